This is an optimization exercise on Yosys and OpenROAD, whose aim is small area, not a production implementation.
RTL that was checked went through simulation tests only; none was proved equivalent to the original.
Runs are listed by start time; runs that overlapped did not see each other's results, and the first one shown may already differ from the original design.
Not every run is shown, and edits may drop behaviour that the tests do not exercise.
Function not checked in run 1: the RTL went through the layout flow alone.
The clock cells of runs 5 to 9 come from the design's own scripts or RTL, not from TritonCTS.
The clock port is modelled as an ideal driver, which makes a skipped or thinned clock tree look cheaper than it is; a real chip needs a root buffer or a tree.
No activity file was given, so power comes from the tool's default toggle rates.

### flow/design.v
module counter 
#(	parameter heso = 4,
	parameter size = 3
	)
(
	input clk,
	input rst_n,
	output reg clk_out,
	output rise,
	output fall
	);
	reg [size - 1'b1 : 0] Q;
	wire wrap = (Q == heso - 1'b1);
	assign rise = wrap & ~clk_out;
	assign fall = wrap & clk_out;
	always @(posedge clk or negedge rst_n) begin
		if (!rst_n) begin
			clk_out <= 0;
			Q <= 0;
		end
		else if (wrap) begin
			Q <= 0;
			clk_out <= !clk_out;
		end
		else begin
			Q <= Q + 1'b1;
		end
	end
endmodule
module adc108s102_interface (
	input clk,
	input rst_n,
	input dout,
	output reg din,
	output reg cs_n,
	output sclk,
	output reg [9:0] data,
	output check
	);
localparam [2:0] add = 3'b000;	
reg [4:0] stt;
reg [15:0] temp;
wire clk_16m, sclk_rise, sclk_fall;
counter
#(
	.heso(4),
	.size(3)
	)
clock_16m(
	.clk(clk),
	.rst_n(rst_n),
	.clk_out(clk_16m),
	.rise(sclk_rise),
	.fall(sclk_fall)
	);
assign sclk = clk_16m;
always @(posedge clk or negedge rst_n) begin
	if (!rst_n) begin
		cs_n <= 1;
		stt <= 0;
		din <= 0;
	end
	else if (sclk_fall) begin
		case (stt)
			0: begin
				cs_n <= 1;
				stt <= 1;
			end
			1: begin
				cs_n <= 0;
				din <= 1'b1;
				stt <= 2;
			end
			2: begin
				din <= 1'b1;
				stt <= 3;
			end
			3: begin
				din <= add[2];
				stt <= 4;
			end
			4: begin
				din <= add[1];
				stt <= 5;
			end	
			5: begin
				din <= add[0];
				stt <= 6;
			end
			6: begin
				din <= 1'b1;
				stt <= 7;
			end
			7: begin
				din <= 1'b1;
				stt <= 8;
			end
			8: begin
				din <= 1'b1;
				stt <= 9;
			end
			9: begin
				din <= 1'b1;
				stt <= 10;
			end
			10: begin
				din <= 1'b1;
				stt <= 11;
			end
			11: begin
				din <= 1'b1;
				stt <= 12;
			end
			12: begin
				din <= 1'b1;
				stt <= 13;
			end
			13: begin
				din <= 1'b1;
				stt <= 14;
			end
			14: begin
				din <= 1'b1;
				stt <= 15;
			end
			15: begin
				din <= 1'b1;
				stt <= 16;
			end
			16: begin
				din <= 1'b1;
				stt <= 0;
			end
			default: ;
		endcase	
	end
end
always @(posedge clk) begin
	if (sclk_fall && stt == 5'd0) begin
		data <= temp[11:2];
	end
end
reg [3:0] index;
always @(posedge clk or negedge rst_n) begin
	if (!rst_n) begin
		index <= 4'd15;
	end
	else if (sclk_fall) begin
		if (cs_n || stt == 5'd0) begin
			index <= 4'd15;
		end
		else if (index == 4'd0) begin
			index <= 4'd15;
		end
		else begin
			index <= index - 1'b1;
		end
	end
end
always @(posedge clk) begin
	if (sclk_rise && ~cs_n) begin
		temp [index] <= dout;
	end
end
assign check = temp[15] | temp[14] | temp[13] | temp[12] | temp[1] | temp[0];
endmodule
`timescale 1ns / 1ps
module seg_7_4(
    input clk,
    input rst_n,
    input [9:0] value,
    output [3:0] an_n,
    output reg [6:0] seg
    );
	 reg [3:0] an;
	 reg [3:0] m;
	 wire [3:0] nghin;
	 wire [3:0] tram;
	 wire [3:0] chuc;
	 wire [3:0] donvi;
	 reg [9:0] data;
	 reg [18:0] dem;
	 wire clk_sample, sample_rise, sample_fall;
   counter
#(
	.heso(1000),
	.size(27)
	)
clock_sample(
	.clk(clk),
	.rst_n(rst_n),
	.clk_out(clk_sample),
	.rise(sample_rise),
	.fall(sample_fall)
	);
always @(posedge clk) begin
	if (sample_rise)
		data <= value;
end
	assign nghin = data/1000;
	assign tram = (data/100)%10;
	assign chuc = (data/10)%10;
	assign donvi = data%10;
always @ (posedge clk or negedge rst_n)
begin
if (~rst_n) begin
	an <= 4'b0001;
	dem <= 0;
end
else if(dem>=100)
	begin
		if(an==4'b1000) an<= 4'b0001;
		else an <= an<<1;
		dem <=0;
	end
else dem <= dem + 1'b1;	
end
always @*
begin
   case(an)
	8 : m = nghin;
	4 : m = tram;
	2 : m = chuc;
	1 : m = donvi;
	default: m = donvi;
	endcase
	case (m)
	0: seg = 7'b0000001;
	1: seg = 7'b1001111;
	2: seg = 7'b0010010;
	3: seg = 7'b0000110;
	4: seg = 7'b1001100;
	5: seg = 7'b0100100;
	6: seg = 7'b0100000;
	7: seg = 7'b0001111;
	8: seg = 7'b0000000;
	9: seg = 7'b0000100;
	default: seg = 7'b1111111;
	endcase	
end
assign an_n = {~an[3], ~an[2], ~an[1], ~an[0]};
endmodule
module read_analog (
	input clk,
	input rst_n,
	input dout,
	output cs_n,
	output sclk,
	output din,
	output check,
	output [3:0] an,
	output [6:0] seg
	);
	wire [9:0] data;
adc108s102_interface adc108s102_interface (
	.clk(clk),
	.rst_n(rst_n),
	.dout(dout),
	.din(din),
	.cs_n(cs_n),
	.sclk(sclk),
	.data(data),
	.check(check)
	);
seg_7_4 seg_7_4 (
	.clk(clk),
	.rst_n(rst_n),
	.value(data),
	.an_n(an),
	.seg(seg)
	);
endmodule
### flow/constraint.sdc
create_clock -name core_clock -period 30.0 [get_ports {clk}]
set_input_delay 6.0000 -clock core_clock [delete_from_list [all_inputs] [get_ports {clk}]]
set_output_delay 6.0000 -clock core_clock [all_outputs]
set_load 0.01 [all_outputs]
### flow/config.mk
export PLATFORM = sky130hd
export DESIGN_NAME = read_analog
export DESIGN_NICKNAME = read_analog
export VERILOG_FILES = /design/flow/design.v
export SDC_FILE = /design/flow/constraint.sdc
export NUM_CORES = 4
export LEC_CHECK = 0
export CAP_MARGIN = 20
export CORE_MARGIN = 2
export CORE_UTILIZATION = 40
export SLEW_MARGIN = 20
### flow/run.sh
#!/bin/bash
# synth_recipe.tcl (not shown) runs the flow's synth.tcl, then flattens the netlist and writes it again
# the make line also repeats each setting of config.mk as NAME=value (left out here)
make -C /OpenROAD-flow-scripts/flow DESIGN_CONFIG=/design/flow/config.mk WORK_HOME=/design/flow/orfs CLKGATE_MAP_FILE= SYNTH_SCRIPT=/design/flow/synth_recipe.tcl finish
==> summary.txt, run 1 <==
status=complete, no violations; CTS tree=done; clk root buf=clkbuf_16; Cell Area, Synth=roughly 8500 sq um; height of the die=150 um; crit-path max FO=21; RSZ-0062 raised after global routing=false; EDFF count, synth=36; asr flop ratio synth=around 65%; max-cap viol count=0; Die X-Extent=150 um; final setup fails=0; kind of end point of the critical path=primary output; site row count=53; clk latency of the worst-skew pair=340 ps; CP peak stage delay=660 ps; Worst Hold Class=register to register; leading post-synthesis cells by cell area=dfrtp_1 18%, edfxtp_1 13%, ha_1 8.4%, nor2_1 4.5%, xnor2_1 4.4%; post-CTS sizing=0; sequential area share after synthesis=32.3%; CP Data Required Time=24000 ps; Clock Skew=about 9.0 ps; WL per Instance=15.1 um; final hold slack=421 ps; Clock transition at path regs=70 ps; DR pass1 iterations=7; final wirelength=19.1 mm; vias in the first global route=approximately 6600; most used cell, CP=ha_1; final non-filler cell total=1264; Post-synth top cells=101 x nor2_1, 96 x nand2_1, 60 x dfrtp_1, 57 x ha_1, 57 x o21ai_0; max-slew violation count=0; # DRC=0; Final ANT Viol Nets=0; Final Critical Period=24100 ps; startpoint class of the critical path=register; final cycle utilization of the critical path=80.3%; first-pass GRT wire length=32.4 mm; CTS Buffer Depth=2; Starting Density=40.6%; cts bufs inserted=9; Area after DPL=8960 sq um; initial antenna violation count=0; final hold violation count=0; library cells used by synthesis=99; setup TNS=0 ps; die area=approximately 22000 sq um; cell accounting for the most synthesized area=dfrtp_1; Yosys reg bits=102; Vias=between 7000 and 8000; gr ovfl total=0; Layout Nets=1044; Synthesis Warnings=4; most frequent cell after synthesis=nor2_1; GRT Overall Usage=17.4%; CP arrival=18100 ps; Relative slew margins=32.1%; dpl cells=1248; Slew @ Worst Pin=1010 ps; ratio of cells with drive above 1 in the final layout=8.19%; GPL Wtd Cong=0.869; leading register cell type out of synthesis=dfrtp_1; I/O Buffers=17; Setup CP Type=register to primary output; final instance area=a little over 9000 sq um; # diodes=0; CP max-delay cell=a2111oi_2; top cell type's share of synthesized area=17.7%; Post-CTS Hold Buffers=0; CTS Sinks=102; # Post-CTS Setup Buffers=0; Peak Freq=41.5 MHz; # IOs=18; H-tree lvl count=3; number of vias per cell=5.65; DRT iter0 DRCs=362; post-synthesis instance total=between 900 and 1000; Avg Cell Area, Syn=between 8 and 9 sq um; largest net degree at the start of global routing=67; core box area=between 20000 and 25000 sq um; P&R area growth vs syn=9.36%; dpl hpwl=14.6 mm
[through the flow]
stage	setup WS (ps)	utilization, %
floorplan	8910	-
global placement	6780	42.9
detailed placement	6420	42.9
CTS	6020	44.4
global route	4450	44.4
finish	5900	44.4
[kinds of logic (layout without fill, tap and decap cells)]
logic type	after synthesis	after routing	share of synthesized area, %
adder cells (fa/ha/maj)	58	58	8.53
other	1	13	0.0442
AO/OA/AOI/OAI	256	256	21.7
multiplexers	34	34	4.37
XOR/XNOR	63	63	6.51
flip-flops	102	102	32.3
AND/OR/NAND/NOR	387	387	23.2
buffers and inverters	65	76	3.31
[critical path, delay by kind of cell (launching register included)]
family                   cells  cell delay, ps
AO/OA/AOI/OAI               32            6900
adder cells (fa/ha/maj)      9            2680
flip-flops                   1             420
AND/OR/NAND/NOR             26            6330
multiplexers                 2             530
buffers and inverters        3             880
[layout by cell type, fill, tap and decap left out, drive strengths merged, types with 13 or more instances in the layout]
master / count
o21ai: 63
conb: 13
nor3: 26
edfxtp: 36
mux2: 18
xor2: 20
a211oi: 15
nor2: 102
nand2b: 13
and3: 19
nand3: 27
ha: 57
nand4: 13
or3: 17
mux2i: 16
nor4: 19
clkdlybuf4s50: 16
nor2b: 13
inv: 39
a21oi: 44
nand2: 97
xnor2: 43
dfrtp: 60
[routing by layer]
| metal | track usage (%) | wire length [um] | up-vias |
|---|---|---|---|
| li1 | - | - | 3620 |
| met1 | 24.9 | 9330 | 3358 |
| met2 | 28.0 | 8780 | 142 |
| met3 | 1.28 | 547 | 24 |
| met4 | 5.90 | 427 | 0 |
| met5 | 0 | 0 | - |
[registers in the layout, indices dropped and copies added (netlist names)]
| signal | flops |
|---|---|
| adc108s102_interface.clock_16m.clk_out | 1 |
| seg_7_4.an | 4 |
| seg_7_4.dem | 19 |
| adc108s102_interface.clock_16m.Q | 3 |
| adc108s102_interface.temp | 16 |
| seg_7_4.clock_sample.clk_out | 1 |
| adc108s102_interface.data | 10 |
| adc108s102_interface.din | 1 |
| seg_7_4.clock_sample.Q | 27 |
| adc108s102_interface.index | 4 |
| adc108s102_interface.stt | 5 |
| adc108s102_interface.cs_n | 1 |
| seg_7_4.data | 10 |
[final timing paths]
| path | cells past startpoint | start | slack, ps | endpoint |
|---|---|---|---|---|
| worst max-delay path | 72 | seg_7_4.an[2] | 5900 | seg[2] |
| max in group asynchronous | 2 | rst_n | 23640 | adc108s102_interface.stt[2] |
| min in group asynchronous | 2 | rst_n | 5820 | seg_7_4.clock_sample.Q[16] |
| worst min register to register | 0 | adc108s102_interface.data[9] | 420 | seg_7_4.data[9] |
| worst min-delay path | 0 | adc108s102_interface.data[9] | 420 | seg_7_4.data[9] |
| worst max register to register | 6 | adc108s102_interface.index[0] | 27620 | adc108s102_interface.temp[8] |
[cell type report]
class                           instances  area [sq um]
Clock inverter                          6          57.6
Inverter                               36           148
Multi-Input combinational cell        811          5510
Sequential cell                       102          2740
Fill cell                            2093         11600
Tap cell                              275           344
Timing Repair Buffer                   24           218
Clock buffer                           10           250
Power of run 1 is not shown: the default activity estimate is doubtful for this run.
==> run 2: changes to the inputs <==
==> flow/design.v (replaced) <==
module counter (
	input clk,
	input rst_n,
	output reg [2:0] p,
	output step,
	output rise
	);
	assign step = &p;
	assign rise = ~p[2] & p[1] & p[0];
	always @(posedge clk or negedge rst_n) begin
		if (!rst_n)
			p <= 3'd0;
		else
			p <= p + 1'b1;
	end
endmodule
module adc108s102_interface (
	input clk,
	input rst_n,
	input dout,
	output din,
	output cs_n,
	output sclk,
	output reg [12:0] data,
	output sample,
	output check
	);
wire [2:0] p;
wire step, rise;
counter timebase (
	.clk(clk),
	.rst_n(rst_n),
	.p(p),
	.step(step),
	.rise(rise)
	);
assign sclk = p[2];
reg [4:0] v;
reg [7:0] u;
reg hold;
wire v_wrap = v[4] & ~v[3];                  
wire v_last = ~v[4] & (&v[3:0]);             
wire u_wrap = (&u[7:3]) & u[0];              
wire u_near = (&u[7:5]) & (u[4] | u[3]);     
assign sample = step & u_wrap;
always @(posedge clk or negedge rst_n) begin
	if (!rst_n) begin
		v <= 5'd30;
		u <= 8'd125;
		hold <= 1'b0;
	end
	else if (step) begin
		v <= v_wrap ? 5'd0 : v + 1'b1;
		u <= u_wrap ? 8'd0 : u + 1'b1;
		if (u_wrap)
			hold <= 1'b0;
		else if (v_last & u_near)
			hold <= 1'b1;
	end
end
assign cs_n = v[4];
assign din = ~((v[4] & v[3]) | (v == 5'd2) | (v == 5'd3) | (v == 5'd4));
wire data_bit = ~v[4] & ((v[3:0] >= 4'd4) & (v[3:0] <= 4'd13));
wire data_first = (v == 5'd4);
wire frame_bit = ~v[4] & ((v[3:0] <= 4'd3) | (v[3:0] >= 4'd14));
function [3:0] adj;
	input [3:0] d;
	begin
		adj[3] = d[3] | (d[2] & (d[1] | d[0]));
		adj[2] = (d[3] & d[0]) | (d[2] & ~d[1] & ~d[0]);
		adj[1] = (d[1] & (~d[2] | d[0])) | (d[3] & ~d[0]);
		adj[0] = (~d[3] & ~d[2] & d[0]) | (d[2] & d[1] & ~d[0]) | (d[3] & ~d[0]);
	end
endfunction
wire [3:0] a_u = adj(data[3:0]);
wire [3:0] a_t = adj(data[7:4]);
wire [3:0] a_h = adj(data[11:8]);
always @(posedge clk) begin
	if (rise & data_bit & ~hold) begin
		if (data_first)
			data <= {12'd0, dout};
		else
			data <= {a_h[3], a_h[2:0], a_t[3], a_t[2:0], a_u[3], a_u[2:0], dout};
	end
end
reg [2:0] a;
always @(posedge clk or negedge rst_n) begin
	if (!rst_n)
		a <= 3'b000;
	else if (rise & frame_bit)
		a <= dout ? 3'b011 : {a[1:0], a[1] & (a[2] ^ a[0])};
end
assign check = |a;
endmodule
module seg_7_4(
    input clk,
    input rst_n,
    input sample,
    input [12:0] value,
    output [3:0] an_n,
    output reg [6:0] seg
    );
reg [12:0] data;
reg [6:0] dem;
reg [1:0] k;
always @(posedge clk) begin
	if (sample)
		data <= value;
end
wire dem_wrap = dem[6] & dem[5] & dem[2];    
always @(posedge clk or negedge rst_n) begin
	if (!rst_n) begin
		dem <= 7'd0;
		k <= 2'd0;
	end
	else if (dem_wrap) begin
		dem <= 7'd0;
		k <= k + 1'b1;
	end
	else
		dem <= dem + 1'b1;
end
assign an_n = ~(4'b0001 << k);
reg [3:0] m;
always @* begin
	case (k)
	2'd3: m = {3'b000, data[12]};
	2'd2: m = data[11:8];
	2'd1: m = data[7:4];
	default: m = data[3:0];
	endcase
	case (m)
	0: seg = 7'b0000001;
	1: seg = 7'b1001111;
	2: seg = 7'b0010010;
	3: seg = 7'b0000110;
	4: seg = 7'b1001100;
	5: seg = 7'b0100100;
	6: seg = 7'b0100000;
	7: seg = 7'b0001111;
	8: seg = 7'b0000000;
	9: seg = 7'b0000100;
	default: seg = 7'b1111111;
	endcase
end
endmodule
module read_analog (
	input clk,
	input rst_n,
	input dout,
	output cs_n,
	output sclk,
	output din,
	output check,
	output [3:0] an,
	output [6:0] seg
	);
wire [12:0] data;
wire sample;
adc108s102_interface adc108s102_interface (
	.clk(clk),
	.rst_n(rst_n),
	.dout(dout),
	.din(din),
	.cs_n(cs_n),
	.sclk(sclk),
	.data(data),
	.sample(sample),
	.check(check)
	);
seg_7_4 seg_7_4 (
	.clk(clk),
	.rst_n(rst_n),
	.sample(sample),
	.value(data),
	.an_n(an),
	.seg(seg)
	);
endmodule
==> summary.txt, run 2 <==
status=complete, no violations (unchanged); Yosys reg bits=55 (was 102); Setup CP Type=register to primary output (unchanged); # diodes=0 (unchanged); Synthesis Warnings=3 (was 4); Starting Density=41.7% (was 40.6%); # DRC=0 (unchanged); dpl hpwl=3.46 mm (was 14.6 mm); largest registers=adc108s102_interface.data (13), seg_7_4.data (13), adc108s102_interface.u (8) (was seg_7_4.clock_sample.Q (27), seg_7_4.dem (19), adc108s102_interface.temp (16)); CTS Sinks=55 (was 102); Synth Area in Simple Gates=14.4% (was 23.2%); CP arrival=2870 ps (was 18100 ps); final hold violation count=0 (unchanged); first-pass GRT wire length=8.43 mm (was 32.4 mm); asr flop ratio synth=52.7% (was 64.7%); clk latency of the worst-skew pair=300 ps (was 340 ps); largest family of logic cells by synthesized area=compound AO/OA/AOI/OAI gates (was simple AND/OR/NAND/NOR gates); CP max-delay cell=clkdlybuf4s50_1 (was a2111oi_2); post-synthesis instance total=265 (was 966); Worst Hold Class=register to register (unchanged); most frequent cell after synthesis=nor2_1 (unchanged); CP peak stage delay=550 ps (was 660 ps); H-tree lvl count=2 (was 3); DRT iter0 DRCs=91 (was 362); post-CTS sizing=0 (unchanged); RSZ-0062 raised after global routing=false (unchanged); height of the die=88.4 um (was 150 um); ratio of cells with drive above 1 in the final layout=10.5% (was 8.19%); CTS Buffer Depth=2 (unchanged); fill count=657 (was 2093); Cell Area, Synth=2850 sq um (was 8480 sq um); cell accounting for the most synthesized area=edfxtp_1 (was dfrtp_1); Vias=1915 (was 7144); adder-cell share of the synthesized area=8.78% (was 8.53%); leading post-synthesis cells by cell area=edfxtp_1 27%, dfrtp_1 17%, dfstp_2 9.2%, ha_1 8.8%, nor2_1 3.7% (was dfrtp_1 18%, edfxtp_1 13%, ha_1 8.4%, nor2_1 4.5%, xnor2_1 4.4%); Final Critical Period=8870 ps (was 24100 ps); Clock Skew=7.11 ps (was 8.95 ps); Slew @ Worst Pin=700 ps (was 1010 ps); Relative slew margins=53.3% (was 32.1%); post-place setup slack=21460 ps (was 6420 ps); I/O Buffers=17 (unchanged); library cells used by synthesis=49 (was 99); kind of end point of the critical path=primary output (unchanged); Final WS setup=21130 ps (was 5900 ps); final setup fails=0 (unchanged); # IOs=18 (unchanged); gr ovfl total=0 (unchanged); core box area=6830 sq um (was 20900 sq um); post-synthesis compound-gate area fraction=16.4% (was 21.7%); max-slew violation count=0 (unchanged); number of vias per cell=5.00 (was 5.65); Avg Cell Area, Syn=10.8 sq um (was 8.78 sq um); DR pass1 iterations=4 (was 7); final cycle utilization of the critical path=29.6% (was 80.3%); CTS tree=done (unchanged); cell breakdown of the critical path=inv_1 -> ha_1 -> a222oi_1 -> a21oi_1 -> inv_1 -> ha_1 -> mux2_4 -> a2bb2oi_1 -> clkdlybuf4s50_1; sequential area share after synthesis=53.3% (was 32.3%); commonest non-fill, non-tap cell in the layout=nor2_1 (unchanged); Post-synth top cells=28 x nor2_1, 26 x edfxtp_1, 23 x inv_1, 20 x ha_1, 19 x dfrtp_1 (was 101 x nor2_1, 96 x nand2_1, 60 x dfrtp_1, 57 x ha_1, 57 x o21ai_0); final hold slack=430 ps (was 421 ps); FF/Latch Area=1520 sq um (was 2740 sq um); # Post-CTS Setup Buffers=0 (unchanged); site row count=30 (was 53); initial antenna violation count=0 (unchanged); largest net degree at the start of global routing=30 (was 67); setup TNS=0 ps (unchanged); GRT Overall Usage=13.7% (was 17.4%); vias in the first global route=1799 (was 6617); Die X-Extent=88.4 um (was 150 um); top cell type's share of synthesized area=27.4% (was 17.7%); EDFF count, synth=26 (was 36); leading register cell type out of synthesis=edfxtp_1 (was dfrtp_1); die area=7810 sq um (was 22400 sq um); multi-input logic area=1220 sq um (was 5510 sq um); startpoint class of the critical path=register (unchanged); Layout Nets=309 (was 1044); Final ANT Viol Nets=0 (unchanged); Post-CTS Hold Buffers=0 (unchanged); crit-path max FO=5 (was 21); GPL Wtd Cong=0.775 (was 0.869); Post-Synth XOR/XNOR Area=2.15% (was 6.51%); clk root buf=clkbuf_8 (was clkbuf_16); Clock transition at path regs=90 ps (was 70 ps); most frequent cells in the layout=28 x nor2_1, 26 x edfxtp_1, 23 x inv_1 (was 101 x nor2_1, 96 x nand2_1, 60 x dfrtp_1); max-cap viol count=0 (unchanged); P&R area growth vs syn=13.9% (was 9.36%); final wirelength=4.85 mm (was 19.1 mm); CP Data Required Time=24000 ps (about the same); WL per Instance=12.7 um (was 15.1 um); cts bufs inserted=5 (was 9); proportion of synthesized area in mux cells=0.922% (was 4.37%); Peak Freq=113 MHz (was 41.5 MHz)
## run 2: path summary, 6_finish.rpt
kind | from | end | slack, ps | cells after the start
min in group asynchronous | rst_n | adc108s102_interface.v[0] | 6070 | 2
worst min-delay path | adc108s102_interface.data[12] | seg_7_4.data[12] | 430 | 0
max in group asynchronous | rst_n | adc108s102_interface.u[5] | 23610 | 2
worst max register to register | adc108s102_interface.timebase.p[0] | seg_7_4.data[6] | 27800 | 3
worst max-delay path | seg_7_4.k[0] | seg[1] | 21130 | 9
worst min register to register | adc108s102_interface.data[12] | seg_7_4.data[12] | 430 | 0
## run 2: worst max-delay path: cells and delay by family (launching register included)
kind | cells | cell delay [ps]
flops | 1 | 410
mux | 1 | 250
compound gates | 3 | 580
fa+ha+maj | 2 | 490
buf+inv | 3 | 840
## run 2: cells by family after synthesis
group / Yosys count
xor gates and xnor gates: 7
DFF: 55
AOI/OAI and AO/OA: 70
and+or+nand+nor: 82
muxes: 2
adders and majority gates: 20
buffers and inverters: 29
## run 2: final cells by class
type / count / share of cell area, %
sequential: 55 / 46.8
tap: 96 / 3.70
inverter: 23 / 2.66
multi-input combinational: 181 / 37.6
clock inverter: 1 / 0.231
timing repair buffer: 20 / 5.94
clock buffer: 7 / 3.01
## run 2: through the flow
step	std cells	instance area, sq um	utilization [%]
floorplan	265	2850	-
global placement	375	3140	46.0
detailed placement	375	3140	46.0
CTS	383	3240	47.5
global route	383	3240	47.5
finish	383	3240	47.5
## run 2: layer usage
metal	routed length, um	vias to the layer above	track usage, %
li1	-	981	-
met1	2310	903	18.4
met2	2320	25	22.4
met3	163	6	2.99
met4	59	0	4.13
met5	0	-	0
Power of run 2 is not shown: the default activity estimate is doubtful for this run.
==> run 3: changes to the inputs <==
--- a/flow/design.v
+++ b/flow/design.v
@@ -22,5 +22,5 @@
 	output cs_n,
 	output sclk,
-	output reg [12:0] data,
+	output reg [11:0] data,
 	output sample,
 	output check
@@ -41,16 +41,16 @@
 wire v_wrap = v[4] & ~v[3];                  
 wire v_last = ~v[4] & (&v[3:0]);             
-wire u_wrap = (&u[7:3]) & u[0];              
-wire u_near = (&u[7:5]) & (u[4] | u[3]);     
+wire u_wrap = &u;                            
+wire u_near = (&u[7:5]) & (u[4] | (&u[3:1]));  
 assign sample = step & u_wrap;
 always @(posedge clk or negedge rst_n) begin
 	if (!rst_n) begin
 		v <= 5'd30;
-		u <= 8'd125;
+		u <= 8'd131;
 		hold <= 1'b0;
 	end
 	else if (step) begin
 		v <= v_wrap ? 5'd0 : v + 1'b1;
-		u <= u_wrap ? 8'd0 : u + 1'b1;
+		u <= (u + 1'b1) | {5'd0, u_wrap, u_wrap, 1'b0};
 		if (u_wrap)
 			hold <= 1'b0;
@@ -75,11 +75,10 @@
 wire [3:0] a_u = adj(data[3:0]);
 wire [3:0] a_t = adj(data[7:4]);
-wire [3:0] a_h = adj(data[11:8]);
 always @(posedge clk) begin
 	if (rise & data_bit & ~hold) begin
 		if (data_first)
-			data <= {12'd0, dout};
+			data <= {11'd0, dout};
 		else
-			data <= {a_h[3], a_h[2:0], a_t[3], a_t[2:0], a_u[3], a_u[2:0], dout};
+			data <= {data[10:8], a_t[3], a_t[2:0], a_u[3], a_u[2:0], dout};
 	end
 end
@@ -97,9 +96,9 @@
     input rst_n,
     input sample,
-    input [12:0] value,
+    input [11:0] value,
     output [3:0] an_n,
     output reg [6:0] seg
     );
-reg [12:0] data;
+reg [11:0] data;
 reg [6:0] dem;
 reg [1:0] k;
@@ -108,16 +107,15 @@
 		data <= value;
 end
-wire dem_wrap = dem[6] & dem[5] & dem[2];    
+wire dem_wrap = &dem[4:0];
 always @(posedge clk or negedge rst_n) begin
 	if (!rst_n) begin
-		dem <= 7'd0;
+		dem <= 7'b0111110;
 		k <= 2'd0;
 	end
-	else if (dem_wrap) begin
-		dem <= 7'd0;
-		k <= k + 1'b1;
+	else begin
+		dem <= {dem[5:0], dem[6] ^ dem[2] ^ dem_wrap};
+		if (dem_wrap)
+			k <= k + 1'b1;
 	end
-	else
-		dem <= dem + 1'b1;
 end
 assign an_n = ~(4'b0001 << k);
@@ -125,22 +123,18 @@
 always @* begin
 	case (k)
-	2'd3: m = {3'b000, data[12]};
+	2'd3: m = {3'b000, data[11] & data[9]};
 	2'd2: m = data[11:8];
 	2'd1: m = data[7:4];
 	default: m = data[3:0];
 	endcase
-	case (m)
-	0: seg = 7'b0000001;
-	1: seg = 7'b1001111;
-	2: seg = 7'b0010010;
-	3: seg = 7'b0000110;
-	4: seg = 7'b1001100;
-	5: seg = 7'b0100100;
-	6: seg = 7'b0100000;
-	7: seg = 7'b0001111;
-	8: seg = 7'b0000000;
-	9: seg = 7'b0000100;
-	default: seg = 7'b1111111;
-	endcase
+end
+always @* begin
+	seg[6] = ~((m[3]) | (~m[2] & ~m[0]) | (m[2] & m[0]) | (m[1]));
+	seg[5] = ~((~m[2]) | (~m[1] & ~m[0]) | (m[1] & m[0]));
+	seg[4] = (~m[3] & ~m[2] & m[1] & ~m[0]);
+	seg[3] = (~m[3] & ~m[2] & ~m[1] & m[0]) | (m[2] & ~m[1] & ~m[0]) | (m[2] & m[1] & m[0]);
+	seg[2] = (m[2] & ~m[1]) | (m[0]);
+	seg[1] = ~((m[3]) | (m[2] & ~m[1]) | (m[2] & ~m[0]) | (~m[1] & ~m[0]));
+	seg[0] = (~m[3] & ~m[2] & ~m[1]) | (m[3] & m[1]) | (m[2] & m[1] & m[0]);
 end
 endmodule
@@ -156,5 +150,5 @@
 	output [6:0] seg
 	);
-wire [12:0] data;
+wire [11:0] data;
 wire sample;
 adc108s102_interface adc108s102_interface (
==> flow/flow/run.sh (new file) <==
#!/bin/bash
# Own layout flow: the standard ORFS flow (standard.sh), with
#  - synthesis: synth_recipe.tcl unchanged, except that abc maps the logic
#    with an area-oriented script (area.script) and the adder extraction
#    (half/full adder cells) is left out, so abc maps all the logic;
#  - port buffers: every input and output port still gets its own buffer,
#    a sky130_fd_sc_hd__buf_1.
# Each tool's full output stays in orfs/logs; standard.sh's own output goes
# to standard.log in this folder.
set -euo pipefail
W=$PWD
export MY_ABC_SCRIPT=$W/flow/area.script
bash standard.sh \
  SYNTH_SCRIPT=$W/flow/synth.tcl \
  ADDER_MAP_FILE= \
  "BUFFER_PORTS_ARGS=-buffer_cell sky130_fd_sc_hd__buf_1" \
  finish > $W/standard.log 2>&1
==> flow/flow/area.script (new file) <==
&get -n
&st
&dch
&nf -a
&put
==> flow/flow/synth.tcl (new file) <==
# The standard flow's synthesis script (synth_recipe.tcl in the work folder), run as is,
# with abc's mapping script replaced by $MY_ABC_SCRIPT.
proc abc {args} {
  set i [lsearch -exact $args -script]
  if { $i >= 0 } {
    set args [lreplace $args [expr {$i + 1}] [expr {$i + 1}] $::env(MY_ABC_SCRIPT)]
  }
  puts "abc (area script): $args"
  yosys abc {*}$args
}
source [file join [file dirname [file dirname [file normalize [info script]]]] synth_recipe.tcl]
==> flow/standard.sh (new file) <==
#!/bin/bash
# synth_recipe.tcl (not shown) runs the flow's synth.tcl, then flattens the netlist and writes it again
# the make line also repeats each setting of config.mk as NAME=value (left out here)
make -C /OpenROAD-flow-scripts/flow DESIGN_CONFIG=/design/flow/config.mk WORK_HOME=/design/flow/orfs CLKGATE_MAP_FILE= SYNTH_SCRIPT=/design/flow/synth_recipe.tcl "${@:-finish}"
removed: flow/run.sh
==> summary.txt, run 3 <==
clk root buf=clkbuf_8 (unchanged); DR pass1 iterations=4 (unchanged); Peak supply drop=~0.027 mV; Synthesis Warnings=3 (unchanged); library cells used by synthesis=35 (was 49); commonest non-fill, non-tap cell in the layout=nor2_1 (unchanged); cts bufs inserted=5 (unchanged); routing usage on met3=4.07% (was 2.99%); leading register cell type out of synthesis=edfxtp_1 (unchanged); EDFF count, synth=24 (was 26); post-layout util=46.7% (was 47.5%); fill count=513 (was 657); WL per Instance=12.6 um (was 12.7 um); Peak Freq=121 MHz (was 113 MHz); Layout Nets=232 (was 309); CP Data Required Time=24000 ps (about the same); # IOs=18 (unchanged); Cell Area, Synth=2280 sq um (was 2850 sq um); Clock Skew=7.94 ps (was 7.11 ps); top cell type's share of synthesized area=31.6% (was 27.4%); DRT iter0 DRCs=73 (was 91); max-slew violation count=0 (unchanged); clk latency of the worst-skew pair=310 ps (was 300 ps); # diodes=0 (unchanged); final hold violation count=0 (unchanged); number of vias per cell=5.07 (was 5.00); dpl hpwl=2.63 mm (was 3.46 mm); Yosys reg bits=53 (was 55); ratio of cells with drive above 1 in the final layout=11.3% (was 10.5%); most frequent cell after synthesis=nor2_1 (unchanged); largest net degree at the start of global routing=30 (unchanged); CP arrival=2280 ps (was 2870 ps); Vias=1532 (was 1915); crit-path max FO=12 (was 5); gr ovfl total=0 (unchanged); vias in the first global route=1379 (was 1799); cell accounting for the most synthesized area=edfxtp_1 (unchanged); GRT Overall Usage=13.1% (was 13.7%); post-CTS sizing=0 (unchanged); CTS tree=done (unchanged); Post-CTS Hold Buffers=0 (unchanged); PD cells=46.6 nW/um^2; Die X-Extent=79.5 um (was 88.4 um); Final ANT Viol Nets=0 (unchanged); core box area=5510 sq um (was 6830 sq um); met2 usage=20.2% (was 22.4%); total power=roughly 0.12 mW; GPL Wtd Cong=0.781 (was 0.775); status=complete, no violations (unchanged); largest registers=adc108s102_interface.data (12), seg_7_4.data (12), adc108s102_interface.u (8) (was adc108s102_interface.data (13), seg_7_4.data (13), adc108s102_interface.u (8)); Worst Hold Class=register to register (unchanged); Setup CP Type=register to primary output (unchanged); final setup fails=0 (unchanged); Relative slew margins=60.7% (was 53.3%); Avg Cell Area, Syn=11.3 sq um (was 10.8 sq um); startpoint class of the critical path=register (unchanged); final cycle utilization of the critical path=27.6% (was 29.6%); Starting Density=41.4% (was 41.7%); Final Critical Period=8280 ps (was 8870 ps); sequential area share after synthesis=64.1% (was 53.3%); height of the die=79.5 um (was 88.4 um); setup TNS=0 ps (unchanged); final wirelength=3.81 mm (was 4.85 mm); leading post-synthesis cells by cell area=edfxtp_1 32%, dfrtp_1 19%, dfstp_2 14%, nor2_1 4.1%, a21oi_1 3.7% (was edfxtp_1 27%, dfrtp_1 17%, dfstp_2 9.2%, ha_1 8.8%, nor2_1 3.7%); CTS Buffer Depth=2 (unchanged); first-pass GRT wire length=6.33 mm (was 8.43 mm); Clock transition at path regs=100 ps (was 90 ps); Post-synth top cells=25 x nor2_1, 24 x edfxtp_1, 17 x a21oi_1, 17 x dfrtp_1, 16 x nand2_1 (was 28 x nor2_1, 26 x edfxtp_1, 23 x inv_1, 20 x ha_1, 19 x dfrtp_1); post-synthesis instance total=201 (was 265); H-tree lvl count=2 (unchanged); Leak=0.965 nW; asr flop ratio synth=54.7% (was 52.7%); I/O Buffers=17 (unchanged); die area=6320 sq um (was 7810 sq um); # Post-CTS Setup Buffers=0 (unchanged); max-cap viol count=0 (unchanged); # DRC=0 (unchanged); GRT met1 Usage=17.5% (was 18.4%); CTS Sinks=53 (was 55); RSZ-0062 raised after global routing=false (unchanged); GRT busiest layer=met2 (unchanged); most frequent cells in the layout=25 x nor2_1, 24 x edfxtp_1, 17 x a21oi_1, 17 x dfrtp_1, 17 x buf_1 (was 28 x nor2_1, 26 x edfxtp_1, 23 x inv_1); kind of end point of the critical path=primary output (unchanged); site row count=27 (was 30); initial antenna violation count=0 (unchanged); Slew @ Worst Pin=589 ps (was 700 ps); P&R area growth vs syn=12.8% (was 13.9%)
-- run 3: cell count changes after synthesis, sizes merged, moves of 3 or more --
| cell | change |
|---|---|
| nor2 | -4 |
| inv | -23 |
| and3b | +3 |
| o21ai | -12 |
| nor3b | +3 |
| nand3b | +3 |
| a22oi | -3 |
| clkinv | +10 |
| buf | -5 |
| ha | -20 |
-- run 3: per-stage QoR --
step                hold WS (ps)  cell area [sq um]  worst slack, ps  std cells
finish                       371               2570            21720        302
global route                 375               2570            21380        302
CTS                          371               2570            21700        302
detailed placement           357               2480            22050        294
global placement             353               2480            22140        294
floorplan                    348               2280            22230        201
-- run 3: cells by family (layout without fill, tap and decap cells) --
| family | count (synthesis) | count (layout) | synth area share (%) |
|---|---|---|---|
| buffers and inverters | 10 | 39 | 1.65 |
| xor gates and xnor gates | 7 | 7 | 2.69 |
| muxes | 1 | 1 | 0.494 |
| and+or+nand+nor | 85 | 85 | 18.8 |
| AOI/OAI and AO/OA | 45 | 45 | 12.2 |
| DFF | 53 | 53 | 64.1 |
-- run 3: where the power goes --
group | total (mW) | switching [mW] | internal, mW
Sequential | 0.0760 | 0.000294 | 0.0757
Clock | 0.0424 | 0.0237 | 0.0188
Combinational | 0.00145 | 0.00104 | 0.000410
Total | 0.120 | 0.0250 | 0.0949
-- run 3: routing by layer --
| layer | routed length, um | up-vias |
|---|---|---|
| met5 | 0 | - |
| met4 | 57 | 0 |
| met3 | 175 | 5 |
| met2 | 1690 | 28 |
| met1 | 1890 | 715 |
| li1 | - | 784 |
-- run 3: final timing paths --
check                                                from                      endpoint  slack, ps  cells after the start
max in group asynchronous                           rst_n     adc108s102_interface.v[3]      24010                      2
min in group asynchronous                           rst_n                seg_7_4.dem[0]       5670                      2
worst min register to register             seg_7_4.dem[1]                seg_7_4.dem[2]        370                      0
worst min-delay path                       seg_7_4.dem[1]                seg_7_4.dem[2]        370                      0
worst max-delay path                         seg_7_4.k[0]                        seg[6]      21720                      6
worst max register to register  adc108s102_interface.v[2]  adc108s102_interface.data[7]      28330                      4
-- run 3: critical path: stages, from the launching register on --
cell and delay [ps]:
dfrtp_1 490, nor2_1 260, clkinv_1 150, o2111ai_1 520, o21ai_0 180, a211oi_1 190, buf_1 170
-- run 3: final cells by class --
class                      count  area (sq um)  share of cell area, %
sequential                    53          1460                   56.8
timing repair buffer          21          93.8                   3.65
inverter                      10          37.5                   1.46
clock inverter                 2          13.8                  0.535
multi-input combinational    138           793                   30.8
clock buffer                   6          82.6                   3.21
tap                           72          90.1                   3.50
==> run 4: changes to the inputs <==
--- a/flow/flow/run.sh
+++ b/flow/flow/run.sh
@@ -5,5 +5,6 @@
 #    (half/full adder cells) is left out, so abc maps all the logic;
 #  - port buffers: every input and output port still gets its own buffer,
-#    a sky130_fd_sc_hd__buf_1.
+#    a sky130_fd_sc_hd__buf_1;
+#  - clock tree: clkbuf_8 buffers only, no dummy loads.
 # Each tool's full output stays in orfs/logs; standard.sh's own output goes
 # to standard.log in this folder.
@@ -15,3 +16,4 @@
   ADDER_MAP_FILE= \
   "BUFFER_PORTS_ARGS=-buffer_cell sky130_fd_sc_hd__buf_1" \
+  "CTS_ARGS=-sink_clustering_enable -sink_clustering_size 80 -sink_clustering_max_diameter 500 -buf_list sky130_fd_sc_hd__clkbuf_8 -root_buf sky130_fd_sc_hd__clkbuf_8 -dont_use_dummy_load -repair_clock_nets" \
   finish > $W/standard.log 2>&1
==> flow/flow/area.script (replaced) <==
&get -n
&deepsyn -T 60
&put
dch
amap
--- a/flow/config.mk
+++ b/flow/config.mk
@@ -9,3 +9,4 @@
 export CORE_MARGIN = 2
 export CORE_UTILIZATION = 40
+export GPL_TIMING_DRIVEN = 0
 export SLEW_MARGIN = 20
==> summary.txt, run 4 <==
status=complete, no violations (unchanged); final wirelength=3.25 mm (was 3.81 mm); asr flop ratio synth=54.7% (unchanged); largest registers=adc108s102_interface.data (12), seg_7_4.data (12), adc108s102_interface.u (8) (unchanged); Worst Hold Class=register to register (unchanged); Seq pwr share=68.2% (was 63.4%); final hold violation count=0 (unchanged); cell accounting for the most synthesized area=edfxtp_1 (unchanged); most frequent cells in the layout=35 x nor2_1, 32 x clkinv_1, 24 x edfxtp_1 (was 25 x nor2_1, 24 x edfxtp_1, 17 x a21oi_1, 17 x dfrtp_1, 17 x buf_1); cell breakdown of the critical path=clkinv_1 -> nor2_1 -> a32o_1 -> a221oi_1 -> clkinv_1 -> nor2_1 -> a21oi_1 -> nor2_1 -> clkinv_1 -> o21ai_0 -> and3_1 -> buf_1 (was nor2_1 -> clkinv_1 -> o2111ai_1 -> o21ai_0 -> a211oi_1 -> buf_1); Final Critical Period=8740 ps (was 8280 ps); max-slew violation count=0 (unchanged); number of vias per cell=4.80 (was 5.07); Post-CTS Hold Buffers=0 (unchanged); switching share of power=18.1% (was 20.9%); commonest non-fill, non-tap cell in the layout=nor2_1 (unchanged); CTS tree=done (unchanged); ratio of cells with drive above 1 in the final layout=9.59% (was 11.3%); top cell type's share of synthesized area=33.2% (was 31.6%); kind of end point of the critical path=primary output (unchanged); total power=0.111 mW (was 0.120 mW); sequential area share after synthesis=67.2% (was 64.1%); final cycle utilization of the critical path=29.1% (was 27.6%); Vias=1388 (was 1532); CTS Sinks=53 (unchanged); CTS Buffer Depth=2 (unchanged); library cells used by synthesis=27 (was 35); clk latency of the worst-skew pair=290 ps (was 310 ps); die area=6040 sq um (was 6320 sq um); Cell Area, Synth=2170 sq um (was 2280 sq um); Internal=0.0913 mW (was 0.0949 mW); EDFF count, synth=24 (unchanged); buffers plus inverters on the worst setup path=4 (was 2); Setup CP Type=register to primary output (unchanged); core box area=5170 sq um (was 5510 sq um); most frequent cell after synthesis=nor2_1 (unchanged); # IOs=18 (unchanged); P&R area growth vs syn=10.9% (was 12.8%); Clock Skew=17.5 ps (was 7.94 ps); post-layout util=46.6% (was 46.7%); largest net degree at the start of global routing=30 (unchanged); # Post-CTS Setup Buffers=0 (unchanged); # diodes=0 (unchanged); site row count=26 (was 27); startpoint class of the critical path=register (unchanged); Clock Power Share=30.5% (was 35.4%); CP arrival=2740 ps (was 2280 ps); height of the die=77.7 um (was 79.5 um); cts bufs inserted=5 (unchanged); GRT Overall Usage=12.1% (was 13.1%); Avg Cell Area, Syn=11.1 sq um (was 11.3 sq um); Layout Nets=224 (was 232); Yosys reg bits=53 (unchanged); Clock transition at path regs=90 ps (was 100 ps); Die X-Extent=77.7 um (was 79.5 um); DR pass1 iterations=4 (unchanged); H-tree lvl count=2 (unchanged); Synthesis Warnings=3 (unchanged); Starting Density=42.0% (was 41.4%); I/O Buffers=17 (unchanged); initial antenna violation count=0 (unchanged); DRT iter0 DRCs=72 (was 73); leading post-synthesis cells by cell area=edfxtp_1 33%, dfrtp_1 20%, dfstp_2 15%, nor2_1 6.2%, clkinv_1 5.5% (was edfxtp_1 32%, dfrtp_1 19%, dfstp_2 14%, nor2_1 4.1%, a21oi_1 3.7%); crit-path leading delay family=compound AO/OA/AOI/OAI gates (unchanged); gr ovfl total=0 (unchanged); CP peak stage delay=420 ps (was 520 ps); RSZ-0062 raised after global routing=false (unchanged); Slew @ Worst Pin=691 ps (was 589 ps); CP Data Required Time=24000 ps (about the same); Final ANT Viol Nets=0 (unchanged); post-CTS sizing=0 (unchanged); Post-synth top cells=36 x nor2_1, 32 x clkinv_1, 24 x edfxtp_1, 17 x dfrtp_1, 14 x a21oi_1 (was 25 x nor2_1, 24 x edfxtp_1, 17 x a21oi_1, 17 x dfrtp_1, 16 x nand2_1); final setup fails=0 (unchanged); setup TNS=0 ps (unchanged); max-cap viol count=0 (unchanged); dpl hpwl=2.41 mm (was 2.63 mm); Leak=0.860 nW (was 0.965 nW); leading register cell type out of synthesis=edfxtp_1 (unchanged); clk root buf=clkbuf_8 (unchanged); vias in the first global route=1350 (was 1379); switching pwr=0.0202 mW (was 0.0250 mW); CP max-delay cell=dfrtp_1 (was o2111ai_1); GPL Wtd Cong=0.758 (was 0.781); Peak Freq=114 MHz (was 121 MHz); Relative slew margins=53.7% (was 60.7%); Peak supply drop=0.0207 mV (was 0.0275 mV); PD cells=46.2 nW/um^2 (was 46.6 nW/um^2); WL per Instance=11.2 um (was 12.6 um); post-synthesis instance total=196 (was 201); # DRC=0 (unchanged); combinational share of power=1.3% (was 1.2%); first-pass GRT wire length=5.75 mm (was 6.33 mm); crit-path max FO=4 (was 12)
==> run 4: cell count changes after synthesis, sizes merged, moves of 6 or more <==
| cell | change |
|---|---|
| nand3 | -7 |
| nor2 | +11 |
| clkinv | +22 |
| o21ai | -6 |
==> run 4: cell families after synthesis <==
family	share of synthesized area (%)
simple gates	14.6
flops	67.2
buf+inv	5.53
compound gates	12.7
==> run 4: stage by stage <==
stage                     area (sq um)  setup slack [ps]  std cells  hold WS, ps
after floorplan                   2170             21890        196          348
after global placement            2320             21710        283          353
after detailed placement          2340             21620        284          356
after CTS                         2410             21280        289          372
after global routing              2410             21140        289          378
final                             2410             21260        289          370
==> run 4: cell type report <==
type	count	area, sq um
Fill cell	469	2760
Sequential cell	53	1460
Inverter	32	120
Multi-Input combinational cell	111	599
Timing Repair Buffer	18	72.6
Clock buffer	5	68.8
Tap cell	70	87.6
==> run 4: path summary, 6_finish.rpt <==
kind / startpoint / endpoint / slack, ps / cells past startpoint
worst min register to register: seg_7_4.dem[1] / seg_7_4.dem[2] / 370 / 0
max in group asynchronous: rst_n / adc108s102_interface.a[0] / 23860 / 1
worst min-delay path: seg_7_4.dem[1] / seg_7_4.dem[2] / 370 / 0
worst max register to register: adc108s102_interface.timebase.p[0] / seg_7_4.data[1] / 27450 / 12
worst max-delay path: seg_7_4.k[0] / seg[6] / 21260 / 12
min in group asynchronous: rst_n / seg_7_4.k[0] / 5710 / 1
==> run 4: power groups by stage <==
stage,clock [mW],sequential (mW),combinational [mW]
4_1_cts,0.0357,0.0761,0.00149
3_5_place_dp,0,0.0775,0.00150
6_report,0.0340,0.0761,0.00139
2_1_floorplan,0,0.0775,0.000500
3_3_place_gp,0,0.0775,0.00146
5_1_grt,0.0385,0.0761,0.00171
==> run 4: per-layer routing <==
metal  vias to the layer above  global-route usage [%]  wire (um)
met4                         0                    4.82         39
li1                        730                       -          -
met2                        31                    19.5       1490
met3                         4                    3.84        170
met5                         -                       0          0
met1                       623                    15.3       1550
==> run 5: changes to the inputs <==
==> flow/flow/run.sh (replaced) <==
#!/bin/bash
# Own layout flow: the standard ORFS flow (standard.sh), with
#  - synthesis: synth_recipe.tcl unchanged, except that abc maps the logic
#    with an area-oriented script (area.script) and the adder extraction
#    (half/full adder cells) is left out, so abc maps all the logic;
#  - port buffers: every input and output port still gets its own buffer,
#    a sky130_fd_sc_hd__buf_1;
#  - clock tree: three clkbuf_8, fed by the clk port, each driving a third
#    of the register clock pins (cts_hook.tcl), instead of TritonCTS's
#    two-level tree.
# Each tool's full output stays in orfs/logs; standard.sh's own output goes
# to standard.log in this folder.
set -euo pipefail
W=$PWD
export MY_ABC_SCRIPT=$W/flow/area.script
export CLOCK_BUF_CELL=sky130_fd_sc_hd__clkbuf_8
export CLOCK_BUF_COUNT=3
bash standard.sh \
  SYNTH_SCRIPT=$W/flow/synth.tcl \
  ADDER_MAP_FILE= \
  "BUFFER_PORTS_ARGS=-buffer_cell sky130_fd_sc_hd__buf_1" \
  PRE_CTS_TCL=$W/flow/cts_hook.tcl \
  finish > $W/standard.log 2>&1
==> flow/flow/cts_hook.tcl (new file) <==
# Clock tree: CLOCK_BUF_COUNT clock buffers of type CLOCK_BUF_CELL, fed
# directly by the clk port, each driving the register clock pins of one
# group of sinks (groups split by position), each placed at the centre of
# its group. Sourced by ORFS's cts.tcl before it calls
# clock_tree_synthesis, which it replaces.
rename clock_tree_synthesis my_tritoncts
proc clock_tree_synthesis {args} {
  set block [ord::get_db_block]
  set clknet [$block findNet clk]
  set master [[ord::get_db] findMaster $::env(CLOCK_BUF_CELL)]
  set nbuf $::env(CLOCK_BUF_COUNT)
  set pts {}
  foreach it [$clknet getITerms] {
    set b [[$it getInst] getBBox]
    lappend pts [list [expr {([$b xMin] + [$b xMax]) / 2}] [expr {([$b yMin] + [$b yMax]) / 2}] $it]
  }
  # split into groups: sort along the wider side of the sink region
  set xs [lmap p $pts {lindex $p 0}]
  set ys [lmap p $pts {lindex $p 1}]
  set dx [expr {[tcl::mathfunc::max {*}$xs] - [tcl::mathfunc::min {*}$xs]}]
  set dy [expr {[tcl::mathfunc::max {*}$ys] - [tcl::mathfunc::min {*}$ys]}]
  set key [expr {$dx >= $dy ? 0 : 1}]
  set pts [lsort -integer -index $key $pts]
  set n [llength $pts]
  for {set g 0} {$g < $nbuf} {incr g} {
    set lo [expr {$g * $n / $nbuf}]
    set hi [expr {($g + 1) * $n / $nbuf - 1}]
    set grp [lrange $pts $lo $hi]
    set inst [odb::dbInst_create $block $master clkbuf_${g}_clk]
    set leaf [odb::dbNet_create $block clknet_${g}_clk]
    $leaf setSigType CLOCK
    set sx 0
    set sy 0
    foreach p $grp {
      lassign $p x y it
      set sx [expr {$sx + $x}]
      set sy [expr {$sy + $y}]
      $it disconnect
      $it connect $leaf
    }
    [$inst findITerm A] connect $clknet
    [$inst findITerm X] connect $leaf
    $inst setLocation [expr {$sx / [llength $grp]}] [expr {$sy / [llength $grp]}]
    $inst setPlacementStatus PLACED
    puts "clock buffer $::env(CLOCK_BUF_CELL) $g drives [llength $grp] clock pins"
  }
  set_propagated_clock [all_clocks]
}
==> summary.txt, run 5 <==
Clock Skew=5.55 ps (was 17.5 ps); Relative slew margins=52.9% (was 53.7%); leading register cell type out of synthesis=edfxtp_1 (unchanged); ratio of cells with drive above 1 in the final layout=8.76% (was 9.59%); number of vias per cell=4.80 (about the same); startpoint class of the critical path=register (unchanged); site row count=26 (unchanged); largest net degree at the start of global routing=30 (unchanged); adder-cell share of the synthesized area=0% (unchanged); Vias=1377 (was 1388); P&R area growth vs syn=9.61% (was 10.9%); post-synthesis compound-gate area fraction=12.7% (unchanged); Final Critical Period=8600 ps (was 8740 ps); Clock transition at path regs=100 ps (was 90 ps); WL met2=1.48 mm (was 1.49 mm); crit-path max FO=4 (unchanged); asr flop ratio synth=54.7% (unchanged); Die X-Extent=77.7 um (unchanged); post-synthesis instance total=196 (unchanged); WL per Instance=11.3 um (was 11.2 um); most frequent cells in the layout=35 x nor2_1, 32 x clkinv_1, 24 x edfxtp_1 (unchanged); largest registers=adc108s102_interface.data (12), seg_7_4.data (12), adc108s102_interface.u (8) (unchanged); Peak supply drop=0.0194 mV (was 0.0207 mV); leading post-synthesis cells by cell area=edfxtp_1 33%, dfrtp_1 20%, dfstp_2 15%, nor2_1 6.2%, clkinv_1 5.5% (unchanged); status=complete, no violations (unchanged); proportion of synthesized area in mux cells=0% (unchanged); routed wl met3=123 um (was 170 um); post-CTS sizing=0 (unchanged); setup TNS=0 ps (unchanged); cell accounting for the most synthesized area=edfxtp_1 (unchanged); height of the die=77.7 um (unchanged); CP Data Required Time=24000 ps (about the same); max-cap viol count=0 (unchanged); Post-synth top cells=36 x nor2_1, 32 x clkinv_1, 24 x edfxtp_1, 17 x dfrtp_1, 14 x a21oi_1 (unchanged); Starting Density=42.0% (unchanged); I/O Buffers=17 (unchanged); Layout Nets=222 (was 224); Yosys reg bits=53 (unchanged); Post-Synth XOR/XNOR Area=0% (unchanged); Setup CP Type=register to primary output (unchanged); max-slew violation count=0 (unchanged); largest family of logic cells by synthesized area=simple AND/OR/NAND/NOR gates (unchanged); initial antenna violation count=0 (unchanged); Peak Freq=116 MHz (was 114 MHz); Final ANT Viol Nets=0 (unchanged); kind of end point of the critical path=primary output (unchanged); PD cells=43.5 nW/um^2 (was 46.2 nW/um^2); clk latency of the worst-skew pair=160 ps (was 290 ps); # diodes=0 (unchanged); final cycle utilization of the critical path=28.7% (was 29.1%); commonest non-fill, non-tap cell in the layout=nor2_1 (unchanged); Slew @ Worst Pin=704 ps (was 691 ps); Avg Cell Area, Syn=11.1 sq um (unchanged); GPL Wtd Cong=0.758 (unchanged); first-pass GRT wire length=5.75 mm (unchanged); DRT iter0 DRCs=63 (was 72); GRT Overall Usage=11.1% (was 12.1%); final hold violation count=0 (unchanged); EDFF count, synth=24 (unchanged); final hold slack=372 ps (was 370 ps); # DRC=0 (unchanged); DR pass1 iterations=4 (unchanged); Cell Area, Synth=2170 sq um (unchanged); gr ovfl total=0 (unchanged); Synth Area in Simple Gates=14.6% (unchanged); # IOs=18 (unchanged); core box area=5170 sq um (unchanged); dpl hpwl=2.41 mm (unchanged); Leak=0.846 nW (was 0.860 nW); library cells used by synthesis=27 (unchanged); final setup fails=0 (unchanged); Worst Hold Class=register to register (unchanged); # Post-CTS Setup Buffers=0 (unchanged); vias in the first global route=1336 (was 1350); RSZ-0062 raised after global routing=false (unchanged); CP arrival=2600 ps (was 2740 ps); top cell type's share of synthesized area=33.2% (unchanged); Metal-1 WL=1.60 mm (was 1.55 mm); die area=6040 sq um (unchanged); Synthesis Warnings=3 (unchanged); final wirelength=3.25 mm (about the same); sequential area share after synthesis=67.2% (unchanged); most frequent cell after synthesis=nor2_1 (unchanged); Post-CTS Hold Buffers=0 (unchanged); Top Layer Used=met4 (unchanged)
-- run 5: path summary, 6_finish.rpt --
check | from | end | slack, ps | cells past startpoint
setup / recovery | seg_7_4.k[0] | seg[6] | 21400 | 12
hold / removal | seg_7_4.dem[1] | seg_7_4.dem[2] | 370 | 0
max in group asynchronous | rst_n | adc108s102_interface.a[0] | 23750 | 1
setup reg to reg | adc108s102_interface.timebase.p[0] | seg_7_4.data[6] | 27460 | 12
hold reg to reg | seg_7_4.dem[1] | seg_7_4.dem[2] | 370 | 0
min in group asynchronous | rst_n | seg_7_4.dem[6] | 5840 | 1
-- run 5: final cells by class --
type                            count  area (sq um)
Fill cell                         472          2790
Sequential cell                    53          1460
Multi-Input combinational cell    111           599
Inverter                           32           120
Tap cell                           70          87.6
Timing Repair Buffer               18          72.6
Buffer                              3          41.3
-- run 5: power breakdown --
| part | switching, mW | internal (mW) |
|---|---|---|
| sequential | 0.000286 | 0.0758 |
| combinational | 0.000965 | 0.000427 |
| clock | 0.0168 | 0.00930 |
-- run 5: layer usage --
metal / GRT usage (%) / up-vias
met5: 0 / -
met4: 1.43 / 0
met3: 0.698 / 5
met2: 19.2 / 26
met1: 16.0 / 622
li1: - / 724
-- run 5: cells by family after synthesis --
logic type	Yosys count
AO/OA/AOI/OAI	41
buffers and inverters	32
flip-flops	53
AND/OR/NAND/NOR	70
-- run 5: through the flow --
stage                     cell area (sq um)  setup WS, ps  power, mW  cells  utilization, %
after floorplan                        2170         21890     0.0780    196               -
after global placement                 2320         21710     0.0790    283            44.9
after detailed placement               2340         21620     0.0790    284            45.2
after CTS                              2380         21420      0.105    287            46.0
after global routing                   2380         21280      0.108    287            46.1
final                                  2380         21400      0.104    287            46.1
-- run 5: worst max-delay path, stage by stage, from the launching register on --
cell	delay [ps]
dfrtp_1	430
clkinv_1	100
nor2_1	80
a32o_1	260
a221oi_1	400
clkinv_1	200
nor2_1	220
a21oi_1	70
nor2_1	150
clkinv_1	100
o21ai_0	100
and3_1	180
buf_1	150
==> run 6: changes to the inputs <==
--- a/flow/design.v
+++ b/flow/design.v
@@ -77,8 +77,6 @@
 always @(posedge clk) begin
 	if (rise & data_bit & ~hold) begin
-		if (data_first)
-			data <= {11'd0, dout};
-		else
-			data <= {data[10:8], a_t[3], a_t[2:0], a_u[3], a_u[2:0], dout};
+		data[11:8] <= {data[10:8], a_t[3]};
+		data[7:0] <= data_first ? {7'd0, dout} : {a_t[2:0], a_u[3], a_u[2:0], dout};
 	end
 end
==> summary.txt, run 6 <==
cell accounting for the most synthesized area=edfxtp_1 (unchanged); # IOs=18 (unchanged); Clock transition at path regs=110 ps (was 100 ps); asr flop ratio synth=54.7% (unchanged); CP max-delay cell=dfrtp_1 (unchanged); gr ovfl total=0 (unchanged); CP peak stage delay=440 ps (was 430 ps); post-place setup slack=22010 ps (was 21620 ps); GRT busiest layer=met2 (unchanged); P&R area growth vs syn=9.67% (was 9.61%); height of the die=77.5 um (was 77.7 um); status=complete, no violations (unchanged); I/O Buffers=17 (unchanged); largest registers=adc108s102_interface.data (12), seg_7_4.data (12), adc108s102_interface.u (8) (unchanged); CP arrival=2180 ps (was 2600 ps); Internal=0.0855 mW (about the same); routing usage on met3=0.930% (was 0.698%); final wirelength=3.17 mm (was 3.25 mm); most frequent cells in the layout=36 x clkinv_1, 34 x nor2_1, 24 x edfxtp_1 (was 35 x nor2_1, 32 x clkinv_1, 24 x edfxtp_1); clk latency of the worst-skew pair=160 ps (about the same); Relative slew margins=42.5% (was 52.9%); library cells used by synthesis=28 (was 27); Clock Skew=8.11 ps (was 5.55 ps); core box area=5170 sq um (unchanged); final cycle utilization of the critical path=27.3% (was 28.7%); final setup fails=0 (unchanged); setup TNS=0 ps (unchanged); Slew @ Worst Pin=855 ps (was 704 ps); leading post-synthesis cells by cell area=edfxtp_1 33%, dfrtp_1 20%, dfstp_2 15%, clkinv_1 6.3%, nor2_1 6.1% (was edfxtp_1 33%, dfrtp_1 20%, dfstp_2 15%, nor2_1 6.2%, clkinv_1 5.5%); die area=6010 sq um (was 6040 sq um); Yosys reg bits=53 (unchanged); first-pass GRT wire length=5.98 mm (was 5.75 mm); crit-path leading delay family=simple AND/OR/NAND/NOR gates (was compound AO/OA/AOI/OAI gates); Starting Density=41.8% (was 42.0%); WL per Instance=11.0 um (was 11.3 um); Cell Area, Synth=2160 sq um (was 2170 sq um); final hold violation count=0 (unchanged); startpoint class of the critical path=register (unchanged); CP Data Required Time=24000 ps (about the same); vias in the first global route=1307 (was 1336); Peak supply drop=0.0202 mV (was 0.0194 mV); initial antenna violation count=0 (unchanged); number of vias per cell=4.79 (was 4.80); cell breakdown of the critical path=clkinv_1 -> nor2_1 -> a222oi_1 -> nor2b_1 -> clkinv_1 -> nand2_1 -> o21ai_0 -> nor2_1 -> nor2_1 -> nor2_1 -> buf_1 (was clkinv_1 -> nor2_1 -> a32o_1 -> a221oi_1 -> clkinv_1 -> nor2_1 -> a21oi_1 -> nor2_1 -> clkinv_1 -> o21ai_0 -> and3_1 -> buf_1); sequential area share after synthesis=67.6% (was 67.2%); fill count=471 (was 472); dpl hpwl=2.41 mm (about the same); reg-to-reg slack, setup=26920 ps (was 27460 ps); Layout Nets=224 (was 222); switching pwr=0.0186 mW (was 0.0181 mW); Final ANT Viol Nets=0 (unchanged); Final WS setup=21830 ps (was 21400 ps); GRT met1 Usage=18.3% (was 16.0%); top cell type's share of synthesized area=33.4% (was 33.2%); site row count=26 (unchanged); ratio of cells with drive above 1 in the final layout=8.68% (was 8.76%); Setup CP Type=register to primary output (unchanged); multi-input logic area=572 sq um (was 599 sq um); buffers plus inverters on the worst setup path=3 (was 4); FF/Latch Area=1460 sq um (unchanged); max-slew violation count=0 (unchanged); max-cap viol count=0 (unchanged); switching share of power=17.9% (was 17.5%); PD cells=43.9 nW/um^2 (was 43.5 nW/um^2); # Post-CTS Setup Buffers=0 (unchanged); post-CTS sizing=0 (unchanged); leading register cell type out of synthesis=edfxtp_1 (unchanged); Seq pwr share=73.1% (was 73.4%); crit-path max FO=5 (was 4); largest net degree at the start of global routing=30 (unchanged); combinational share of power=1.3% (about the same); GPL Wtd Cong=0.810 (was 0.758); most used cell, CP=nor2_1; kind of end point of the critical path=primary output (unchanged); Peak Freq=122 MHz (was 116 MHz); Leak=0.845 nW (was 0.846 nW); RSZ-0062 raised after global routing=false (unchanged); Worst Hold Class=register to register (unchanged); # diodes=0 (unchanged); Clock Power Share=25.7% (was 25.2%); DR pass1 iterations=4 (unchanged); Post-CTS Hold Buffers=0 (unchanged); Die X-Extent=77.5 um (was 77.7 um); DRT iter0 DRCs=63 (unchanged); Vias=1384 (was 1377); post-synthesis instance total=198 (was 196); met2 usage=18.4% (was 19.2%); Avg Cell Area, Syn=10.9 sq um (was 11.1 sq um); EDFF count, synth=24 (unchanged); total power=0.104 mW (about the same); # DRC=0 (unchanged); Final Critical Period=8180 ps (was 8600 ps); Post-synth top cells=36 x clkinv_1, 35 x nor2_1, 24 x edfxtp_1, 17 x dfrtp_1, 16 x nand2_1 (was 36 x nor2_1, 32 x clkinv_1, 24 x edfxtp_1, 17 x dfrtp_1, 14 x a21oi_1); commonest non-fill, non-tap cell in the layout=clkinv_1 (was nor2_1); Synthesis Warnings=3 (unchanged); GRT Overall Usage=11.8% (was 11.1%); most frequent cell after synthesis=clkinv_1 (was nor2_1)
==> run 6: cell types whose count changed after synthesis, moves of 2 or more <==
cell / previous run / this run
nand2_1: 11 / 16
clkinv_1: 32 / 36
nor2b_1: 8 / 4
a211oi_1: 4 / 2
a22oi_1: 0 / 2
and2_0: 0 / 2
and3_1: 3 / 1
nor3_1: 2 / 4
o21ai_0: 4 / 2
==> run 6: path summary, 6_finish.rpt <==
check	from	end	depth (start not counted)
hold reg to reg	seg_7_4.dem[2]	seg_7_4.dem[3]	0
setup reg to reg	adc108s102_interface.timebase.p[0]	adc108s102_interface.u[1]	18
min in group asynchronous	rst_n	seg_7_4.dem[6]	1
max in group asynchronous	rst_n	adc108s102_interface.timebase.p[0]	1
setup / recovery	seg_7_4.k[0]	seg[0]	11
hold / removal	seg_7_4.dem[2]	seg_7_4.dem[3]	0
==> run 6: layout make-up <==
class                           instances  area share [%]
Sequential cell                        53            61.7
Tap cell                               70            3.70
Timing Repair Buffer                   18            3.06
Inverter                               36            5.70
Multi-Input combinational cell        109            24.1
Buffer                                  3            1.74
==> run 6: cell families (layout without fill, tap and decap cells) <==
logic type | count (synthesis) | in the layout | share of synthesized area (%)
AO/OA/AOI/OAI | 40 | 40 | 12.4
AND/OR/NAND/NOR | 69 | 69 | 13.7
buffers and inverters | 36 | 57 | 6.25
flip-flops | 53 | 53 | 67.6
==> run 6: metal layers <==
layer / vias to the layer above / wire [um]
met5: - / 0
met2: 30 / 1330
met1: 628 / 1650
met3: 6 / 125
met4: 0 / 65
li1: 720 / -
==> run 6: power groups by stage <==
stage	Clock [mW]	Sequential, mW	Combinational (mW)
after CTS	0.0272	0.0761	0.00143
after floorplan	0	0.0775	0.000460
after global placement	0	0.0775	0.00141
after detailed placement	0	0.0775	0.00143
after global routing	0.0302	0.0761	0.00167
final	0.0267	0.0760	0.00134
==> run 6: through the flow <==
step	cells	cell area (sq um)	hold slack [ps]	utilization [%]
floorplan	198	2160	348	-
global placement	285	2310	352	44.7
detailed placement	286	2330	355	45.0
CTS	289	2370	369	45.8
global route	289	2370	379	45.8
finish	289	2370	369	45.8
==> run 7: changes to the inputs <==
--- a/flow/design.v
+++ b/flow/design.v
@@ -105,12 +105,12 @@
 		data <= value;
 end
-wire dem_wrap = &dem[4:0];
+wire dem_wrap = ~|dem[5:1];
 always @(posedge clk or negedge rst_n) begin
 	if (!rst_n) begin
-		dem <= 7'b0111110;
+		dem <= 7'b0000011;
 		k <= 2'd0;
 	end
 	else begin
-		dem <= {dem[5:0], dem[6] ^ dem[2] ^ dem_wrap};
+		dem <= {dem[5:0], ~(dem[6] ^ dem[3]) ^ dem_wrap};
 		if (dem_wrap)
 			k <= k + 1'b1;
==> summary.txt, run 7 <==
post-CTS sizing=0 (unchanged); number of vias per cell=4.86 (was 4.79); max-cap viol count=0 (unchanged); CP arrival=2370 ps (was 2180 ps); RSZ-0062 raised after global routing=false (unchanged); asr flop ratio synth=54.7% (unchanged); Yosys reg bits=53 (unchanged); Vias=1410 (was 1384); gr ovfl total=0 (unchanged); combinational share of power=1.6% (was 1.3%); proportion of synthesized area in mux cells=0% (unchanged); leading register cell type out of synthesis=edfxtp_1 (unchanged); final setup fails=0 (unchanged); Clock Skew=6.86 ps (was 8.11 ps); WP depth=12 (was 11); final instance area=2360 sq um (was 2370 sq um); # Post-CTS Setup Buffers=0 (unchanged); fill count=527 (was 471); largest registers=adc108s102_interface.data (12), seg_7_4.data (12), adc108s102_interface.u (8) (unchanged); commonest non-fill, non-tap cell in the layout=nor2_1 (was clkinv_1); sequential area share after synthesis=67.7% (was 67.6%); Layout Nets=225 (was 224); Starting Density=41.9% (was 41.8%); Post-Synth XOR/XNOR Area=0% (unchanged); first-pass GRT wire length=6.02 mm (was 5.98 mm); Cell Area, Synth=2150 sq um (was 2160 sq um); core box area=5140 sq um (was 5170 sq um); top cell type's share of synthesized area=33.5% (was 33.4%); Post-CTS Hold Buffers=0 (unchanged); Slew @ Worst Pin=746 ps (was 855 ps); library cells used by synthesis=24 (was 28); I/O Buffers=17 (unchanged); Clock transition at path regs=110 ps (about the same); final cycle utilization of the critical path=27.9% (was 27.3%); CP peak stage delay=420 ps (was 440 ps); cell accounting for the most synthesized area=edfxtp_1 (unchanged); status=complete, no violations (unchanged); Internal=0.0854 mW (was 0.0855 mW); Worst Hold Class=register to register (unchanged); Setup CP Type=register to primary output (unchanged); buffers plus inverters on the worst setup path=3 (unchanged); # DRC=0 (unchanged); switching pwr=0.0184 mW (was 0.0186 mW); Seq pwr share=73.0% (was 73.1%); Final WS setup=21630 ps (was 21830 ps); Avg Cell Area, Syn=10.8 sq um (was 10.9 sq um); site row count=26 (unchanged); # diodes=0 (unchanged); DRT iter0 DRCs=43 (was 63); Leak=0.859 nW (was 0.845 nW); Peak Freq=119 MHz (was 122 MHz); Final ANT Viol Nets=0 (unchanged); max-slew violation count=0 (unchanged); largest family of logic cells by synthesized area=simple AND/OR/NAND/NOR gates (unchanged); post-synthesis compound-gate area fraction=12.6% (was 12.4%); switching share of power=17.8% (was 17.9%); DR pass1 iterations=4 (unchanged); post-layout util=45.9% (was 45.8%); Synth Area in Simple Gates=14.1% (was 13.7%); initial antenna violation count=0 (unchanged); P&R area growth vs syn=9.71% (was 9.67%); final non-filler cell total=290 (was 289); CP max-delay cell=dfrtp_1 (unchanged); post-place setup slack=21820 ps (was 22010 ps); setup TNS=0 ps (unchanged); largest net degree at the start of global routing=30 (unchanged); startpoint class of the critical path=register (unchanged); leading post-synthesis cells by cell area=edfxtp_1 33%, dfrtp_1 23%, dfstp_2 11%, nor2_1 6.1%, clkinv_1 5.6% (was edfxtp_1 33%, dfrtp_1 20%, dfstp_2 15%, clkinv_1 6.3%, nor2_1 6.1%); most frequent cells in the layout=34 x nor2_1, 32 x clkinv_1, 24 x edfxtp_1 (was 36 x clkinv_1, 34 x nor2_1, 24 x edfxtp_1); Post-synth top cells=35 x nor2_1, 32 x clkinv_1, 24 x edfxtp_1, 22 x a21oi_1, 20 x dfrtp_1 (was 36 x clkinv_1, 35 x nor2_1, 24 x edfxtp_1, 17 x dfrtp_1, 16 x nand2_1); kind of end point of the critical path=primary output (unchanged); clk latency of the worst-skew pair=160 ps (about the same); Relative slew margins=49.9% (was 42.5%); Synthesis Warnings=3 (unchanged); Register-to-Register Path Depth=14 (was 18); crit-path max FO=5 (unchanged); adder-cell share of the synthesized area=0% (unchanged); WL per Instance=11.4 um (was 11.0 um); EDFF count, synth=24 (unchanged); cell breakdown of the critical path=clkinv_1 -> nor2_1 -> a22oi_1 -> o21ai_0 -> a21oi_1 -> clkinv_1 -> nor2_1 -> a21oi_1 -> nor2b_1 -> nor3b_1 -> nor2b_1 -> buf_1 (was clkinv_1 -> nor2_1 -> a222oi_1 -> nor2b_1 -> clkinv_1 -> nand2_1 -> o21ai_0 -> nor2_1 -> nor2_1 -> nor2_1 -> buf_1); ratio of cells with drive above 1 in the final layout=7.27% (was 8.68%); final hold violation count=0 (unchanged); # IOs=18 (unchanged); crit-path leading delay family=simple AND/OR/NAND/NOR gates (unchanged); final hold slack=364 ps (was 369 ps); height of the die=77.4 um (was 77.5 um); dpl cells=287 (was 286); Worst Hold Depth=0 (unchanged); GRT Overall Usage=11.8% (about the same); final wirelength=3.31 mm (was 3.17 mm); CP Data Required Time=24000 ps (about the same); dpl hpwl=2.46 mm (was 2.41 mm); post-synthesis instance total=199 (was 198); Final Critical Period=8370 ps (was 8180 ps); vias in the first global route=1364 (was 1307); die area=5980 sq um (was 6010 sq um); GPL Wtd Cong=0.811 (was 0.810); Peak supply drop=0.0188 mV (was 0.0202 mV); most frequent cell after synthesis=nor2_1 (was clkinv_1); Area after DPL=2320 sq um (was 2330 sq um); total power=0.104 mW (about the same); PD cells=44.0 nW/um^2 (was 43.9 nW/um^2); Die X-Extent=77.4 um (was 77.5 um); Clock Power Share=25.4% (was 25.7%)
==> run 7: changes by cell type after synthesis, sizes merged, moves of 2 or more <==
cell    delta
dfstp      -3
o22a       -2
clkinv     -4
o21ai      +3
or2        +3
a21oi      +7
nor3b      +2
dfrtp      +3
and2       -2
or3        -3
==> run 7: area by class of cell <==
type | instances | area [sq um] | area share [%]
buffer | 3 | 41.3 | 1.75
inverter | 32 | 120 | 5.09
multi-input combinational | 114 | 582 | 24.6
sequential | 53 | 1460 | 61.7
tap | 70 | 87.6 | 3.71
timing repair buffer | 18 | 72.6 | 3.07
==> run 7: worst reg2reg max path, cell delays in order, from the launching register on <==
cell	delay, ps
dfrtp_1	390
nand2_1	80
clkinv_1	70
nand2_1	70
clkinv_1	110
nand2_1	100
nor2_1	180
nand2_1	130
nor2_1	170
nand2_1	110
nor2_1	140
clkinv_1	100
nor2_1	140
clkinv_1	130
nor2_2	520
==> run 7: final timing paths <==
check,to,from,slack [ps]
max reg2reg,seg_7_4.data[4],adc108s102_interface.timebase.p[0],27210
min,seg_7_4.dem[1],seg_7_4.dem[0],360
min in group asynchronous,seg_7_4.dem[6],rst_n,5840
max in group asynchronous,adc108s102_interface.a[2],rst_n,23740
max,seg[4],seg_7_4.k[1],21630
min reg2reg,seg_7_4.dem[1],seg_7_4.dem[0],360
==> run 7: cell families after synthesis <==
kind of cell | Yosys count
buffers and inverters | 32
AOI/OAI and AO/OA | 44
DFF | 53
and+or+nand+nor | 70
==> run 7: power by group through the flow <==
stage | clock [mW] | sequential (mW) | combinational, mW
floorplan | 0 | 0.0772 | 0.000647
global placement | 0 | 0.0772 | 0.00174
detailed placement | 0 | 0.0772 | 0.00180
CTS | 0.0281 | 0.0758 | 0.00180
global route | 0.0311 | 0.0758 | 0.00207
finish | 0.0263 | 0.0758 | 0.00171
==> run 7: per-layer routing <==
metal | part of all wire (%) | wire length, um | global-route usage (%)
met1 | 50 | 1640 | 17.4
met2 | 45 | 1490 | 20.1
met3 | 3.9 | 130 | 0.698
met4 | 1.4 | 48 | 1.25
met5 | 0 | 0 | 0
==> run 8: changes to the inputs <==
--- a/flow/config.mk
+++ b/flow/config.mk
@@ -6,7 +6,7 @@
 export NUM_CORES = 4
 export LEC_CHECK = 0
-export CAP_MARGIN = 20
+export CAP_MARGIN = 0
 export CORE_MARGIN = 2
 export CORE_UTILIZATION = 40
 export GPL_TIMING_DRIVEN = 0
-export SLEW_MARGIN = 20
+export SLEW_MARGIN = 0
==> summary.txt, run 8 <==
status=complete, no violations (unchanged); max-cap viol count=0 (unchanged); dpl cells=283 (was 287); buffers plus inverters on the worst setup path=3 (unchanged); largest net degree at the start of global routing=30 (unchanged); Yosys reg bits=53 (unchanged); RSZ-0062 raised after global routing=false (unchanged); Synthesis Warnings=3 (unchanged); core box area=5140 sq um (unchanged); # diodes=0 (unchanged); height of the die=77.3 um (was 77.4 um); CP max-delay cell=a222oi_1 (was dfrtp_1); CP arrival=2250 ps (was 2370 ps); final hold slack=362 ps (was 364 ps); startpoint class of the critical path=register (unchanged); post-layout util=45.7% (was 45.9%); Peak Freq=121 MHz (was 119 MHz); asr flop ratio synth=54.7% (unchanged); final cycle utilization of the critical path=27.5% (was 27.9%); CP peak stage delay=510 ps (was 420 ps); P&R area growth vs syn=9.25% (was 9.71%); leading post-synthesis cells by cell area=edfxtp_1 34%, dfrtp_1 23%, dfstp_2 11%, clkinv_1 5.9%, nor2_1 5.9% (was edfxtp_1 33%, dfrtp_1 23%, dfstp_2 11%, nor2_1 6.1%, clkinv_1 5.6%); post-CTS sizing=0 (unchanged); combinational share of power=1.3% (was 1.6%); Layout Nets=221 (was 225); setup TNS=0 ps (unchanged); leading register cell type out of synthesis=edfxtp_1 (unchanged); site row count=26 (unchanged); Post-CTS Hold Buffers=0 (unchanged); sequential area share after synthesis=67.8% (was 67.7%); final hold violation count=0 (unchanged); Slew @ Worst Pin=1050 ps (was 746 ps); most used cell, CP=clkinv_1; Clock Skew=7.92 ps (was 6.86 ps); largest registers=adc108s102_interface.data (12), seg_7_4.data (12), adc108s102_interface.u (8) (unchanged); cell breakdown of the critical path=clkinv_1 -> nor2_1 -> a222oi_1 -> clkinv_1 -> o21ai_0 -> a21boi_0 -> and3_1 -> buf_1 (was clkinv_1 -> nor2_1 -> a22oi_1 -> o21ai_0 -> a21oi_1 -> clkinv_1 -> nor2_1 -> a21oi_1 -> nor2b_1 -> nor3b_1 -> nor2b_1 -> buf_1); GPL Wtd Cong=0.812 (was 0.811); final setup fails=0 (unchanged); # DRC=0 (unchanged); most frequent cells in the layout=34 x clkinv_1, 34 x nor2_1, 24 x edfxtp_1 (was 34 x nor2_1, 32 x clkinv_1, 24 x edfxtp_1); library cells used by synthesis=25 (was 24); Cell Area, Synth=2150 sq um (about the same); post-synthesis instance total=196 (was 199); WL per Instance=11.4 um (about the same); initial antenna violation count=0 (unchanged); crit-path max FO=5 (unchanged); kind of end point of the critical path=primary output (unchanged); # IOs=18 (unchanged); final non-filler cell total=286 (was 290); DR pass1 iterations=4 (unchanged); GRT Overall Usage=10.8% (was 11.8%); vias in the first global route=1240 (was 1364); Relative slew margins=29.5% (was 49.9%); switching pwr=0.0184 mW (about the same); post-place setup slack=21930 ps (was 21820 ps); Peak supply drop=0.0322 mV (was 0.0188 mV); Seq pwr share=73.3% (was 73.0%); Die X-Extent=77.3 um (was 77.4 um); die area=5980 sq um (about the same); DRT iter0 DRCs=55 (was 43); Final Critical Period=8250 ps (was 8370 ps); PD cells=44.2 nW/um^2 (was 44.0 nW/um^2); I/O Buffers=17 (unchanged); Final ANT Viol Nets=0 (unchanged); Final WS setup=21750 ps (was 21630 ps); final wirelength=3.27 mm (was 3.31 mm); Vias=1388 (was 1410); Avg Cell Area, Syn=11.0 sq um (was 10.8 sq um); CP Data Required Time=24000 ps (about the same); ratio of cells with drive above 1 in the final layout=6.48% (was 7.27%); Starting Density=41.8% (was 41.9%); Worst Hold Class=register to register (unchanged); total power=0.104 mW (about the same); crit-path leading delay family=compound AO/OA/AOI/OAI gates (was simple AND/OR/NAND/NOR gates); Clock Power Share=25.4% (about the same); max-slew violation count=0 (unchanged); # Post-CTS Setup Buffers=0 (unchanged); Post-synth top cells=34 x clkinv_1, 34 x nor2_1, 24 x edfxtp_1, 20 x dfrtp_1, 16 x a21oi_1 (was 35 x nor2_1, 32 x clkinv_1, 24 x edfxtp_1, 22 x a21oi_1, 20 x dfrtp_1); Leak=0.852 nW (was 0.859 nW); Internal=0.0854 mW (about the same); switching share of power=17.7% (was 17.8%); cell accounting for the most synthesized area=edfxtp_1 (unchanged); dpl hpwl=2.41 mm (was 2.46 mm); EDFF count, synth=24 (unchanged); number of vias per cell=4.85 (was 4.86); Area after DPL=2310 sq um (was 2320 sq um); Clock transition at path regs=100 ps (was 110 ps); Setup CP Type=register to primary output (unchanged); top cell type's share of synthesized area=33.5% (about the same); clk latency of the worst-skew pair=160 ps (about the same); gr ovfl total=0 (unchanged); first-pass GRT wire length=5.52 mm (was 6.02 mm); final instance area=2350 sq um (was 2360 sq um)
## run 8: changes by cell type in the layout (fill, tap and decap cells not counted), sizes merged, moves of 2 or more
cell / delta
or3: +2
or2: -2
nor2b: -2
o22a: +2
a21oi: -6
and3: +2
clkinv: +2
nor3b: -2
nand2: -2
nand3: -2
## run 8: cell type report
type / instances / area (sq um)
buffer: 3 / 41.3
fill: 516 / 2790
inverter: 34 / 128
multi-input combinational: 109 / 569
sequential: 53 / 1460
tap: 70 / 87.6
timing repair buffer: 17 / 65.1
## run 8: power groups by stage
stage | sequential (mW) | combinational (mW) | clock [mW]
floorplan | 0.0775 | 0.000460 | 0
global placement | 0.0775 | 0.00140 | 0
detailed placement | 0.0775 | 0.00145 | 0
CTS | 0.0760 | 0.00145 | 0.0279
global route | 0.0761 | 0.00169 | 0.0303
finish | 0.0760 | 0.00136 | 0.0264
## run 8: final timing paths
kind | from | slack [ps] | endpoint | cells after the start
setup / recovery | seg_7_4.k[0] | 21750 | seg[6] | 8
hold / removal | seg_7_4.dem[0] | 360 | seg_7_4.dem[1] | 0
setup reg to reg | adc108s102_interface.timebase.p[0] | 26910 | seg_7_4.data[5] | 14
hold reg to reg | seg_7_4.dem[0] | 360 | seg_7_4.dem[1] | 0
max in group asynchronous | rst_n | 23740 | seg_7_4.dem[6] | 1
min in group asynchronous | rst_n | 5850 | adc108s102_interface.u[4] | 1
## run 8: worst register-to-register path: stages (launching register included)
cell,delay (ps)
dfrtp_1,380
nand2_1,90
clkinv_1,70
nand2_1,100
clkinv_1,90
nand2_1,80
nor2_1,170
nand2_1,120
nor2_1,180
nand2_1,110
nor2_1,140
clkinv_1,90
nor2_1,140
clkinv_1,120
nor2_1,810
## run 8: cell families (layout without fill, tap and decap cells)
| kind of cell | count (synthesis) | in the layout | synth area share [%] |
|---|---|---|---|
| compound gates | 44 | 44 | 13.3 |
| buf+inv | 34 | 54 | 5.94 |
| simple gates | 65 | 65 | 13.0 |
| flops | 53 | 53 | 67.8 |
## run 8: layer usage
metal / GRT usage (%) / routed length (um) / up-vias / share of wire [%]
met2: 19.7 / 1500 / 20 / 46
met1: 14.5 / 1620 / 649 / 49
met3: 0.941 / 118 / 4 / 3.6
met5: 0 / 0 / - / 0
li1: - / - / 715 / -
met4: 1.25 / 35 / 0 / 1.1
==> run 9: changes to the inputs <==
--- a/flow/design.v
+++ b/flow/design.v
@@ -36,6 +36,10 @@
 	);
 assign sclk = p[2];
-reg [4:0] v;
-reg [7:0] u;
+localparam [4:0] V0 = 5'd30;
+localparam [7:0] U0 = 8'd131;
+reg [4:0] v_r;
+reg [7:0] u_r;
+wire [4:0] v = v_r ^ V0;
+wire [7:0] u = u_r ^ U0;
 reg hold;
 wire v_wrap = v[4] & ~v[3];                  
@@ -46,11 +50,11 @@
 always @(posedge clk or negedge rst_n) begin
 	if (!rst_n) begin
-		v <= 5'd30;
-		u <= 8'd131;
+		v_r <= 5'd0;
+		u_r <= 8'd0;
 		hold <= 1'b0;
 	end
 	else if (step) begin
-		v <= v_wrap ? 5'd0 : v + 1'b1;
-		u <= (u + 1'b1) | {5'd0, u_wrap, u_wrap, 1'b0};
+		v_r <= (v_wrap ? 5'd0 : v + 1'b1) ^ V0;
+		u_r <= ((u + 1'b1) | {5'd0, u_wrap, u_wrap, 1'b0}) ^ U0;
 		if (u_wrap)
 			hold <= 1'b0;
==> summary.txt, run 9 <==
status=complete, no violations (unchanged); setup TNS=0 ps (unchanged); leading post-synthesis cells by cell area=edfxtp_1 34%, dfrtp_1 32%, nor2_1 5.6%, clkinv_1 5.1%, a21oi_1 3.8% (was edfxtp_1 34%, dfrtp_1 23%, dfstp_2 11%, clkinv_1 5.9%, nor2_1 5.9%); GRT met1 Usage=16.1% (was 14.5%); routing usage on met3=1.06% (was 0.941%); RSZ-0062 raised after global routing=false (unchanged); CP max-delay cell=a222oi_1 (unchanged); core box area=5110 sq um (was 5140 sq um); P&R area growth vs syn=9.34% (was 9.25%); sequential area share after synthesis=68.0% (was 67.8%); final wirelength=3.24 mm (was 3.27 mm); max-cap viol count=0 (unchanged); post-CTS sizing=0 (unchanged); largest net degree at the start of global routing=30 (unchanged); Yosys reg bits=53 (unchanged); # Post-CTS Setup Buffers=0 (unchanged); final cycle utilization of the critical path=27.3% (was 27.5%); kind of end point of the critical path=primary output (unchanged); startpoint class of the critical path=register (unchanged); vias in the first global route=1299 (was 1240); Synthesis Warnings=3 (unchanged); commonest non-fill, non-tap cell in the layout=nor2_1; height of the die=77.0 um (was 77.3 um); PD cells=44.4 nW/um^2 (was 44.2 nW/um^2); Vias=1370 (was 1388); EDFF count, synth=24 (unchanged); die area=5920 sq um (was 5980 sq um); Leak=0.863 nW (was 0.852 nW); WL per Instance=11.4 um (about the same); cell accounting for the most synthesized area=edfxtp_1 (unchanged); Cell Area, Synth=2130 sq um (was 2150 sq um); ratio of cells with drive above 1 in the final layout=3.29% (was 6.48%); library cells used by synthesis=25 (unchanged); final setup fails=0 (unchanged); site row count=26 (unchanged); most frequent cell after synthesis=nor2_1; first-pass GRT wire length=5.88 mm (was 5.52 mm); Clock transition at path regs=100 ps (about the same); clk latency of the worst-skew pair=160 ps (about the same); # IOs=18 (unchanged); dpl hpwl=2.39 mm (was 2.41 mm); Starting Density=41.7% (was 41.8%); top cell type's share of synthesized area=33.8% (was 33.5%); I/O Buffers=17 (unchanged); Final ANT Viol Nets=0 (unchanged); leading register cell type out of synthesis=dfrtp_1 (was edfxtp_1); total power=0.103 mW (was 0.104 mW); cell breakdown of the critical path=clkinv_1 -> nor2_1 -> a222oi_1 -> clkinv_1 -> o21ai_0 -> o21ai_0 -> nor2_1 -> buf_1 (was clkinv_1 -> nor2_1 -> a222oi_1 -> clkinv_1 -> o21ai_0 -> a21boi_0 -> and3_1 -> buf_1); Slew @ Worst Pin=1060 ps (was 1050 ps); Avg Cell Area, Syn=11.0 sq um (about the same); Relative slew margins=29.0% (was 29.5%); met2 usage=20.6% (was 19.7%); final hold violation count=0 (unchanged); Worst Hold Class=register to register (unchanged); CP Data Required Time=24000 ps (about the same); largest registers=adc108s102_interface.data (12), seg_7_4.data (12), adc108s102_interface.u_r (8) (was adc108s102_interface.data (12), seg_7_4.data (12), adc108s102_interface.u (8)); Clock Skew=8.38 ps (was 7.92 ps); initial antenna violation count=0 (unchanged); Peak Freq=122 MHz (was 121 MHz); most frequent cells in the layout=32 x nor2_1, 29 x clkinv_1, 27 x dfrtp_1 (was 34 x clkinv_1, 34 x nor2_1, 24 x edfxtp_1); CP arrival=2190 ps (was 2250 ps); Post-CTS Hold Buffers=0 (unchanged); number of vias per cell=4.84 (was 4.85); Post-synth top cells=32 x nor2_1, 29 x clkinv_1, 27 x dfrtp_1, 24 x edfxtp_1, 16 x a21oi_1 (was 34 x clkinv_1, 34 x nor2_1, 24 x edfxtp_1, 20 x dfrtp_1, 16 x a21oi_1); GRT busiest layer=met2 (unchanged); gr ovfl total=0 (unchanged); GPL Wtd Cong=0.832 (was 0.812); # DRC=0 (unchanged); max-slew violation count=0 (unchanged); Peak supply drop=0.0313 mV (was 0.0322 mV); asr flop ratio synth=54.7% (unchanged); post-synthesis instance total=193 (was 196); Setup CP Type=register to primary output (unchanged); DRT iter0 DRCs=72 (was 55); GRT Overall Usage=11.6% (was 10.8%); crit-path max FO=5 (unchanged); CP peak stage delay=590 ps (was 510 ps); Die X-Extent=77.0 um (was 77.3 um); # diodes=0 (unchanged); Final Critical Period=8190 ps (was 8250 ps); Layout Nets=218 (was 221); DR pass1 iterations=4 (unchanged)
[run 9: cell types whose count changed after synthesis, sizes merged, moves of 2 or more]
cell / before / now
dfrtp: 20 / 27
dfstp: 9 / 2
nor2: 34 / 32
nor3: 6 / 9
o21ai: 6 / 8
clkinv: 34 / 29
[run 9: per-stage QoR]
step           util [%]  cells  hold slack, ps  cell area, sq um  setup WS [ps]
5_1_grt            45.6    283             369              2330          21550
3_3_place_gp       44.7    280             349              2280          22030
6_report           45.6    283             369              2330          21810
3_5_place_dp       44.8    280             353              2290          21990
4_1_cts            45.6    283             371              2330          21790
2_1_floorplan         -    193             345              2130          22090
[run 9: area by class of cell]
| class | instances | area (sq um) |
|---|---|---|
| Fill cell | 511 | 2780 |
| Sequential cell | 53 | 1450 |
| Multi-Input combinational cell | 111 | 577 |
| Inverter | 29 | 109 |
| Tap cell | 70 | 87.6 |
| Timing Repair Buffer | 17 | 65.1 |
| Buffer | 3 | 41.3 |
[run 9: metal layers]
layer  vias to the layer above  wire length [um]  share of wire (%)
met4                         0                27               0.83
li1                        716                 -                  -
met3                         2               138                4.3
met2                        26              1530                 47
met5                         -                 0                  0
met1                       626              1540                 47
[run 9: path summary, 6_finish.rpt]
kind	start	end	slack [ps]	depth (start not counted)
worst max-delay path	seg_7_4.k[0]	seg[6]	21810	8
worst min-delay path	seg_7_4.dem[0]	seg_7_4.dem[1]	370	0
worst max register to register	adc108s102_interface.timebase.p[0]	seg_7_4.data[3]	26770	13
worst min register to register	seg_7_4.dem[0]	seg_7_4.dem[1]	370	0
max in group asynchronous	rst_n	adc108s102_interface.hold	23740	1
min in group asynchronous	rst_n	adc108s102_interface.u_r[6]	5850	1
[run 9: kinds of logic (layout without fill, tap and decap cells)]
logic type,after synthesis,count (layout),share of synthesized area (%)
DFF,53,53,68.0
buffers and inverters,29,49,5.11
and+or+nand+nor,67,67,13.7
AOI/OAI and AO/OA,44,44,13.1
[run 9: critical path: cells and delay by family (launching register included)]
| family | cells | cell delay, ps |
|---|---|---|
| AO/OA/AOI/OAI | 3 | 990 |
| AND/OR/NAND/NOR | 2 | 210 |
| buffers and inverters | 3 | 420 |
| flip-flops | 1 | 420 |
[run 9: where the power goes]
part           switching (mW)  internal [mW]
Combinational        0.000972       0.000387
Clock                  0.0167        0.00930
Sequential           0.000299         0.0757

[what the ideal ports hide]
The flow's constraints put no driver on any port. The routed layouts listed below were extracted and timed again, unchanged, in two steps.
Step 1 (the two cells are an assumption about what drives the block):
set clk [get_ports {clk}]
set_driving_cell -lib_cell sky130_fd_sc_hd__clkbuf_16 $clk
set_driving_cell -lib_cell sky130_fd_sc_hd__buf_2 [delete_from_list [all_inputs] $clk]
Step 2, shift: input delay + t, output delay - t, t = (earliest + latest rising clock arrival at the registers) / 2. This alone moves slack from input paths to output paths.
Three values: ideal, step 1, step 2; two values: the first two.
run | shift t [ns] | slack for setup (ns) | worst hold slack (ns) | worst setup path after step 2 | cell pins on the clock port's net
run 1 | 0.370 | 5.897 / 5.862 / 6.232 | 0.421 / 0.421 / 0.421 | register to output | 1
run 2 | 0.324 | 21.133 / 21.105 / 21.429 | 0.430 / 0.430 / 0.430 | register to output | 1
run 3 | 0.334 | 21.725 / 21.697 / 22.031 | 0.371 / 0.371 / 0.371 | register to output | 1
run 4 | 0.312 | 21.262 / 21.234 / 21.546 | 0.370 / 0.370 / 0.370 | register to output | 1
run 5 | 0.200 | 21.397 / 21.353 / 21.553 | 0.372 / 0.372 / 0.372 | register to output | 3
run 6 | 0.202 | 21.825 / 21.782 / 21.984 | 0.369 / 0.369 / 0.369 | register to output | 3
run 7 | 0.204 | 21.630 / 21.584 / 21.788 | 0.364 / 0.364 / 0.364 | register to output | 3
run 8 | 0.202 | 21.752 / 21.707 / 21.909 | 0.362 / 0.362 / 0.362 | register to output | 3
run 9 | 0.199 | 21.806 / 21.763 / 21.962 | 0.369 / 0.369 / 0.369 | register to output | 3
After both steps setup and hold are still met in every run listed.
